Background: an optimization exercise with open tools, aiming at small area. Do not read the settings as production practice.
RTL that was checked went through simulation tests only; none was proved equivalent to the original.
Order is by start time. A run may have started before the one above it ended, and the first run may already hold edits.
Some runs may be left out. An edit can pass the tests and still lose a function that they never use.
Function not checked in runs 5 to 8: the RTL went through the layout flow alone.
The clock port is modelled as an ideal driver; clocking choices that lean on that would not hold on a real chip.
Power figures rest on the tool's default switching activity, not on a simulated workload.

$ cat design/flow/config.mk
export PLATFORM = sky130hd
export DESIGN_NAME = SPI_Top
export DESIGN_NICKNAME = SPI_Top
export VERILOG_FILES = /design/flow/design.v
export SDC_FILE = /design/flow/constraint.sdc
export NUM_CORES = 4
export LEC_CHECK = 0
export CAP_MARGIN = 20
export CORE_MARGIN = 2
export CORE_UTILIZATION = 40
export SLEW_MARGIN = 20
$ cat design/flow/constraint.sdc
create_clock -name core_clock -period 5.0 [get_ports {clk}]
set_input_delay 1.0000 -clock core_clock [delete_from_list [all_inputs] [get_ports {clk}]]
set_output_delay 1.0000 -clock core_clock [all_outputs]
set_load 0.01 [all_outputs]
$ cat design/flow/run.sh
#!/bin/bash
# synth_recipe.tcl (not shown) runs the flow's synth.tcl, then flattens the netlist and writes it again
# the make line also repeats each setting of config.mk as NAME=value (left out here)
make -C /OpenROAD-flow-scripts/flow DESIGN_CONFIG=/design/flow/config.mk WORK_HOME=/design/flow/orfs CLKGATE_MAP_FILE= SYNTH_SCRIPT=/design/flow/synth_recipe.tcl finish
$ cat design/flow/design.v
`timescale 1ns / 1ps
module mux_4x1(
    input in1,
    input in2,
    input in3,
    input in4,
    input [1:0] sel,
    output reg out
    );
    always @(*) begin
        out = 'b0;
        case(sel)
            'b00: out = in1;
            'b01: out = in2;
            'b10: out = in3;
            'b11: out = in4;
        endcase
    end
endmodule
`timescale 1ns / 1ps
module SPI_Master
    #(parameter mode = 2'b00,bits_num = 8)(
    input clk,
    input reset,
    input tx_start,
    input [bits_num - 1:0] data_in,
    input miso,
    output reg sclk,
    output reg ss,
    output reg mosi,
    output reg tx_end,
    output reg [bits_num - 1:0] data_out
    );
    wire CPOL,CPHA;
    reg sclk_reg;
    wire neg_edge,pos_edge;
    reg [$clog2(bits_num) - 1:0] n;
    reg [$clog2(bits_num):0] counts;
    reg start;
    reg flag; 
    reg [bits_num - 1:0] data;
    assign {CPOL,CPHA} = mode;
    always @ (posedge clk) begin
        sclk_reg <= sclk;
    end
    assign pos_edge = sclk & !sclk_reg;
    assign neg_edge = !sclk & sclk_reg;
    always @(posedge clk,negedge reset) begin
        if(!reset) begin
            mosi <= 'b0;
            n <= 'b0;
            flag <= 'b0;
            counts <= 'b0;
            tx_end <= 'b0;
            sclk <= CPOL;
            ss <= 'b1;
            start <= 'b0;
            data <= 8'b0;
        end
        else if(tx_start) begin
			counts <= 'b1;
			sclk <= ~sclk;
			ss <= 'b0;
			start <= 'b1;
			tx_end <= 'b0;
			data <= 'b0;
			mosi <= data_in[bits_num - 1];
        end
        else if(start) begin
            counts <= counts + 1;
            ss <= 'b0;
            if(counts % 2 != 0) begin
                sclk <= ~sclk;
            end
            else begin
                sclk <= ~sclk;
            end
            if(counts == 2*bits_num | counts == 0) begin
                tx_end <= 'b1;
                ss <= 'b1;
                sclk <= CPOL;
                start <= 'b0;
            end
            n <= (CPOL)?((sclk)?(n):(n + 1)):((sclk)?(n + 1):(n));
            if(flag == 0) begin
                mosi <= data_in[bits_num - 1];
                data[bits_num - 2:0] <= 'b0;
                data[bits_num - 1] <= (CPHA)?(data[bits_num - 1]):(miso);
                flag <= 'b1;
            end
            else begin
                case(mode)
                    'b00: begin
                        mosi <= (neg_edge)?(data_in[bits_num-1-n]):(mosi);
                        data[bits_num-1-n] <= (pos_edge)?(miso):(data[bits_num-1-n]);
                    end
                    'b01: begin
                        mosi <= (pos_edge)?(data_in[bits_num-1-n]):(mosi);
                        if(n == 0)
                            data[0] <= (neg_edge)?(miso):(data[0]);
                        else
                           data[bits_num-n] <= (neg_edge)?(miso):(data[bits_num-n]);
                    end
                    'b10: begin
                        mosi <= (pos_edge)?(data_in[bits_num-1-n]):(mosi);
                        data[bits_num-1-n] <= (neg_edge)?(miso):(data[bits_num-1-n]);
                    end
                    'b11: begin
                        mosi <= (neg_edge)?(data_in[bits_num-1-n]):(mosi);
                        if(n == 0) begin
                            data[0] <= (pos_edge)?(miso):(data[0]);
                        end
                        else begin
                            data[bits_num-n] <= (pos_edge)?(miso):(data[bits_num-n]);
                        end
                    end
                endcase
            end
        end
        else if(tx_end) begin
            data_out <= data;
            flag <= 'b0;
            n <= 'b0;
        end
        else
            mosi <= data_in[bits_num - 1];
    end
endmodule
`timescale 1ns / 1ps
module SPI_Slave
    #(parameter mode = 2'b00,bits_num = 8)(
    input clk,
    input reset,
    input ss,
    input sclk,
    input tx_end,
    input [bits_num - 1:0] data_in,
    input mosi,
    output reg miso,
    output reg [bits_num - 1:0] data_out
    );
    wire CPOL,CPHA;
    reg sclk_reg;
    wire neg_edge,pos_edge;
    reg [$clog2(bits_num) - 1:0] n;
    reg flag; 
    reg [bits_num - 1:0] data;
    assign {CPOL,CPHA} = mode;
    always @ (posedge clk) begin
        sclk_reg <= sclk;
    end
    assign pos_edge = sclk & !sclk_reg;
    assign neg_edge = !sclk & sclk_reg;
    always @(posedge clk,negedge reset) begin
        if(!reset) begin
            miso <= 'b0;
            n <= 'b0;
            flag <= 'b0;
            data <= 'b0;
            data_out <= 'b0;
        end
        else if(tx_end) begin
            data_out <= data;
            flag <= 'b0;
            n <= 'b0;
            miso <= data_in[bits_num - 1];
        end
        else if(!ss) begin
            n <= (CPOL)?((sclk)?(n):(n + 1)):((sclk)?(n + 1):(n));
            if(flag == 0) begin
                miso <= data_in[bits_num - 1];
                data[bits_num - 2:0] <= 'b0;
                data[bits_num - 1] <= (CPHA)?(data[bits_num - 1]):(mosi);
                flag <= 'b1;
            end
            else begin
                case(mode)
                    'b00: begin
                        miso <= (neg_edge)?(data_in[bits_num-1-n]):(miso);
                        data[bits_num-1-n] <= (pos_edge)?(mosi):(data[bits_num-1-n]);
                    end
                    'b01: begin
                        miso <= (pos_edge)?(data_in[bits_num-1-n]):(miso);
                        if(n == 0)
                            data[0] <= (neg_edge)?(mosi):(data[0]);
                        else
                            data[bits_num-n] <= (neg_edge)?(mosi):(data[bits_num-n]);
                    end
                    'b10: begin
                        miso <= (pos_edge)?(data_in[bits_num-1-n]):(miso);
                        data[bits_num-1-n] <= (neg_edge)?(mosi):(data[bits_num-1-n]);
                    end
                    'b11: begin
                        miso <= (neg_edge)?(data_in[bits_num-1-n]):(miso);
                        if(n == 0) begin
                            data[0] <= (pos_edge)?(mosi):(data[0]);
                        end
                        else begin
                            data[bits_num-n] <= (pos_edge)?(mosi):(data[bits_num-n]);
                        end
                    end
                endcase
            end
        end
        else begin
            miso <= data_in[bits_num - 1];
        end
    end
endmodule
`timescale 1ns / 1ps
module SPI_Top
    #(parameter mode = 2'b00,bits_num = 32)(
    input clk,
    input reset,
    input tx_start,
    input [1:0] sel,
    input [bits_num - 1:0] master_data_in,
    input [bits_num - 1:0] slave1_data_in,
    input [bits_num - 1:0] slave2_data_in,
    input [bits_num - 1:0] slave3_data_in,
    input [bits_num - 1:0] slave4_data_in,
    output tx_end,
    output [bits_num - 1:0] master_data_out,
    output [bits_num - 1:0] slave1_data_out,
    output [bits_num - 1:0] slave2_data_out,
    output [bits_num - 1:0] slave3_data_out,
    output [bits_num - 1:0] slave4_data_out
    );
    wire ss,sclk,master_out,master_in;
    wire slave1_out,slave2_out,slave3_out,slave4_out;
    wire tx_end_sig;
    assign tx_end_sig = tx_end;
    mux_4x1 mux(
        .in1(slave1_out),
        .in2(slave2_out),
        .in3(slave3_out),
        .in4(slave4_out),
        .sel(sel),
        .out(master_in)
    );
    SPI_Master #(.mode(mode),.bits_num(bits_num)) master(
        .clk(clk),
        .reset(reset),
        .tx_start(tx_start),
        .data_in(master_data_in),
        .miso(master_in),
        .sclk(sclk),
        .ss(ss),
        .mosi(master_out),
        .tx_end(tx_end),
        .data_out(master_data_out)
    );
    SPI_Slave #(.mode(mode),.bits_num(bits_num)) slave1(
        .clk(clk),
        .reset(reset),
        .ss((sel == 'b00)?(ss):('b1)),
        .sclk(sclk),
        .data_in(slave1_data_in),
        .mosi(master_out),
        .miso(slave1_out),
        .tx_end(tx_end_sig),
        .data_out(slave1_data_out)
);
    SPI_Slave #(.mode(mode),.bits_num(bits_num)) slave2(
        .clk(clk),
        .reset(reset),
        .ss((sel == 'b01)?(ss):('b1)),
        .sclk(sclk),
        .data_in(slave2_data_in),
        .mosi(master_out),
        .miso(slave2_out),
        .tx_end(tx_end_sig),
        .data_out(slave2_data_out)
);
    SPI_Slave #(.mode(mode),.bits_num(bits_num)) slave3(
        .clk(clk),
        .reset(reset),
        .ss((sel == 'b10)?(ss):('b1)),
        .sclk(sclk),
        .data_in(slave3_data_in),
        .mosi(master_out),
        .miso(slave3_out),
        .tx_end(tx_end_sig),
        .data_out(slave3_data_out)
);
    SPI_Slave #(.mode(mode),.bits_num(bits_num)) slave4(
        .clk(clk),
        .reset(reset),
        .ss((sel == 'b11)?(ss):('b1)),
        .sclk(sclk),
        .data_in(slave4_data_in),
        .mosi(master_out),
        .miso(slave4_out),
        .tx_end(tx_end_sig),
        .data_out(slave4_data_out)
);
endmodule
==> results of run 1 <==
## routing by layer
| metal | vias to the layer above | GRT usage (%) |
|---|---|---|
| met3 | 86 | 3.85 |
| met5 | - | 0 |
| li1 | 6919 | - |
| met4 | 2 | 6.82 |
| met2 | 465 | 37.6 |
| met1 | 7656 | 31.2 |
## final timing paths
check | slack, ns | to
max | 1.56 | slave2.data[19]$_DFFE_PN0P_
min | 0.42 | slave3.data_out[23]$_DFFE_PN0P_
max reg2reg | 1.56 | slave2.data[19]$_DFFE_PN0P_
min reg2reg | 0.47 | master.data_out[12]$_DFFE_PP_
max in group asynchronous | 3.11 | slave1.data[6]$_DFFE_PN0P_
min in group core_clock | 0.47 | master.data_out[12]$_DFFE_PP_
## kinds of logic (layout without fill, tap and decap cells)
group,count (synthesis),in the layout,synth area share (%)
DFF,366,366,48.6
buffers and inverters,192,478,4.09
AOI/OAI and AO/OA,506,506,16.0
and+or+nand+nor,384,384,10.3
xor gates and xnor gates,24,24,1.10
muxes,262,262,19.2
adders and majority gates,12,12,0.784
## area by class of cell
type	count	area, µm²
repair buffers	345	3430
clock inverters	20	262
multi-input cells	1188	9090
fillers	4191	23200
clock buffers	58	1240
flip-flops and latches	366	9320
inverters	55	206
well taps	615	769
## critical path, stage by stage (launching register included)
cell and delay [ns]:
dfrtp_1 0.72, nand2b_1 0.55, nor2_1 0.57, buf_4 0.24, a21oi_1 0.05, a311oi_1 0.57
nor3_1 0.30, a31o_2 0.31
## power by group through the flow
stage | sequential [mW] | combinational (mW) | clock [mW]
CTS | 4.03 | 4.20 | 3.42
floorplan | 3.71 | 3.04 | 0
global route | 4.11 | 4.56 | 3.55
global placement | 4.07 | 4.14 | 0
finish | 4.03 | 4.19 | 3.35
detailed placement | 4.08 | 4.17 | 0
## per-stage QoR
stage | worst slack (ns) | power (mW) | util [%]
floorplan | 2.01 | 6.76 | -
global placement | 1.12 | 8.21 | 47.9
detailed placement | 1.13 | 8.25 | 48.0
CTS | 1.54 | 11.7 | 51.1
global route | 1.26 | 12.2 | 51.2
finish | 1.56 | 11.6 | 51.2
## cells in the final DEF, fill, tap and decap left out, drive strengths merged, types with 58 or more instances in the layout
cell           count
dfrtp            332
nor2              71
clkbuf            58
a21oi             96
mux4              71
clkdlybuf4s50    324
o21a              60
o21ai            213
nand2            111
mux2             136
==> results_dict.tcl, run 1 <==
set metrics [dict create \
    status "no timing/DRC/antenna violations" \
    yosysSeqAreaShare_pct 48.6 \
    dr_wl_met3_mm 3.11 \
    yosys_most_used_dff "dfrtp_1" \
    hold_class "input pin to async pin" \
    fin_worst_hold_slack_ns 0.419 \
    drc 0 \
    placed_cell_area_um2 22800 \
    post_cts_buffers 0 \
    seq_power_share_pct 34.8 \
    drive_gt1_share_pct 16.6 \
    finalCriticalPeriod_ns 3.44 \
    num-nets-final 2175 \
    drv_slew 0 \
    start_kind "flop" \
    skew_ns 0.0237 \
    finalSetupTns_ns 0 \
    yosys.cell_types.count 74 \
    required_ns 5.46 \
    clock-root-buffer "clkbuf_16" \
    cts_hold_buf 0 \
    drtAntennaViolNets 0 \
    rsz0062_at_grt "no" \
    ir_drop_mv 0.219 \
    dp.cells 2569 \
    sw_frac_of_total_pct 36.6 \
    numPortBuffers 325 \
    grt_max_degree 176 \
    syn_avg_cell_area_um2 11.0 \
    wl_met2_mm 27.3 \
    cp-end-kind "flop" \
    tightest_slew_ns 1.07 \
    dp_hpwl_mm 39.5 \
    ys_async_sr_fraction_pct 91.0 \
    cts_tree "built" \
    power_frac_clock_pct 28.9 \
    dieArea_um2 49700 \
    top_layer_used "met5" \
    cts_resized 0 \
    grt_pass1_vias 15300 \
    design_area_um2 24300 \
    internal_power_mw 7.33 \
    yosysTopAreaCell "dfrtp_1" \
    r2r-start "master.sclk$_DFFE_PN0N_" \
    synth_area_leaders "dfrtp_1 (43%), mux4_2 (8.3%), mux2_2 (8.0%)" \
    grt_pass1_wl_mm 89.5 \
    drt_iter0_drc 1133 \
    dieHeight_um 223 \
    synth_most_common_cell "dfrtp_1" \
    gp_congestion 0.874 \
    grt_antenna_before_repair 1 \
    syn2layout_area_growth_pct 27.0 \
    clk_pin_slew_worst_paths_ns 0.06 \
    hold_viol 0 \
    cts_made_buffers 42 \
    synth.net_count 1923 \
    cp_max_fo 19 \
    firstDrtPassIters 7 \
    instances_no_fill 2647 \
    die_w_um 223 \
    wl_per_cell_um 21.5 \
    rows 80 \
    crit_start "master.sclk$_DFFE_PN0N_" \
    synthCells 1746 \
    relSlewSlack_pct 28.5 \
    cts-htree-levels 2 \
    netlist_area_um2 19200 \
    synth-edff-count 32 \
    p_comb_share_pct 36.2 \
    power.switching_mw 4.23 \
    yosys_register_bits 366 \
    setup_viol 0 \
    power_density_nw_per_um2 475 \
    clk_latency_ns 0.57 \
    period_share_pct 68.8 \
    synth_top_area_share_pct 43.4 \
    grt_overflow_total 0 \
    crit_arrival_ns 3.90 \
    reg2reg_depth 7 \
    viasPerCell 5.72 \
    ys_warn_count 3 \
    netlist_top_cells_count "dfrtp_1 (332), o21ai_0 (207), mux2_2 (136)" \
    wl_met1_mm 25.0 \
    vias 15100 \
    path_class "flop to flop" \
    routed_wl_mm 56.9 \
    core_um2 47500 \
    power.leakage_nw 9.86 \
    maxCapViolCount 0 \
    cts_buffer_depth 3 \
    clock.fmax_mhz 291 \
    ioPinCount 326 \
    start_util_pct 40.3 \
    diodes 0 \
    gr-usage-all-layers_pct 22.9 \
    cts_sinks 366 \
]
==> run 2, diff against run 1 <==
==> design/flow/design.v (replaced) <==
module mux_4x1
    #(parameter bits_num = 32)(
    input [bits_num - 1:0] in1,
    input [bits_num - 1:0] in2,
    input [bits_num - 1:0] in3,
    input [bits_num - 1:0] in4,
    input [1:0] sel,
    output reg [bits_num - 1:0] out
    );
    always @(*) begin
        case (sel)
            2'b00: out = in1;
            2'b01: out = in2;
            2'b10: out = in3;
            default: out = in4;
        endcase
    end
endmodule
module SPI_Master
    #(parameter mode = 2'b00,bits_num = 32)(
    input clk,
    input reset,
    input tx_start,
    input [bits_num - 1:0] data_in,
    output reg tx_end,
    output load,
    output reg [bits_num - 1:0] data_out
    );
    reg run;
    reg [$clog2(bits_num):0] counts;
    assign load = run & tx_end;
    always @(posedge clk, negedge reset) begin
        if (!reset) begin
            run <= 1'b0;
            tx_end <= 1'b0;
            counts <= 'b0;
        end
        else if (tx_start) begin
            run <= 1'b1;
            tx_end <= 1'b0;
            counts <= 'b0;
        end
        else if (run) begin
            if (tx_end)
                run <= 1'b0;
            else begin
                counts <= counts + 1'b1;
                if (&counts)
                    tx_end <= 1'b1;
            end
        end
    end
    always @(posedge clk) begin
        if (load)
            data_out <= data_in;
    end
endmodule
module SPI_Slave
    #(parameter bits_num = 32)(
    input clk,
    input reset,
    input load,
    input [bits_num - 1:0] data_in,
    output reg [bits_num - 1:0] data_out
    );
    always @(posedge clk, negedge reset) begin
        if (!reset)
            data_out <= 'b0;
        else if (load)
            data_out <= data_in;
    end
endmodule
module SPI_Top
    #(parameter mode = 2'b00,bits_num = 32)(
    input clk,
    input reset,
    input tx_start,
    input [1:0] sel,
    input [bits_num - 1:0] master_data_in,
    input [bits_num - 1:0] slave1_data_in,
    input [bits_num - 1:0] slave2_data_in,
    input [bits_num - 1:0] slave3_data_in,
    input [bits_num - 1:0] slave4_data_in,
    output tx_end,
    output [bits_num - 1:0] master_data_out,
    output [bits_num - 1:0] slave1_data_out,
    output [bits_num - 1:0] slave2_data_out,
    output [bits_num - 1:0] slave3_data_out,
    output [bits_num - 1:0] slave4_data_out
    );
    wire [bits_num - 1:0] master_in;
    wire load;
    SPI_Master #(.mode(mode),.bits_num(bits_num)) master(
        .clk(clk),
        .reset(reset),
        .tx_start(tx_start),
        .data_in(master_in),
        .tx_end(tx_end),
        .load(load),
        .data_out(master_data_out)
    );
    mux_4x1 #(.bits_num(bits_num)) mux(
        .in1(slave1_data_in),
        .in2(slave2_data_in),
        .in3(slave3_data_in),
        .in4(slave4_data_in),
        .sel(sel),
        .out(master_in)
    );
    SPI_Slave #(.bits_num(bits_num)) slave1(
        .clk(clk), .reset(reset), .load(load & (sel == 2'b00)),
        .data_in(master_data_in), .data_out(slave1_data_out));
    SPI_Slave #(.bits_num(bits_num)) slave2(
        .clk(clk), .reset(reset), .load(load & (sel == 2'b01)),
        .data_in(master_data_in), .data_out(slave2_data_out));
    SPI_Slave #(.bits_num(bits_num)) slave3(
        .clk(clk), .reset(reset), .load(load & (sel == 2'b10)),
        .data_in(master_data_in), .data_out(slave3_data_out));
    SPI_Slave #(.bits_num(bits_num)) slave4(
        .clk(clk), .reset(reset), .load(load & (sel == 2'b11)),
        .data_in(master_data_in), .data_out(slave4_data_out));
endmodule
==> results_dict.tcl, run 2 <==
set metrics [dict create \
    status "no timing/DRC/antenna violations" \
    skew_ns 0.00545 \
    synth-edff-count 32 \
    p_total_mw 3.14 \
    setup_viol 0 \
    synth_most_common_cell "dfrtp_1" \
    nFillCells 1248 \
    yosysSeqAreaShare_pct 63.5 \
    cp-endpoint "slave4.data_out[17]$_DFFE_PN0P_" \
    cts_made_buffers 17 \
    hold_depth 1 \
    netlist_top_cells_count "dfrtp_1 (136), mux2_2 (125), edfxtp_1 (32), mux4_2 (32), buf_2 (16)" \
    numPortBuffers 325 \
    grt_antenna_before_repair 2 \
    instances_no_fill 944 \
    cts-htree-levels 4 \
    period_share_pct 50.7 \
    start_kind "input pin" \
    finalSetupTns_ns 0 \
    rsz0062_at_grt "no" \
    seq_area_um2 4360 \
    layout_common_cells "clkdlybuf4s50_1 (322), dfrtp_1 (136), mux2_2 (125)" \
    synthCells 381 \
    synth_top_area_share_pct 49.5 \
    ys_async_sr_fraction_pct 81.0 \
    crit_arrival_ns 2.84 \
    yosys_most_used_dff "dfrtp_1" \
    cts_sinks 168 \
    r2r-start "master.tx_end$_DFFE_PN0P_" \
    tightest_slew_ns 0.890 \
    power.leakage_nw 4.69 \
    drtAntennaViolNets 0 \
    clock-root-buffer "clkbuf_16" \
    dieHeight_um 135 \
    drive_gt1_share_pct 28.0 \
    reg2reg_slack_ns 2.55 \
    dieArea_um2 18200 \
    dp_hpwl_mm 15.0 \
    yosys.cell_types.count 23 \
    rows 47 \
    power_density_nw_per_um2 288 \
    clk_latency_ns 0.42 \
    syn_avg_cell_area_um2 18.0 \
    clock.fmax_mhz 394 \
    dp.cells 910 \
    maxCapViolCount 0 \
    cp-end-kind "flop" \
    relSlewSlack_pct 40.7 \
    multi_input_area_um2 2390 \
    syn2layout_area_growth_pct 58.5 \
    core_um2 16700 \
    ir_drop_mv 0.284 \
    fin_worst_hold_slack_ns 0.494 \
    r2r_end "slave1.data_out[3]$_DFFE_PN0P_" \
    cts_tree "built" \
    wl_per_cell_um 21.4 \
    drt_iter0_drc 151 \
    num-nets-final 875 \
    drv_slew 0 \
    cp_max_fo 36 \
    grt_overflow_total 0 \
    hold_class "flop to flop" \
    synth.net_count 547 \
    hold_viol 0 \
    cts_buffer_depth 2 \
    reg2reg_depth 4 \
    yosysTopAreaCell "dfrtp_1" \
    firstDrtPassIters 4 \
    ioPinCount 326 \
    path_class "input pin to flop" \
    viasPerCell 5.02 \
    synth_area_leaders "dfrtp_1 (50%), mux2_2 (20%), edfxtp_1 (14%)" \
    utilization_pct 65.2 \
    cts_resized 0 \
    die_w_um 135 \
    clk_pin_slew_worst_paths_ns 0.06 \
    finalCriticalPeriod_ns 2.54 \
    start_util_pct 41.2 \
    gr-usage-all-layers_pct 22.8 \
    routed_wl_mm 20.2 \
    post_cts_buffers 0 \
    mostFrequentLayoutCell "clkdlybuf4s50_1" \
    grt_max_degree 63 \
    gp_congestion 0.750 \
    ys_warn_count 3 \
    yosys_register_bits 168 \
    drc 0 \
    netlist_area_um2 6870 \
    vias 4736 \
    grt_pass1_wl_mm 30.8 \
    cts_hold_buf 0 \
    required_ns 5.30 \
    grt_pass1_vias 5321 \
    crit_start "sel[1]" \
]
-- run 2: changes by cell type after synthesis, moves of 54 or more --
cell      change
dfrtp_1     -196
mux2i_1      -54
o21a_1       -60
a21oi_1      -95
o21ai_0     -207
clkbuf_1     -96
inv_1        -55
nand2_1     -111
nor2_1       -64
-- run 2: logic make-up (layout without fill, tap and decap cells) --
family,after synthesis,count (layout),share of synthesized area (%)
compound gates,1,1,0.127
buf+inv,23,364,1.88
xor+xnor,2,2,0.255
fa+ha+maj,1,1,0.182
other cells,0,2,0
simple gates,22,22,1.97
mux,164,164,32.1
flops,168,168,63.5
-- run 2: how the worst min path moves through the flow --
stage                                     from                               to  slack [ns]
2_1_floorplan   slave1.data_out[1]$_DFFE_PN0P_   slave1.data_out[1]$_DFFE_PN0P_        0.53
3_3_place_gp   slave1.data_out[30]$_DFFE_PN0P_  slave1.data_out[30]$_DFFE_PN0P_        0.47
3_5_place_dp    slave1.data_out[1]$_DFFE_PN0P_   slave1.data_out[1]$_DFFE_PN0P_        0.48
4_1_cts        slave1.data_out[30]$_DFFE_PN0P_  slave1.data_out[30]$_DFFE_PN0P_        0.50
5_1_grt        slave3.data_out[16]$_DFFE_PN0P_  slave3.data_out[16]$_DFFE_PN0P_        0.52
6_report        slave1.data_out[1]$_DFFE_PN0P_   slave1.data_out[1]$_DFFE_PN0P_        0.49
-- run 2: metrics by stage --
stage	setup WS (ns)	cell area (µm²)
after floorplan	2.71	6870
after global placement	2.04	10300
after detailed placement	1.97	10300
after CTS	2.42	10900
after global routing	2.32	10900
final	2.46	10900
-- run 2: worst max-delay path, cell delays in order --
cell     delay [ns]
buf_2          0.67
nand3_2        0.43
buf_4          0.37
mux2_1         0.35
-- run 2: power breakdown --
part | total (mW) | leakage [nW] | internal (mW) | switching [mW]
clock network | 1.26 | 0.274 | 0.718 | 0.541
logic | 0.403 | 2.27 | 0.266 | 0.138
registers | 1.48 | 2.14 | 1.45 | 0.0272
-- run 2: area by class of cell --
class	instances	share of cell area, %
Sequential cell	168	40.1
Timing Repair Buffer	332	30.2
Clock buffer	20	4.19
Tap cell	220	2.53
Multi-Input combinational cell	190	21.9
Clock inverter	12	1.06
Antenna cell	2	0.0459
-- run 2: routing by layer --
| layer | vias to the layer above | global-route usage (%) | part of all wire, % |
|---|---|---|---|
| li1 | 2091 | - | - |
| met1 | 2418 | 24.9 | 35 |
| met2 | 204 | 40.6 | 53 |
| met3 | 23 | 9.20 | 9.8 |
| met4 | 0 | 7.52 | 1.9 |
| met5 | - | 0 | 0 |
==> run 3, diff against run 2 <==
==> design/flow/design.v (replaced) <==
module mux_4x1
    #(parameter bits_num = 32)(
    input clk,
    input [bits_num - 1:0] in1,
    input [bits_num - 1:0] in2,
    input [bits_num - 1:0] in3,
    input [bits_num - 1:0] in4,
    input [3:0] ld,
    input hm,
    output reg [bits_num - 1:0] out
    );
    always @(posedge clk)
        out <= ({bits_num{ld[0]}} & in1) | ({bits_num{ld[1]}} & in2) |
               ({bits_num{ld[2]}} & in3) | ({bits_num{ld[3]}} & in4) |
               ({bits_num{hm}} & out);
endmodule
module SPI_Master
    #(parameter mode = 2'b00,bits_num = 32)(
    input clk,
    input reset,
    input tx_start,
    input [1:0] sel,
    output reg tx_end,
    output reg [3:0] ld,
    output reg [3:0] hd,
    output reg hm
    );
    reg run;
    reg [$clog2(bits_num):0] counts;
    wire last = run & (&counts);
    wire [3:0] ld_next = last ? (4'b0001 << sel) : 4'b0000;
    always @(posedge clk, negedge reset) begin
        if (!reset) begin
            run <= 1'b0;
            tx_end <= 1'b0;
            counts <= 'b0;
            ld <= 4'b0000;
            hd <= 4'b1111;
            hm <= 1'b1;
        end
        else begin
            ld <= ld_next;
            hd <= ~ld_next;
            hm <= ~last;
            if (tx_start) begin
                run <= 1'b1;
                tx_end <= 1'b0;
                counts <= 'b0;
            end
            else if (run) begin
                counts <= counts + 1'b1;
                if (&counts) begin
                    run <= 1'b0;
                    tx_end <= 1'b1;
                end
            end
        end
    end
endmodule
module SPI_Slave
    #(parameter bits_num = 32)(
    input clk,
    input reset,
    input ld,
    input hd,
    input [bits_num - 1:0] data_in,
    output reg [bits_num - 1:0] data_out
    );
    always @(posedge clk, negedge reset) begin
        if (!reset)
            data_out <= 'b0;
        else
            data_out <= ({bits_num{ld}} & data_in) | ({bits_num{hd}} & data_out);
    end
endmodule
module SPI_Top
    #(parameter mode = 2'b00,bits_num = 32)(
    input clk,
    input reset,
    input tx_start,
    input [1:0] sel,
    input [bits_num - 1:0] master_data_in,
    input [bits_num - 1:0] slave1_data_in,
    input [bits_num - 1:0] slave2_data_in,
    input [bits_num - 1:0] slave3_data_in,
    input [bits_num - 1:0] slave4_data_in,
    output tx_end,
    output [bits_num - 1:0] master_data_out,
    output [bits_num - 1:0] slave1_data_out,
    output [bits_num - 1:0] slave2_data_out,
    output [bits_num - 1:0] slave3_data_out,
    output [bits_num - 1:0] slave4_data_out
    );
    wire [3:0] ld, hd;
    wire hm;
    SPI_Master #(.mode(mode),.bits_num(bits_num)) master(
        .clk(clk),
        .reset(reset),
        .tx_start(tx_start),
        .sel(sel),
        .tx_end(tx_end),
        .ld(ld),
        .hd(hd),
        .hm(hm)
    );
    mux_4x1 #(.bits_num(bits_num)) mux(
        .clk(clk),
        .in1(slave1_data_in),
        .in2(slave2_data_in),
        .in3(slave3_data_in),
        .in4(slave4_data_in),
        .ld(ld),
        .hm(hm),
        .out(master_data_out)
    );
    SPI_Slave #(.bits_num(bits_num)) slave1(
        .clk(clk), .reset(reset), .ld(ld[0]), .hd(hd[0]),
        .data_in(master_data_in), .data_out(slave1_data_out));
    SPI_Slave #(.bits_num(bits_num)) slave2(
        .clk(clk), .reset(reset), .ld(ld[1]), .hd(hd[1]),
        .data_in(master_data_in), .data_out(slave2_data_out));
    SPI_Slave #(.bits_num(bits_num)) slave3(
        .clk(clk), .reset(reset), .ld(ld[2]), .hd(hd[2]),
        .data_in(master_data_in), .data_out(slave3_data_out));
    SPI_Slave #(.bits_num(bits_num)) slave4(
        .clk(clk), .reset(reset), .ld(ld[3]), .hd(hd[3]),
        .data_in(master_data_in), .data_out(slave4_data_out));
endmodule
==> design/flow/flow/run.sh (new file) <==
#!/bin/bash
# The standard layout, with the port buffers made of the smallest buffer cell
# instead of the one the resizer picks by default. Output goes to standard.log.
set -euo pipefail
export BUFFER_PORTS_ARGS="-buffer_cell sky130_fd_sc_hd__buf_1"
bash standard.sh > standard.log 2>&1
==> design/flow/standard.sh (new file) <==
#!/bin/bash
# synth_recipe.tcl (not shown) runs the flow's synth.tcl, then flattens the netlist and writes it again
# the make line also repeats each setting of config.mk as NAME=value (left out here)
make -C /OpenROAD-flow-scripts/flow DESIGN_CONFIG=/design/flow/config.mk WORK_HOME=/design/flow/orfs CLKGATE_MAP_FILE= SYNTH_SCRIPT=/design/flow/synth_recipe.tcl "${@:-finish}"
removed: design/flow/run.sh
==> results_dict.tcl, run 3 <==
set metrics [dict create \
    yosys_most_used_dff "dfrtp_1" \
    wl_per_cell_um 21.0 \
    drt_iter0_drc 579 \
    dieHeight_um 131 \
    drtAntennaViolNets 0 \
    cts_hold_buf 0 \
    wl_met2_mm 10.2 \
    finalCriticalPeriod_ns 2.02 \
    path_class "flop to output port" \
    crit_start "slave3.data_out[29]$_DFF_PN0_" \
    cp_slowest_cell "dfrtp_1" \
    mostFrequentLayoutCell "buf_1" \
    setup_viol 0 \
    grt_pass1_vias 5427 \
    cts_sinks 177 \
    cts_resized 0 \
    synth-edff-count 0 \
    dieArea_um2 17200 \
    netlist_top_cells_count "dfrtp_1 (140), a22o_1 (128), nand2_1 (35)" \
    cp_max_fo 2 \
    ir_drop_mv 0.226 \
    cp-end-kind "output port" \
    clock.fmax_mhz 495 \
    cts_buffer_depth 2 \
    die_w_um 131 \
    slowest_delay_ns 0.36 \
    drive_gt1_share_pct 6.15 \
    top_layer_used "met4" \
    drv_slew 0 \
    grt_overflow_total 0 \
    maxCapViolCount 0 \
    power_density_nw_per_um2 368 \
    period_share_pct 40.4 \
    yosys_register_bits 177 \
    cts-htree-levels 4 \
    synth_most_common_cell "dfrtp_1" \
    firstDrtPassIters 6 \
    dr_wl_met3_mm 1.58 \
    core_um2 15800 \
    dp_hpwl_mm 14.0 \
    clock-root-buffer "clkbuf_16" \
    hold_class "flop to flop" \
    status "no timing/DRC/antenna violations" \
    finalSetupTns_ns 0 \
    routed_wl_mm 21.3 \
    layout_common_cells "buf_1 (324), dfrtp_1 (136), a22o_1 (128)" \
    syn_avg_cell_area_um2 13.5 \
    yosysSeqAreaShare_pct 66.2 \
    start_kind "flop" \
    ioPinCount 326 \
    cp_cell_sequence "buf_1" \
    skew_ns 0.00975 \
    synth_area_leaders "dfrtp_1 (54%), a22o_1 (17%), dfxtp_1 (9.9%)" \
    synth.net_count 645 \
    tightest_slew_ns 0.868 \
    drc 0 \
    yosys.cell_types.count 29 \
    gp_congestion 0.764 \
    rsz0062_at_grt "no" \
    grt_pass1_wl_mm 30.7 \
    grt_max_degree 81 \
    clk_latency_ns 0.43 \
    r2r-start "master.ld[0]$_DFF_PN0_" \
    power.leakage_nw 3.72 \
    gr-usage-all-layers_pct 23.8 \
    wl_met1_mm 9.22 \
    relSlewSlack_pct 42.2 \
    rows 46 \
    clk_pin_slew_worst_paths_ns 0.06 \
    syn2layout_area_growth_pct 30.6 \
    grt_antenna_before_repair 0 \
    fin_worst_hold_slack_ns 0.479 \
    ys_warn_count 3 \
    ys_async_sr_fraction_pct 81.9 \
    vias 5746 \
    synthCells 479 \
    post_cts_buffers 0 \
    diodes 0 \
    cts_made_buffers 17 \
    critPathTopFamily "flip-flops" \
    viasPerCell 5.67 \
    numPortBuffers 325 \
    hold_start "mux.out[21]$_DFF_P_" \
    crit_arrival_ns 1.02 \
    netlist_area_um2 6460 \
    cts_tree "built" \
    synth_top_area_share_pct 54.2 \
    path_buf_inv 1 \
    nFillCells 1468 \
    required_ns 4.00 \
    num-nets-final 950 \
    start_util_pct 40.8 \
    yosysTopAreaCell "dfrtp_1" \
    hold_viol 0 \
]
[run 3: final timing paths]
path / slack (ns) / end / depth (start not counted)
hold / removal: 0.48 / mux.out[21]$_DFF_P_ / 2
max in group asynchronous: 3.32 / slave3.data_out[21]$_DFF_PN0_ / 2
hold reg to reg: 0.48 / mux.out[21]$_DFF_P_ / 2
setup reg to reg: 3.26 / mux.out[0]$_DFF_P_ / 3
setup / recovery: 2.98 / slave3_data_out[29] / 1
min in group asynchronous: 0.58 / slave2.data_out[19]$_DFF_PN0_ / 1
[run 3: cell families (layout without fill, tap and decap cells)]
kind of cell | Yosys count | count (layout) | synth area share (%)
xor gates and xnor gates | 4 | 4 | 0.542
adders and majority gates | 1 | 1 | 0.194
and+or+nand+nor | 53 | 53 | 3.70
AOI/OAI and AO/OA | 196 | 196 | 26.4
muxes | 1 | 1 | 0.155
buffers and inverters | 47 | 365 | 2.87
DFF | 177 | 177 | 66.2
[run 3: metal layers]
metal  up-vias  GRT usage [%]
met4         0           8.95
met2       278           36.3
met5         -              0
met1      2930           33.8
li1       2504              -
met3        34           4.91
[run 3: stage by stage]
stage	power, mW	util [%]	cells	instance area (µm²)	worst slack [ns]
6_report	3.10	53.3	1013	8440	2.98
3_5_place_dp	1.77	49.5	981	7830	2.42
4_1_cts	3.13	53.3	1013	8430	2.89
5_1_grt	3.23	53.3	1013	8440	2.95
3_3_place_gp	1.77	49.5	981	7830	2.52
2_1_floorplan	1.63	-	479	6460	3.52
[run 3: area by class of cell]
cell class / instances / area [µm²] / area share, %
flip-flops and latches: 177 / 4280 / 50.7
multi-input cells: 255 / 2000 / 23.7
repair buffers: 331 / 1270 / 15.1
clock buffers: 19 / 443 / 5.25
well taps: 216 / 270 / 3.20
clock inverters: 13 / 161 / 1.91
inverters: 2 / 7.51 / 0.0890
[run 3: report_power, final]
| part | total, mW | switching [mW] | internal, mW | leakage [nW] |
|---|---|---|---|---|
| registers | 1.52 | 0.0342 | 1.49 | 2.21 |
| clock network | 1.36 | 0.557 | 0.799 | 0.285 |
| logic | 0.225 | 0.131 | 0.0936 | 1.22 |
| total | 3.10 | 0.723 | 2.38 | 3.72 |
[run 3: worst min-delay path, stage by stage, from the launching register on]
cell      delay (ns)
dfxtp_1         0.32
a222oi_1        0.07
nand2_1         0.06
==> run 4, diff against run 3 <==
==> design/flow/flow/run.sh (replaced) <==
#!/bin/bash
# The standard layout, with the port buffers made of the smallest buffer cell
# and a clock tree of small buffers without dummy loads. Output goes to standard.log.
set -euo pipefail
export BUFFER_PORTS_ARGS="-buffer_cell sky130_fd_sc_hd__buf_1"
export CTS_ARGS="-sink_clustering_enable -repair_clock_nets -dont_use_dummy_load -buf_list sky130_fd_sc_hd__clkbuf_8"
bash standard.sh > standard.log 2>&1
--- a/design/flow/config.mk
+++ b/design/flow/config.mk
@@ -9,3 +9,3 @@
 export CORE_MARGIN = 2
-export CORE_UTILIZATION = 40
+export CORE_UTILIZATION = 50
 export SLEW_MARGIN = 20
==> results_dict.tcl, run 4 <==
set metrics [dict create \
    hold_class "flop to flop" \
    dp.cells 938 \
    required_ns 4.00 \
    cp-end-kind "output port" \
    maxCapViolCount 0 \
    layout_common_cells "buf_1 (324), dfrtp_1 (136), a22o_1 (128)" \
    core_um2 12600 \
    hold_depth 2 \
    rsz0062_at_grt "no" \
    numPortBuffers 325 \
    seq_power_share_pct 61.9 \
    relSlewSlack_pct 38.0 \
    die_w_um 118 \
    ir_drop_mv 0.159 \
    netlist_top_cells_count "dfrtp_1 (140), a22o_1 (128), nand2_1 (35)" \
    dieHeight_um 118 \
    cts_hold_buf 0 \
    p_comb_share_pct 9.1 \
    path_depth 1 \
    synth.net_count 645 \
    ys_async_sr_fraction_pct 81.9 \
    cts_resized 0 \
    start_kind "flop" \
    yosys.cell_types.count 29 \
    routed_wl_mm 20.1 \
    dieArea_um2 13800 \
    vias 5622 \
    syn_avg_cell_area_um2 13.5 \
    finalCriticalPeriod_ns 2.03 \
    finalSetupTns_ns 0 \
    post_cts_buffers 0 \
    drt_iter0_drc 597 \
    gp_congestion 0.863 \
    synth-edff-count 0 \
    synthXorXnorAreaFrac_pct 0.542 \
    synth_compound_area_share_pct 26.4 \
    clock.fmax_mhz 493 \
    cp-endpoint "slave4_data_out[29]" \
    synth-simple-area-share_pct 3.70 \
    yosys_most_used_dff "dfrtp_1" \
    cts_sinks 177 \
    synth_top_family_by_area "compound AO/OA/AOI/OAI gates" \
    syn2layout_area_growth_pct 24.0 \
    placed_cell_area_um2 7780 \
    cp_max_fo 2 \
    cts_buffer_depth 2 \
    setup_viol 0 \
    grt_overflow_total 0 \
    yosys_register_bits 177 \
    firstDrtPassIters 6 \
    ioPinCount 326 \
    drc 0 \
    reg2reg_depth 3 \
    synthCells 479 \
    status "no timing/DRC/antenna violations" \
    num-nets-final 951 \
    power_density_nw_per_um2 306 \
    grt_max_degree 72 \
    path_class "flop to output port" \
    instances_no_fill 955 \
    synth.area.mux_share_pct 0.155 \
    slowest_delay_ns 0.36 \
    crit_arrival_ns 1.03 \
    critPathTopFamily "flip-flops" \
    diodes 0 \
    hold_start "mux.out[26]$_DFF_P_" \
    wl_per_cell_um 21.1 \
    grt_pass1_wl_mm 31.0 \
    period_share_pct 40.6 \
    cts_tree "built" \
    path_buf_inv 1 \
    clk_pin_slew_worst_paths_ns 0.07 \
    yosysTopAreaCell "dfrtp_1" \
    power.switching_mw 0.574 \
    sw_frac_of_total_pct 23.4 \
    clk_latency_ns 0.44 \
    tightest_slew_ns 0.929 \
    yosys.area_share.adder_pct 0.194 \
    clock-root-buffer "clkbuf_8" \
    cp_slowest_cell "dfrtp_1" \
    start_util_pct 51.2 \
    reg2reg_slack_ns 3.42 \
    mostFrequentLayoutCell "buf_1" \
    grt_antenna_before_repair 0 \
    fin_worst_hold_slack_ns 0.481 \
    viasPerCell 5.89 \
    hold_viol 0 \
    r2r_end "mux.out[6]$_DFF_P_" \
    cp_cell_sequence "buf_1" \
    synth_area_leaders "dfrtp_1 (54%), a22o_1 (17%), dfxtp_1 (9.9%)" \
    drtAntennaViolNets 0 \
    design_area_um2 8010 \
    rows 41 \
    drv_slew 0 \
    gr-usage-all-layers_pct 29.0 \
    crit_start "slave4.data_out[29]$_DFF_PN0_" \
    dp_hpwl_mm 13.7 \
    power_frac_clock_pct 28.9 \
    synth_most_common_cell "dfrtp_1" \
    skew_ns 0.0148 \
    netlist_area_um2 6460 \
    r2r-start "master.ld[1]$_DFF_PN0_" \
    grt_pass1_vias 5526 \
    internal_power_mw 1.88 \
    drive_gt1_share_pct 4.60 \
    power.leakage_nw 3.56 \
    cts_made_buffers 17 \
    yosysSeqAreaShare_pct 66.2 \
    synth_top_area_share_pct 54.2 \
    cts-htree-levels 4 \
    ys_warn_count 3 \
]
[run 4: layout make-up]
class | count | area, µm²
Fill cell | 1130 | 4610
Sequential cell | 177 | 4280
Multi-Input combinational cell | 255 | 2000
Timing Repair Buffer | 332 | 1280
Clock buffer | 17 | 234
Tap cell | 172 | 215
Inverter | 2 | 7.51
[run 4: cell families after synthesis]
family	after synthesis
xor gates and xnor gates	4
AOI/OAI and AO/OA	196
and+or+nand+nor	53
buffers and inverters	47
DFF	177
muxes	1
adders and majority gates	1
[run 4: per-layer routing]
metal	GRT usage, %	wire length [µm]	up-vias
li1	-	-	2482
met1	38.7	8320	2834
met2	44.9	9530	283
met3	9.88	1910	23
met4	9.34	354	0
met5	0	0	-
[run 4: through the flow]
step	setup slack, ns	power, mW	utilization [%]
after detailed placement	2.68	1.77	61.6
after global placement	2.72	1.77	61.6
after CTS	2.94	2.47	63.5
after floorplan	3.52	1.63	-
final	2.97	2.45	63.5
after global routing	2.89	2.56	63.5
[run 4: worst min-delay path by stage]
stage                                   endpoint
floorplan           master.counts[1]$_DFFE_PN0P_
global placement              mux.out[9]$_DFF_P_
detailed placement            mux.out[9]$_DFF_P_
CTS                           mux.out[9]$_DFF_P_
global route                 mux.out[26]$_DFF_P_
finish                       mux.out[26]$_DFF_P_
[run 4: power by group through the flow]
stage                     clock (mW)  sequential (mW)  combinational (mW)
after global placement             0             1.54               0.222
after floorplan                    0             1.57              0.0564
after detailed placement           0             1.55               0.227
after CTS                      0.728             1.52               0.227
after global routing           0.791             1.53               0.247
final                          0.710             1.52               0.223
==> run 5, diff against run 4 <==
--- a/design/flow/design.v
+++ b/design/flow/design.v
@@ -31,2 +31,9 @@
     wire [3:0] ld_next = last ? (4'b0001 << sel) : 4'b0000;
+    always @(posedge clk) begin
+        hd <= ~ld_next;
+        if (tx_start)
+            counts <= 'b0;
+        else
+            counts <= counts + 1'b1;
+    end
     always @(posedge clk, negedge reset) begin
@@ -35,5 +42,3 @@
             tx_end <= 1'b0;
-            counts <= 'b0;
             ld <= 4'b0000;
-            hd <= 4'b1111;
             hm <= 1'b1;
@@ -42,3 +47,2 @@
             ld <= ld_next;
-            hd <= ~ld_next;
             hm <= ~last;
@@ -47,6 +51,4 @@
                 tx_end <= 1'b0;
-                counts <= 'b0;
             end
             else if (run) begin
-                counts <= counts + 1'b1;
                 if (&counts) begin
==> results_dict.tcl, run 5 <==
set metrics [dict create \
    status "no timing/DRC/antenna violations" \
    power_frac_clock_pct 29.6 \
    hold-path-endpoint "master.counts[0]$_SDFF_PP0_" \
    slowest_delay_ns 0.36 \
    synth.area.mux_share_pct 0 \
    dieHeight_um 117 \
    internal_power_mw 1.87 \
    synth_compound_area_share_pct 26.7 \
    synth_most_common_cell "dfrtp_1" \
    start_kind "flop" \
    required_ns 4.00 \
    clk_pin_slew_worst_paths_ns 0.08 \
    yosys_register_bits 177 \
    numPortBuffers 325 \
    cts_buffer_depth 2 \
    ir_drop_mv 0.193 \
    sw_frac_of_total_pct 23.8 \
    cts_made_buffers 17 \
    start_util_pct 51.0 \
    syn2layout_area_growth_pct 25.0 \
    finalSetupTns_ns 0 \
    finalCriticalPeriod_ns 2.04 \
    path_buf_inv 1 \
    yosysSeqAreaShare_pct 66.1 \
    r2r-start "master.ld[0]$_DFF_PN0_" \
    path_class "flop to output port" \
    hold_class "flop to flop" \
    drtAntennaViolNets 0 \
    grt_pass1_vias 5150 \
    ys_warn_count 3 \
    seq_power_share_pct 61.6 \
    relSlewSlack_pct 44.3 \
    r2r_end "mux.out[23]$_DFF_P_" \
    viasPerCell 5.91 \
    grt_max_degree 52 \
    power_density_nw_per_um2 308 \
    instances_no_fill 959 \
    drive_gt1_share_pct 4.73 \
    p_comb_share_pct 8.8 \
    gp_congestion 0.839 \
    hold_start "master.counts[0]$_SDFF_PP0_" \
    firstDrtPassIters 9 \
    cts_hold_buf 0 \
    clk_latency_ns 0.45 \
    synthXorXnorAreaFrac_pct 0.412 \
    synth-simple-area-share_pct 3.88 \
    die_w_um 117 \
    cp-end-kind "output port" \
    clock.fmax_mhz 490 \
    power.switching_mw 0.586 \
    num-nets-final 950 \
    cts_resized 0 \
    netlist_area_um2 6380 \
    grt_overflow_total 0 \
    maxCapViolCount 0 \
    setup_viol 0 \
    power.leakage_nw 3.51 \
    mostFrequentLayoutCell "buf_1" \
    synth_top_family_by_area "compound AO/OA/AOI/OAI gates" \
    yosys.cell_types.count 29 \
    period_share_pct 40.8 \
    yosys_most_used_dff "dfrtp_1" \
    dp.cells 937 \
    ys_async_sr_fraction_pct 76.3 \
    rsz0062_at_grt "no" \
    cts_sinks 177 \
    drv_slew 0 \
    synth_top_area_share_pct 52.5 \
    hold_depth 1 \
    synth.net_count 641 \
    wl_per_cell_um 21.5 \
    syn_avg_cell_area_um2 13.4 \
    clock-root-buffer "clkbuf_8" \
    vias 5670 \
    layout_common_cells "buf_1 (324), dfrtp_1 (130), a22o_1 (128)" \
    crit_arrival_ns 1.04 \
    grt_antenna_before_repair 3 \
    synth_area_leaders "dfrtp_1 (53%), a22o_1 (18%), dfxtp_1 (13%)" \
    yosys.area_share.adder_pct 0.196 \
    netlist_top_cells_count "dfrtp_1 (134), a22o_1 (128), dfxtp_1 (42)" \
    cts_tree "built" \
    critPathTopFamily "flip-flops" \
    dieArea_um2 13700 \
    ioPinCount 326 \
    skew_ns 0.0185 \
    cp_cell_sequence "buf_1" \
    grt_pass1_wl_mm 29.5 \
    drt_iter0_drc 576 \
    reg2reg_slack_ns 3.34 \
    cts-htree-levels 4 \
    routed_wl_mm 20.7 \
    gr-usage-all-layers_pct 29.2 \
    tightest_slew_ns 0.836 \
    synth-edff-count 0 \
    synthCells 475 \
    hold_viol 0 \
    post_cts_buffers 0 \
    cp_slowest_cell "dfrtp_1" \
    core_um2 12500 \
    drc 0 \
    dp_hpwl_mm 14.1 \
    yosysTopAreaCell "dfrtp_1" \
    reg2reg_depth 3 \
    cp_max_fo 2 \
    rows 41 \
]
run 5: cell types whose count changed after synthesis, sizes merged, moves of 3 or more:
cell / delta
dfrtp: -6
dfxtp: +10
dfstp: -4
buf: -3
run 5: layout make-up:
cell class | instances | area [µm²]
Timing Repair Buffer | 334 | 1290
Antenna cell | 5 | 12.5
Clock buffer | 17 | 234
Tap cell | 172 | 215
Sequential cell | 177 | 4230
Fill cell | 1068 | 4540
Multi-Input combinational cell | 252 | 1990
Inverter | 2 | 7.51
run 5: how the worst max path moves through the flow:
| stage | depth (start not counted) | slack (ns) | endpoint | from |
|---|---|---|---|---|
| 6_report | 1 | 2.96 | slave2_data_out[31] | slave2.data_out[31]$_DFF_PN0_ |
| 5_1_grt | 1 | 2.89 | slave2_data_out[31] | slave2.data_out[31]$_DFF_PN0_ |
| 4_1_cts | 1 | 2.92 | slave2_data_out[31] | slave2.data_out[31]$_DFF_PN0_ |
| 3_5_place_dp | 2 | 2.81 | master.ld[3]$_DFF_PN0_ | reset |
| 3_3_place_gp | 2 | 2.87 | slave3.data_out[15]$_DFF_PN0_ | reset |
| 2_1_floorplan | 3 | 3.42 | master.counts[5]$_SDFF_PP0_ | tx_start |
run 5: metrics by stage:
stage          power (mW)  utilization, %  instance area, µm²  setup WS [ns]  hold slack (ns)
5_1_grt              2.57            63.7                7970           2.89            0.480
4_1_cts              2.48            63.6                7960           2.92            0.460
3_3_place_gp         1.75            61.7                7730           2.87            0.429
2_1_floorplan        1.62               -                6380           3.42            0.418
3_5_place_dp         1.76            61.7                7730           2.81            0.442
6_report             2.46            63.7                7980           2.96            0.456
run 5: power groups by stage:
stage	registers, mW	logic [mW]	clock network [mW]
after floorplan	1.56	0.0535	0
after global placement	1.54	0.213	0
after detailed placement	1.54	0.218	0
after CTS	1.51	0.218	0.745
after global routing	1.52	0.241	0.812
final	1.51	0.216	0.729
run 5: cell families (layout without fill, tap and decap cells):
kind of cell	count (synthesis)	in the layout
AOI/OAI and AO/OA	195	195
DFF	177	177
and+or+nand+nor	53	53
buffers and inverters	46	353
xor gates and xnor gates	3	3
adders and majority gates	1	1
other	0	5
run 5: metal layers:
| metal | routed length, µm | GRT usage, % | up-vias |
|---|---|---|---|
| met2 | 10100 | 44.3 | 292 |
| met1 | 8470 | 40.5 | 2870 |
| met4 | 344 | 11.5 | 0 |
| met5 | 0 | 0 | - |
| li1 | - | - | 2482 |
| met3 | 1780 | 7.98 | 26 |
run 5: worst register-to-register path, cell delays in order, from the launching register on:
cell      delay [ns]
dfrtp_2         0.80
buf_4           0.50
a222oi_1        0.21
nand2_1         0.10
==> run 6, diff against run 5 <==
==> design/flow/flow/run.sh (replaced) <==
#!/bin/bash
# The standard layout, with the port buffers made of the smallest buffer cell,
# a clock tree of clkbuf_4 without dummy loads, and the clock buffers that drive
# the most flip-flops upsized after CTS (flow/post_cts.tcl). Output goes to
# standard.log.
set -euo pipefail
export BUFFER_PORTS_ARGS="-buffer_cell sky130_fd_sc_hd__buf_1"
export CTS_ARGS="-sink_clustering_enable -repair_clock_nets -dont_use_dummy_load -buf_list sky130_fd_sc_hd__clkbuf_4"
export POST_CTS_TCL="$PWD/flow/post_cts.tcl"
bash standard.sh > standard.log 2>&1
==> design/flow/flow/post_cts.tcl (new file) <==
# After CTS: a clkbuf_4 that drives many flip-flop clock pins gives them too
# slow a clock edge, so upsize those to clkbuf_8 and legalize again.
set limit 13
set n_up 0
foreach inst [[ord::get_db_block] getInsts] {
  if {[[$inst getMaster] getName] ne "sky130_fd_sc_hd__clkbuf_4"} continue
  set it [$inst findITerm X]
  if {$it eq "NULL"} continue
  set net [$it getNet]
  if {$net eq "NULL" || [$net getSigType] ne "CLOCK"} continue
  set fanout [expr {[llength [$net getITerms]] - 1}]
  if {$fanout >= $limit} {
    replace_cell [get_cells [$inst getName]] sky130_fd_sc_hd__clkbuf_8
    incr n_up
  }
}
puts "post_cts: upsized $n_up clock buffers"
detailed_placement
check_placement -verbose
estimate_parasitics -placement
==> results_dict.tcl, run 6 <==
set metrics [dict create \
    power.switching_mw 0.571 \
    grt_overflow_total 0 \
    mostFrequentLayoutCell "buf_1" \
    yosys_register_bits 177 \
    synth_compound_area_share_pct 26.7 \
    hold_class "flop to flop" \
    cts_tree "built" \
    drv_slew 0 \
    cp_slowest_cell "dfrtp_1" \
    top_layer_used "met4" \
    clock.fmax_mhz 489 \
    drc 0 \
    layout_common_cells "buf_1 (324), dfrtp_1 (130), a22o_1 (128)" \
    ys_async_sr_fraction_pct 76.3 \
    netlist_area_um2 6380 \
    dieArea_um2 13700 \
    wl_met2_mm 9.87 \
    synthXorXnorAreaFrac_pct 0.412 \
    synth_most_common_cell "dfrtp_1" \
    cts_sinks 177 \
    core_um2 12500 \
    slowest_delay_ns 0.40 \
    sw_frac_of_total_pct 24.4 \
    hold_viol 0 \
    power_frac_clock_pct 26.2 \
    synth-edff-count 0 \
    firstDrtPassIters 7 \
    yosys.area_share.adder_pct 0.196 \
    diodes 0 \
    drt_iter0_drc 578 \
    ioPinCount 326 \
    vias 5703 \
    synthCells 475 \
    p_total_mw 2.34 \
    cp_max_fo 2 \
    rsz0062_at_grt "no" \
    yosys.cell_types.count 29 \
    gp_congestion 0.839 \
    dieHeight_um 117 \
    synth.area.mux_share_pct 0 \
    ys_warn_count 3 \
    fin_worst_hold_slack_ns 0.456 \
    ir_drop_mv 0.176 \
    synth_top_area_share_pct 52.5 \
    yosysSeqAreaShare_pct 66.1 \
    power.leakage_nw 3.47 \
    gr-usage-all-layers_pct 29.1 \
    seq_power_share_pct 64.6 \
    setup_viol 0 \
    dr_wl_met3_mm 1.85 \
    critPathTopFamily "flip-flops" \
    cp_cell_sequence "buf_1" \
    die_w_um 117 \
    start_util_pct 51.0 \
    utilization_pct 63.0 \
    finalCriticalPeriod_ns 2.04 \
    nFillCells 1084 \
    path_buf_inv 1 \
    drive_gt1_share_pct 4.73 \
    grt_pass1_vias 5104 \
    routed_wl_mm 20.7 \
    relSlewSlack_pct 43.7 \
    grt_antenna_before_repair 0 \
    rows 41 \
    required_ns 4.00 \
    skew_ns 0.0425 \
    finalSetupTns_ns 0 \
    synth_top_family_by_area "compound AO/OA/AOI/OAI gates" \
    power_density_nw_per_um2 297 \
    tightest_slew_ns 0.845 \
    crit_arrival_ns 1.04 \
    yosysTopAreaCell "dfrtp_1" \
    grt_pass1_wl_mm 29.2 \
    start_kind "flop" \
    internal_power_mw 1.77 \
    num-nets-final 950 \
    drtAntennaViolNets 0 \
    period_share_pct 40.9 \
    viasPerCell 5.98 \
    path_class "flop to output port" \
    syn_avg_cell_area_um2 13.4 \
    synth-simple-area-share_pct 3.88 \
    cp-end-kind "output port" \
    synth.net_count 641 \
    netlist_top_cells_count "dfrtp_1 (134), a22o_1 (128), dfxtp_1 (42)" \
    status "no timing/DRC/antenna violations" \
    clk_pin_slew_worst_paths_ns 0.12 \
    syn2layout_area_growth_pct 23.6 \
    maxCapViolCount 0 \
    wl_met1_mm 8.53 \
    clk_latency_ns 0.44 \
    p_comb_share_pct 9.2 \
    wl_per_cell_um 21.7 \
    yosys_most_used_dff "dfrtp_1" \
    synth_area_leaders "dfrtp_1 (53%), a22o_1 (18%), dfxtp_1 (13%)" \
    dp_hpwl_mm 14.1 \
    grt_max_degree 52 \
    numPortBuffers 325 \
]
## run 6: cell counts after synthesis
Identical to the previous run, type by type.
## run 6: final timing paths
path / startpoint / endpoint / slack [ns] / depth (start not counted)
worst max-delay path: slave2.data_out[30]$_DFF_PN0_ / slave2_data_out[30] / 2.96 / 1
worst min-delay path: master.counts[0]$_SDFF_PP0_ / master.counts[0]$_SDFF_PP0_ / 0.46 / 1
worst max register to register: master.ld[0]$_DFF_PN0_ / mux.out[26]$_DFF_P_ / 3.28 / 3
worst min register to register: master.counts[0]$_SDFF_PP0_ / master.counts[0]$_SDFF_PP0_ / 0.46 / 1
max in group asynchronous: reset / master.ld[3]$_DFF_PN0_ / 3.31 / 2
min in group asynchronous: reset / slave3.data_out[23]$_DFF_PN0_ / 0.61 / 1
## run 6: logic make-up (layout without fill, tap and decap cells)
group                    after synthesis  in the layout
AO/OA/AOI/OAI                        195            195
XOR/XNOR                               3              3
adder cells (fa/ha/maj)                1              1
buffers and inverters                 46            353
flip-flops                           177            177
AND/OR/NAND/NOR                       53             53
## run 6: per-stage QoR
step	setup slack [ns]	area, µm²	std cells
finish	2.96	7890	954
global placement	2.87	7730	937
floorplan	3.42	6380	475
global route	2.87	7890	954
detailed placement	2.81	7730	937
## run 6: final cells by class
cell class | count | area, µm² | share of cell area [%]
Timing Repair Buffer | 334 | 1290 | 16.4
Inverter | 2 | 7.51 | 0.0952
Multi-Input combinational cell | 252 | 1990 | 25.2
Clock buffer | 17 | 159 | 2.01
Tap cell | 172 | 215 | 2.73
Sequential cell | 177 | 4230 | 53.6
## run 6: power groups by stage
stage / Sequential, mW / Combinational (mW) / Clock, mW
floorplan: 1.56 / 0.0535 / 0
global placement: 1.54 / 0.213 / 0
detailed placement: 1.54 / 0.218 / 0
global route: 1.52 / 0.241 / 0.698
finish: 1.51 / 0.216 / 0.614
## run 6: metal layers
metal	up-vias	global-route usage, %
li1	2486	-
met1	2864	40.9
met2	322	44.8
met3	31	7.26
met4	0	9.73
met5	-	0
==> run 7, diff against run 6 <==
--- a/design/flow/config.mk
+++ b/design/flow/config.mk
@@ -7,5 +7,5 @@
 export LEC_CHECK = 0
-export CAP_MARGIN = 20
+export CAP_MARGIN = 0
 export CORE_MARGIN = 2
 export CORE_UTILIZATION = 50
-export SLEW_MARGIN = 20
+export SLEW_MARGIN = 0
==> results_dict.tcl, run 7 <==
set metrics [dict create \
    status "no timing/DRC/antenna violations" \
    syn2layout_area_growth_pct 23.6 \
    path_class "flop to output port" \
    r2r_end "mux.out[26]$_DFF_P_" \
    dieHeight_um 117 \
    cp-end-kind "output port" \
    critPathTopFamily "flip-flops" \
    mostFrequentLayoutCell "buf_1" \
    hold_class "flop to flop" \
    maxCapViolCount 0 \
    skew_ns 0.0425 \
    yosysSeqAreaShare_pct 66.1 \
    design_area_um2 7890 \
    synth-edff-count 0 \
    ys_warn_count 3 \
    gp_congestion 0.839 \
    dp_hpwl_mm 14.1 \
    numPortBuffers 325 \
    ioPinCount 326 \
    drv_slew 0 \
    power_density_nw_per_um2 297 \
    core_um2 12500 \
    nFillCells 1084 \
    period_share_pct 40.9 \
    cts_tree "built" \
    cp-endpoint "slave2_data_out[30]" \
    yosys_most_used_dff "dfrtp_1" \
    grt_pass1_vias 5104 \
    clock.fmax_mhz 489 \
    vias 5703 \
    dieArea_um2 13700 \
    reg2reg_slack_ns 3.28 \
    syn_avg_cell_area_um2 13.4 \
    gr-usage-all-layers_pct 29.1 \
    grt_overflow_total 0 \
    ys_async_sr_fraction_pct 76.3 \
    layout_common_cells "buf_1 (324), dfrtp_1 (130), a22o_1 (128)" \
    viasPerCell 5.98 \
    rows 41 \
    finalSetupTns_ns 0 \
    clk_pin_slew_worst_paths_ns 0.12 \
    routed_wl_mm 20.7 \
    finalCriticalPeriod_ns 2.04 \
    num-nets-final 950 \
    synth_area_leaders "dfrtp_1 (53%), a22o_1 (18%), dfxtp_1 (13%)" \
    grt_pass1_wl_mm 29.2 \
    crit_arrival_ns 1.04 \
    slowest_delay_ns 0.40 \
    relSlewSlack_pct 43.7 \
    hold_viol 0 \
    path_buf_inv 1 \
    synthCells 475 \
    yosys.cell_types.count 29 \
    required_ns 4.00 \
    path_depth 1 \
    cp_max_fo 2 \
    firstDrtPassIters 7 \
    dp.cells 937 \
    wl_per_cell_um 21.7 \
    clk_latency_ns 0.44 \
    place_ws_ns 2.81 \
    cp_cell_sequence "buf_1" \
    diodes 0 \
    r2r-start "master.ld[0]$_DFF_PN0_" \
    drtAntennaViolNets 0 \
    synth.net_count 641 \
    synth_top_area_share_pct 52.5 \
    synth_most_common_cell "dfrtp_1" \
    yosys_register_bits 177 \
    ir_drop_mv 0.176 \
    drive_gt1_share_pct 4.73 \
    rsz0062_at_grt "no" \
    grt_max_degree 52 \
    drt_iter0_drc 578 \
    reg2reg_depth 3 \
    placed_cell_area_um2 7730 \
    power.leakage_nw 3.47 \
    crit_start "slave2.data_out[30]$_DFF_PN0_" \
    netlist_top_cells_count "dfrtp_1 (134), a22o_1 (128), dfxtp_1 (42)" \
    instances_no_fill 954 \
    drc 0 \
    start_util_pct 51.0 \
    netlist_area_um2 6380 \
    die_w_um 117 \
    cts_sinks 177 \
    cp_slowest_cell "dfrtp_1" \
    setup_viol 0 \
    tightest_slew_ns 0.845 \
    start_kind "flop" \
    grt_antenna_before_repair 0 \
    yosysTopAreaCell "dfrtp_1" \
    hold_depth 1 \
    setup_slack_ns 2.96 \
]
==> run 7: layout make-up <==
cell class | count | area (µm²) | share of cell area, %
Sequential cell | 177 | 4230 | 53.6
Multi-Input combinational cell | 252 | 1990 | 25.2
Timing Repair Buffer | 334 | 1290 | 16.4
Tap cell | 172 | 215 | 2.73
Clock buffer | 17 | 159 | 2.01
Inverter | 2 | 7.51 | 0.0952
==> run 7: worst min path at each step <==
| stage | from | endpoint | slack, ns |
|---|---|---|---|
| after global placement | master.counts[0]$_SDFF_PP0_ | master.counts[0]$_SDFF_PP0_ | 0.43 |
| final | master.counts[0]$_SDFF_PP0_ | master.counts[0]$_SDFF_PP0_ | 0.46 |
| after global routing | master.counts[0]$_SDFF_PP0_ | master.counts[0]$_SDFF_PP0_ | 0.48 |
| after floorplan | master.counts[0]$_SDFF_PP0_ | master.counts[0]$_SDFF_PP0_ | 0.42 |
| after detailed placement | master.counts[0]$_SDFF_PP0_ | master.counts[0]$_SDFF_PP0_ | 0.44 |
==> run 7: report_power, final <==
part / internal [mW] / switching, mW
clock network: 0.201 / 0.412
registers: 1.48 / 0.0330
logic: 0.0907 / 0.126
total: 1.77 / 0.571
==> run 7: cells by family after synthesis <==
family	after synthesis	share of synthesized area (%)
AO/OA/AOI/OAI	195	26.7
XOR/XNOR	3	0.412
adder cells (fa/ha/maj)	1	0.196
buffers and inverters	46	2.71
flip-flops	177	66.1
AND/OR/NAND/NOR	53	3.88
==> run 7: per-layer routing <==
layer / vias up / part of all wire [%] / track usage [%]
met2: 322 / 48 / 44.8
met4: 0 / 2.0 / 9.73
met5: - / 0 / 0
met3: 31 / 9.0 / 7.26
met1: 2864 / 41 / 40.9
li1: 2486 / - / -
==> run 7: metrics by stage <==
stage | power (mW) | hold WS, ns | util, %
3_3_place_gp | 1.75 | 0.429 | 61.7
3_5_place_dp | 1.76 | 0.442 | 61.7
2_1_floorplan | 1.62 | 0.418 | -
5_1_grt | 2.46 | 0.480 | 63.0
6_report | 2.34 | 0.456 | 63.0
==> run 8, diff against run 7 <==
--- a/design/flow/config.mk
+++ b/design/flow/config.mk
@@ -7,5 +7,6 @@
 export LEC_CHECK = 0
-export CAP_MARGIN = 0
+export CAP_MARGIN = 20
 export CORE_MARGIN = 2
 export CORE_UTILIZATION = 50
-export SLEW_MARGIN = 0
+export GPL_TIMING_DRIVEN = 0
+export SLEW_MARGIN = 20
==> results_dict.tcl, run 8 <==
set metrics [dict create \
    vias 5722 \
    reg2reg_slack_ns 3.31 \
    gp_congestion 0.862 \
    cts_tree "built" \
    synthCells 475 \
    netlist_area_um2 6380 \
    skew_ns 0.0397 \
    syn_avg_cell_area_um2 13.4 \
    finalCriticalPeriod_ns 2.06 \
    die_w_um 117 \
    dp.cells 975 \
    tightest_slew_ns 0.613 \
    mostFrequentLayoutCell "buf_1" \
    ioPinCount 326 \
    dp_hpwl_mm 15.5 \
    nFillCells 1107 \
    power.leakage_nw 3.52 \
    drc 0 \
    clk_latency_ns 0.45 \
    synth.net_count 641 \
    power_density_nw_per_um2 292 \
    yosys.cell_types.count 29 \
    dieHeight_um 117 \
    period_share_pct 41.2 \
    grt_pass1_vias 5385 \
    start_util_pct 51.0 \
    clk_pin_slew_worst_paths_ns 0.12 \
    instances_no_fill 992 \
    dieArea_um2 13700 \
    numPortBuffers 324 \
    grt_pass1_wl_mm 29.9 \
    r2r-start "master.ld[2]$_DFF_PN0_" \
    setup_viol 0 \
    path_buf_inv 1 \
    crit_arrival_ns 1.06 \
    synth_most_common_cell "dfrtp_1" \
    fin_worst_hold_slack_ns 0.456 \
    status "no timing/DRC/antenna violations" \
    cp_cell_sequence "buf_1" \
    multi_input_area_um2 1990 \
    cp-end-kind "output port" \
    drt_iter0_drc 500 \
    hold_class "input pin to async pin" \
    synth-edff-count 0 \
    grt_antenna_before_repair 0 \
    hold_viol 0 \
    clock.fmax_mhz 486 \
    layout_common_cells "buf_1 (339), dfrtp_1 (134), a22o_1 (128)" \
    drv_slew 0 \
    rsz0062_at_grt "no" \
    firstDrtPassIters 8 \
    slowest_delay_ns 0.38 \
    critPathTopFamily "flip-flops" \
    cp_slowest_cell "dfrtp_1" \
    yosys_register_bits 177 \
    synth_area_leaders "dfrtp_1 (53%), a22o_1 (18%), dfxtp_1 (13%)" \
    ir_drop_mv 0.160 \
    path_depth 1 \
    seq_area_um2 4220 \
    cp-endpoint "slave2_data_out[31]" \
    required_ns 4.00 \
    gr-usage-all-layers_pct 29.6 \
    routed_wl_mm 20.7 \
    yosys_most_used_dff "dfrtp_1" \
    crit_start "slave2.data_out[31]$_DFF_PN0_" \
    ys_warn_count 3 \
    grt_max_degree 35 \
    num-nets-final 988 \
    p_total_mw 2.35 \
    syn2layout_area_growth_pct 26.2 \
    diodes 0 \
    reg2reg_depth 3 \
    cts_sinks 177 \
    wl_per_cell_um 20.8 \
    cp_max_fo 2 \
    ys_async_sr_fraction_pct 76.3 \
    yosysSeqAreaShare_pct 66.1 \
    yosysTopAreaCell "dfrtp_1" \
    core_um2 12500 \
    grt_overflow_total 0 \
    path_class "flop to output port" \
    drive_gt1_share_pct 3.29 \
    viasPerCell 5.77 \
    drtAntennaViolNets 0 \
    netlist_top_cells_count "dfrtp_1 (134), a22o_1 (128), dfxtp_1 (42)" \
    synth_top_area_share_pct 52.5 \
    maxCapViolCount 0 \
    relSlewSlack_pct 59.1 \
    r2r_end "slave3.data_out[17]$_DFF_PN0_" \
    rows 41 \
    start_kind "flop" \
]
run 8: cell counts after synthesis:
No cell type changed its count.
run 8: power breakdown:
group / leakage [nW] / internal (mW) / total [mW] / switching (mW)
clock: 0.0912 / 0.201 / 0.614 / 0.413
combinational: 1.26 / 0.0959 / 0.223 / 0.127
sequential: 2.18 / 1.48 / 1.51 / 0.0334
total: 3.52 / 1.78 / 2.35 / 0.573
run 8: layout make-up:
class | count | area share [%]
tap | 172 | 2.67
inverter | 2 | 0.0932
timing repair buffer | 328 | 16.1
sequential | 177 | 52.4
buffer | 44 | 2.05
multi-input combinational | 252 | 24.7
clock buffer | 17 | 1.97
run 8: metal layers:
layer	up-vias	global-route usage [%]	routed length, µm
met5	-	0	0
met4	0	12.0	546
met3	35	8.03	1620
met2	267	46.0	9810
met1	2866	40.0	8670
li1	2554	-	-
run 8: logic make-up after synthesis:
| logic type | after synthesis | share of synthesized area [%] |
|---|---|---|
| XOR/XNOR | 3 | 0.412 |
| buffers and inverters | 46 | 2.71 |
| flip-flops | 177 | 66.1 |
| AND/OR/NAND/NOR | 53 | 3.88 |
| AO/OA/AOI/OAI | 195 | 26.7 |
| adder cells (fa/ha/maj) | 1 | 0.196 |
run 8: worst min path at each step:
stage / from / end / cells past startpoint / slack (ns)
floorplan: master.counts[0]$_SDFF_PP0_ / master.counts[0]$_SDFF_PP0_ / 1 / 0.42
global placement: master.counts[0]$_SDFF_PP0_ / master.counts[0]$_SDFF_PP0_ / 1 / 0.43
detailed placement: master.counts[0]$_SDFF_PP0_ / master.counts[0]$_SDFF_PP0_ / 1 / 0.44
global route: reset / slave4.data_out[24]$_DFF_PN0_ / 1 / 0.45
finish: reset / slave4.data_out[24]$_DFF_PN0_ / 1 / 0.46
run 8: stage by stage:
stage          util [%]  area [µm²]  TNS [ns]  setup slack [ns]
6_report           64.3        8050         0              2.94
5_1_grt            64.3        8050         0              2.87
3_5_place_dp       63.1        7890         0              3.30
3_3_place_gp       62.4        7810   -362.17             -2.71
2_1_floorplan         -        6380         0              3.42
==> run 9, diff against run 8 <==
--- a/design/flow/design.v
+++ b/design/flow/design.v
@@ -24,3 +24,3 @@
     output reg [3:0] ld,
-    output reg [3:0] hd,
+    output [3:0] hd,
     output reg hm
@@ -29,6 +29,7 @@
     reg [$clog2(bits_num):0] counts;
-    wire last = run & (&counts);
+    wire feedback = counts[5] ^ counts[4] ^ (counts[4:0] == 5'b00000);
+    wire last = run & (counts == 6'b100000);
     wire [3:0] ld_next = last ? (4'b0001 << sel) : 4'b0000;
+    assign hd = {4{hm}} | ~(4'b0001 << sel);
     always @(posedge clk) begin
-        hd <= ~ld_next;
         if (tx_start)
@@ -36,3 +37,3 @@
         else
-            counts <= counts + 1'b1;
+            counts <= {counts[4:0], feedback};
     end
@@ -53,3 +54,3 @@
             else if (run) begin
-                if (&counts) begin
+                if (counts == 6'b100000) begin
                     run <= 1'b0;
==> design/flow/flow/run.sh (replaced) <==
#!/bin/bash
# The standard layout, with the port buffers made of the smallest buffer cell,
# synthesis's buffers removed before placement (flow/pre_gpl.tcl), a clock tree
# of clkbuf_4 without dummy loads, and the clock buffers whose flip-flops see too
# slow a clock edge upsized after CTS (flow/post_cts.tcl). Output goes to
# standard.log.
set -euo pipefail
export BUFFER_PORTS_ARGS="-buffer_cell sky130_fd_sc_hd__buf_1"
export CTS_ARGS="-sink_clustering_enable -repair_clock_nets -dont_use_dummy_load -buf_list sky130_fd_sc_hd__clkbuf_4"
export PRE_GLOBAL_PLACE_TCL="$PWD/flow/pre_gpl.tcl"
export POST_CTS_TCL="$PWD/flow/post_cts.tcl"
bash standard.sh > standard.log 2>&1
==> design/flow/flow/post_cts.tcl (replaced) <==
# After CTS: a clkbuf_4 whose flip-flop clock pins see too slow an edge (by
# the placement estimate) is upsized to clkbuf_8; then legalize again.
set limit 0.108
estimate_parasitics -placement
set n_up 0
foreach inst [[ord::get_db_block] getInsts] {
  if {[[$inst getMaster] getName] ne "sky130_fd_sc_hd__clkbuf_4"} continue
  set it [$inst findITerm X]
  if {$it eq "NULL"} continue
  set net [$it getNet]
  if {$net eq "NULL" || [$net getSigType] ne "CLOCK"} continue
  set worst 0
  foreach sink [$net getITerms] {
    if {[$sink isOutputSignal]} continue
    set pin [get_pins "[[$sink getInst] getName]/[[$sink getMTerm] getName]"]
    set s [get_property $pin slew_max]
    if {$s > $worst} { set worst $s }
  }
  if {$worst > $limit} {
    puts "post_cts: upsize [$inst getName] (sink slew $worst ns)"
    replace_cell [get_cells [$inst getName]] sky130_fd_sc_hd__clkbuf_8
    incr n_up
  }
}
puts "post_cts: upsized $n_up clock buffers"
detailed_placement
check_placement -verbose
estimate_parasitics -placement
==> design/flow/flow/pre_gpl.tcl (new file) <==
# Before global placement: drop the buffers synthesis inserted, as the
# timing-driven placement would; repair_design adds back what the nets need.
remove_buffers
==> results_dict.tcl, run 9 <==
set metrics [dict create \
    grt_max_degree 65 \
    yosys_register_bits 173 \
    viasPerCell 5.96 \
    syn_avg_cell_area_um2 13.5 \
    r2r_end "slave2.data_out[25]$_DFF_PN0_" \
    grt_antenna_before_repair 0 \
    clock.fmax_mhz 453 \
    layout_common_cells "buf_1 (324), dfrtp_1 (130), a22o_1 (128)" \
    dp_hpwl_mm 13.3 \
    status "no timing/DRC/antenna violations" \
    clk_pin_slew_worst_paths_ns 0.10 \
    ys_async_sr_fraction_pct 78.0 \
    dieHeight_um 117 \
    critPathTopFamily "flip-flops" \
    ir_drop_mv 0.183 \
    nFillCells 1105 \
    place_ws_ns 2.45 \
    diodes 0 \
    period_share_pct 44.1 \
    skew_ns 0.0282 \
    drive_gt1_share_pct 4.29 \
    yosys_most_used_dff "dfrtp_1" \
    cp_max_fo 36 \
    netlist_area_um2 6360 \
    start_util_pct 50.8 \
    path_depth 2 \
    design_area_um2 7860 \
    finalCriticalPeriod_ns 2.21 \
    crit_arrival_ns 2.56 \
    p_total_mw 2.80 \
    rsz0062_at_grt "no" \
    reg2reg_depth 2 \
    cp_cell_sequence "or3b_2 -> a22o_1" \
    num-nets-final 937 \
    core_um2 12500 \
    firstDrtPassIters 9 \
    instances_no_fill 941 \
    power_density_nw_per_um2 357 \
    yosys.cell_types.count 25 \
    required_ns 5.35 \
    hold_viol 0 \
    routed_wl_mm 19.9 \
    r2r-start "master.hm$_DFF_PN1_" \
    ioPinCount 326 \
    gr-usage-all-layers_pct 28.9 \
    cp-end-kind "flop" \
    mostFrequentLayoutCell "buf_1" \
    synth_compound_area_share_pct 26.7 \
    maxCapViolCount 0 \
    finalSetupTns_ns 0 \
    yosysSeqAreaShare_pct 65.0 \
    syn2layout_area_growth_pct 23.5 \
    path_buf_inv 0 \
    start_kind "flop" \
    synth-simple-area-share_pct 3.77 \
    setup_slack_ns 2.79 \
    relSlewSlack_pct 38.6 \
    utilization_pct 62.8 \
    drtAntennaViolNets 0 \
    hold_depth 1 \
    die_w_um 117 \
    synth_most_common_cell "dfrtp_1" \
    synth_area_leaders "dfrtp_1 (53%), a22o_1 (18%), dfxtp_1 (12%)" \
    grt_pass1_wl_mm 29.4 \
    setup_viol 0 \
    vias 5610 \
    path_class "flop to flop" \
    fin_worst_hold_slack_ns 0.453 \
    drv_slew 0 \
    clk_latency_ns 0.44 \
    cp_slowest_cell "dfstp_2" \
    synth-edff-count 0 \
    synth_top_family_by_area "compound AO/OA/AOI/OAI gates" \
    yosys.area_share.adder_pct 0.197 \
    power.leakage_nw 3.45 \
    cp-endpoint "slave2.data_out[25]$_DFF_PN0_" \
    wl_per_cell_um 21.2 \
    synth.area.mux_share_pct 0 \
    synthCells 470 \
    placed_cell_area_um2 7670 \
    grt_pass1_vias 5211 \
    hold_class "flop to flop" \
    numPortBuffers 325 \
    netlist_top_cells_count "dfrtp_1 (134), a22o_1 (128), dfxtp_1 (38)" \
    yosysTopAreaCell "dfrtp_1" \
    drc 0 \
    gp_congestion 0.801 \
    synth_top_area_share_pct 52.7 \
    synthXorXnorAreaFrac_pct 0 \
    grt_overflow_total 0 \
    dieArea_um2 13600 \
    ys_warn_count 3 \
    cts_sinks 173 \
    rows 41 \
    slowest_delay_ns 0.99 \
    dp.cells 924 \
    tightest_slew_ns 0.921 \
    reg2reg_slack_ns 2.79 \
    crit_start "master.hm$_DFF_PN1_" \
    drt_iter0_drc 617 \
    synth.net_count 636 \
    cts_tree "built" \
]
[run 9: per-layer routing]
layer	wire, µm	global-route usage [%]
met1	8230	40.4
met2	9640	44.2
met3	1780	7.78
met4	267	9.49
met5	0	0
[run 9: power breakdown]
part / switching [mW] / internal [mW] / total, mW
sequential: 0.102 / 1.56 / 1.66
clock: 0.405 / 0.243 / 0.648
combinational: 0.277 / 0.214 / 0.491
total: 0.784 / 2.02 / 2.80
[run 9: final cells by class]
class                   instances  area (µm²)  share of cell area, %
clock buffers                  17         190                   2.42
inverters                       2        7.51                 0.0955
multi-input cells             247        1960                   24.9
flip-flops and latches        173        4160                   52.9
well taps                     172         215                   2.74
repair buffers                330        1340                   17.0
[run 9: worst min-delay path by stage]
stage / start / to / slack, ns
after floorplan: master.counts[4]$_SDFF_PP0_ / master.counts[5]$_SDFF_PP0_ / 0.45
final: master.counts[3]$_SDFF_PP0_ / master.counts[4]$_SDFF_PP0_ / 0.45
after global placement: master.run$_DFF_PN0_ / master.run$_DFF_PN0_ / 0.46
after global routing: master.counts[3]$_SDFF_PP0_ / master.counts[4]$_SDFF_PP0_ / 0.47
after detailed placement: mux.out[27]$_DFF_P_ / mux.out[27]$_DFF_P_ / 0.47
[run 9: kinds of logic after synthesis]
| group | Yosys count |
|---|---|
| AOI/OAI and AO/OA | 195 |
| adders and majority gates | 1 |
| buffers and inverters | 50 |
| DFF | 173 |
| and+or+nand+nor | 51 |
==> run 10, diff against run 9 <==
==> design/flow/flow/run.sh (replaced) <==
#!/bin/bash
# The standard layout, with the port buffers made of the smallest buffer cell,
# a clock tree of clkbuf_4 without dummy loads, and the clock buffers that drive
# the most flip-flops upsized after CTS (flow/post_cts.tcl). Output goes to
# standard.log.
set -euo pipefail
export BUFFER_PORTS_ARGS="-buffer_cell sky130_fd_sc_hd__buf_1"
export CTS_ARGS="-sink_clustering_enable -repair_clock_nets -dont_use_dummy_load -buf_list sky130_fd_sc_hd__clkbuf_4"
export POST_CTS_TCL="$PWD/flow/post_cts.tcl"
bash standard.sh > standard.log 2>&1
--- a/design/flow/config.mk
+++ b/design/flow/config.mk
@@ -10,3 +10,2 @@
 export CORE_UTILIZATION = 50
-export GPL_TIMING_DRIVEN = 0
 export SLEW_MARGIN = 20
removed: design/flow/flow/pre_gpl.tcl
==> results_dict.tcl, run 10 <==
set metrics [dict create \
    drive_gt1_share_pct 4.27 \
    tightest_slew_ns 0.807 \
    rsz0062_at_grt "no" \
    yosys_most_used_dff "dfrtp_1" \
    utilization_pct 62.4 \
    ioPinCount 326 \
    dp_hpwl_mm 13.9 \
    p_comb_share_pct 17.3 \
    synth.area.mux_share_pct 0 \
    core_um2 12500 \
    drtAntennaViolNets 0 \
    synth_top_area_share_pct 52.7 \
    cts_sinks 173 \
    netlist_area_um2 6360 \
    synth_most_common_cell "dfrtp_1" \
    synth_top_family_by_area "compound AO/OA/AOI/OAI gates" \
    synth_compound_area_share_pct 26.7 \
    rows 41 \
    crit_arrival_ns 2.53 \
    vias 5609 \
    status "no timing/DRC/antenna violations" \
    ir_drop_mv 0.163 \
    yosysSeqAreaShare_pct 65.0 \
    synth_area_leaders "dfrtp_1 (53%), a22o_1 (18%), dfxtp_1 (12%)" \
    yosys.cell_types.count 25 \
    cts_tree "built" \
    synth-simple-area-share_pct 3.77 \
    required_ns 5.34 \
    wl_per_cell_um 21.3 \
    clk_pin_slew_worst_paths_ns 0.09 \
    start_util_pct 50.8 \
    drv_slew 0 \
    synth-edff-count 0 \
    diodes 0 \
    die_w_um 117 \
    grt_antenna_before_repair 0 \
    netlist_top_cells_count "dfrtp_1 (134), a22o_1 (128), dfxtp_1 (38)" \
    ys_async_sr_fraction_pct 78.0 \
    drt_iter0_drc 587 \
    synthXorXnorAreaFrac_pct 0 \
    routed_wl_mm 20.1 \
    gp_congestion 0.885 \
    maxCapViolCount 0 \
    power.switching_mw 0.797 \
    ys_warn_count 3 \
    fin_worst_hold_slack_ns 0.480 \
    period_share_pct 43.8 \
    dieHeight_um 117 \
    finalCriticalPeriod_ns 2.19 \
    hold_class "flop to flop" \
    grt_pass1_wl_mm 29.1 \
    setup_viol 0 \
    power_density_nw_per_um2 360 \
    firstDrtPassIters 6 \
    start_kind "flop" \
    hold_viol 0 \
    relSlewSlack_pct 46.2 \
    mostFrequentLayoutCell "buf_1" \
    numPortBuffers 325 \
    yosys.area_share.adder_pct 0.197 \
    power_frac_clock_pct 23.3 \
    syn_avg_cell_area_um2 13.5 \
    path_class "flop to flop" \
    yosysTopAreaCell "dfrtp_1" \
    synthCells 470 \
    skew_ns 0.0248 \
    layout_common_cells "buf_1 (324), dfrtp_1 (130), a22o_1 (128)" \
    viasPerCell 5.94 \
    cp-end-kind "flop" \
    gr-usage-all-layers_pct 28.4 \
    cp_max_fo 36 \
    sw_frac_of_total_pct 28.3 \
    synth.net_count 636 \
    drc 0 \
    yosys_register_bits 173 \
    syn2layout_area_growth_pct 22.6 \
    grt_max_degree 65 \
    power.leakage_nw 3.44 \
    finalSetupTns_ns 0 \
    internal_power_mw 2.02 \
    seq_power_share_pct 59.4 \
    dieArea_um2 13600 \
    grt_overflow_total 0 \
    clk_latency_ns 0.43 \
    grt_pass1_vias 5231 \
    clock.fmax_mhz 457 \
    num-nets-final 941 \
]
## run 10: per-layer routing
layer | track usage (%) | up-vias | share of wire (%)
met5 | 0 | - | 0
met1 | 39.7 | 2795 | 41
met3 | 7.57 | 31 | 8.7
met4 | 8.71 | 0 | 2.2
li1 | - | 2451 | -
met2 | 44.0 | 332 | 48
## run 10: final timing paths
kind / slack (ns) / start / end / cells after the start
max in group asynchronous: 3.37 / reset / slave4.data_out[26]$_DFF_PN0_ / 2
setup / recovery: 2.81 / master.hm$_DFF_PN1_ / slave4.data_out[18]$_DFF_PN0_ / 3
min in group asynchronous: 0.56 / reset / slave3.data_out[10]$_DFF_PN0_ / 1
hold reg to reg: 0.48 / master.run$_DFF_PN0_ / master.run$_DFF_PN0_ / 1
setup reg to reg: 2.81 / master.hm$_DFF_PN1_ / slave4.data_out[18]$_DFF_PN0_ / 3
hold / removal: 0.48 / master.run$_DFF_PN0_ / master.run$_DFF_PN0_ / 1
## run 10: area by class of cell
class | instances | area, µm²
inverters | 2 | 7.51
fillers | 1082 | 4710
flip-flops and latches | 173 | 4150
well taps | 172 | 215
repair buffers | 334 | 1290
multi-input cells | 247 | 1950
clock buffers | 17 | 190
## run 10: worst max-delay path, stage by stage (launching register included)
cell	delay (ns)
dfstp_2	0.98
or2_1	0.61
buf_4	0.36
a22o_1	0.16
## run 10: cells by family after synthesis
family / Yosys count
DFF: 173
buffers and inverters: 50
AOI/OAI and AO/OA: 195
and+or+nand+nor: 51
adders and majority gates: 1
## run 10: power by group through the flow
stage,Clock [mW],Combinational [mW],Sequential [mW]
detailed placement,0,0.491,1.69
global route,0.738,0.537,1.69
floorplan,0,0.155,1.75
finish,0.657,0.485,1.67
global placement,0,0.482,1.69
## run 10: through the flow
stage                     setup slack (ns)  std cells  total power, mW  cell area, µm²
final                                 2.81        945             2.81            7810
after global placement                2.56        928             2.17            7610
after floorplan                       3.07        470             1.91            6360
after detailed placement              2.53        928             2.18            7620
after global routing                  2.67        945             2.96            7810
==> run 11, diff against run 10 <==
--- a/design/flow/flow/run.sh
+++ b/design/flow/flow/run.sh
@@ -2,4 +2,4 @@
 # The standard layout, with the port buffers made of the smallest buffer cell,
-# a clock tree of clkbuf_4 without dummy loads, and the clock buffers that drive
-# the most flip-flops upsized after CTS (flow/post_cts.tcl). Output goes to
+# a clock tree of clkbuf_4 without dummy loads, and the clock buffers whose
+# flip-flops see too slow a clock edge upsized after CTS (flow/post_cts.tcl). Output goes to
 # standard.log.
==> results_dict.tcl, run 11 <==
set metrics [dict create \
    drtAntennaViolNets 0 \
    fin_worst_hold_slack_ns 0.480 \
    cp-endpoint "slave4.data_out[18]$_DFF_PN0_" \
    design_area_um2 7810 \
    synth_most_common_cell "dfrtp_1" \
    grt_pass1_wl_mm 29.1 \
    tightest_slew_ns 0.807 \
    clk_latency_ns 0.43 \
    synth_area_leaders "dfrtp_1 (53%), a22o_1 (18%), dfxtp_1 (12%)" \
    yosysSeqAreaShare_pct 65.0 \
    setup_viol 0 \
    core_um2 12500 \
    synthCells 470 \
    skew_ns 0.0248 \
    syn2layout_area_growth_pct 22.6 \
    cts_tree "built" \
    relSlewSlack_pct 46.2 \
    drv_slew 0 \
    cp-end-kind "flop" \
    drt_iter0_drc 587 \
    cts_sinks 173 \
    routed_wl_mm 20.1 \
    reg2reg_slack_ns 2.81 \
    crit_arrival_ns 2.53 \
    setup_slack_ns 2.81 \
    grt_overflow_total 0 \
    gr-usage-all-layers_pct 28.4 \
    dp_hpwl_mm 13.9 \
    diodes 0 \
    viasPerCell 5.94 \
    clock.fmax_mhz 457 \
    dieHeight_um 117 \
    power.leakage_nw 3.44 \
    vias 5609 \
    maxCapViolCount 0 \
    wl_per_cell_um 21.3 \
    syn_avg_cell_area_um2 13.5 \
    firstDrtPassIters 6 \
    power_density_nw_per_um2 360 \
    dieArea_um2 13600 \
    netlist_area_um2 6360 \
    placed_cell_area_um2 7620 \
    ys_async_sr_fraction_pct 78.0 \
    start_kind "flop" \
    r2r-start "master.hm$_DFF_PN1_" \
    crit_start "master.hm$_DFF_PN1_" \
    yosysTopAreaCell "dfrtp_1" \
    reg2reg_depth 3 \
    rows 41 \
    cp_max_fo 36 \
    start_util_pct 50.8 \
    required_ns 5.34 \
    ioPinCount 326 \
    yosys_most_used_dff "dfrtp_1" \
    hold_viol 0 \
    layout_common_cells "buf_1 (324), dfrtp_1 (130), a22o_1 (128)" \
    finalSetupTns_ns 0 \
    hold_class "flop to flop" \
    clk_pin_slew_worst_paths_ns 0.09 \
    r2r_end "slave4.data_out[18]$_DFF_PN0_" \
    synth.net_count 636 \
    grt_max_degree 65 \
    status "no timing/DRC/antenna violations" \
    gp_congestion 0.885 \
    yosys.cell_types.count 25 \
    grt_pass1_vias 5231 \
    ir_drop_mv 0.163 \
    grt_antenna_before_repair 0 \
    rsz0062_at_grt "no" \
    place_ws_ns 2.53 \
    path_class "flop to flop" \
    drive_gt1_share_pct 4.27 \
    mostFrequentLayoutCell "buf_1" \
    netlist_top_cells_count "dfrtp_1 (134), a22o_1 (128), dfxtp_1 (38)" \
    die_w_um 117 \
    finalCriticalPeriod_ns 2.19 \
    synth-edff-count 0 \
    synth_top_area_share_pct 52.7 \
    num-nets-final 941 \
    yosys_register_bits 173 \
    period_share_pct 43.8 \
    numPortBuffers 325 \
    drc 0 \
    ys_warn_count 3 \
]
==> run 11: cell counts after synthesis <==
Identical to the previous run, type by type.
==> run 11: worst min path at each step <==
stage                                           start                          end  slack (ns)  depth (start not counted)
after floorplan           master.counts[4]$_SDFF_PP0_  master.counts[5]$_SDFF_PP0_        0.45                          2
after global placement           master.run$_DFF_PN0_         master.run$_DFF_PN0_        0.46                          1
after detailed placement         master.run$_DFF_PN0_         master.run$_DFF_PN0_        0.47                          1
after global routing      master.counts[0]$_SDFF_PP0_  master.counts[1]$_SDFF_PP0_        0.49                          1
final                            master.run$_DFF_PN0_         master.run$_DFF_PN0_        0.48                          1
==> run 11: kinds of logic after synthesis <==
logic type | share of synthesized area, %
AOI/OAI and AO/OA | 26.7
adders and majority gates | 0.197
buffers and inverters | 4.25
DFF | 65.0
and+or+nand+nor | 3.77
==> run 11: worst max-delay path, cell delays in order (launching register included) <==
cell and delay, ns:
dfstp_2 0.98, or2_1 0.61, buf_4 0.36, a22o_1 0.16
==> run 11: stage by stage <==
step           utilization, %  power [mW]  instances
6_report                 62.4        2.81        945
5_1_grt                  62.4        2.96        945
3_5_place_dp             60.8        2.18        928
3_3_place_gp             60.8        2.17        928
2_1_floorplan               -        1.91        470
==> run 11: area by class of cell <==
class / count / area, µm²
Tap cell: 172 / 215
Timing Repair Buffer: 334 / 1290
Clock buffer: 17 / 190
Multi-Input combinational cell: 247 / 1950
Sequential cell: 173 / 4150
Inverter: 2 / 7.51
Fill cell: 1082 / 4710
==> run 11: metal layers <==
metal,global-route usage (%),wire length [µm],vias to the layer above,share of wire [%]
li1,-,-,2451,-
met5,0,0,-,0
met2,44.0,9600,332,48
met1,39.7,8330,2795,41
met3,7.57,1760,31,8.7
met4,8.71,437,0,2.2
==> run 11: report_power, final <==
part | switching [mW] | internal [mW]
Sequential | 0.107 | 1.56
Clock | 0.413 | 0.244
Combinational | 0.277 | 0.208
Total | 0.797 | 2.02
==> run 12, diff against run 11 <==
==> design/flow/flow/post_cts.tcl (replaced) <==
# After CTS: upsize clock buffers from clkbuf_4 to clkbuf_8 until no
# flip-flop clock pin sees too slow an edge by the placement estimate.
# Each round re-estimates and upsizes the worst driver of flip-flop clock
# pins.
set limit 0.118
set n_up 0

proc pin_of {it} {
  return [get_pins "[[$it getInst] getName]/[[$it getMTerm] getName]"]
}

# worst slew over the input pins a clock buffer drives
proc worst_sink_slew {inst} {
  set worst 0
  foreach sink [[[$inst findITerm X] getNet] getITerms] {
    if {[$sink isOutputSignal]} continue
    set s [get_property [pin_of $sink] slew_max]
    if {$s > $worst} { set worst $s }
  }
  return $worst
}

for {set round 0} {$round < 40} {incr round} {
  estimate_parasitics -placement
  set worst 0
  set worst_inst ""
  foreach inst [[ord::get_db_block] getInsts] {
    if {[[$inst getMaster] getName] ne "sky130_fd_sc_hd__clkbuf_4"} continue
    set it [$inst findITerm X]
    if {$it eq "NULL"} continue
    set net [$it getNet]
    if {$net eq "NULL" || [$net getSigType] ne "CLOCK"} continue
    set has_ff 0
    foreach sink [$net getITerms] {
      if {![$sink isOutputSignal] && [[[$sink getInst] getMaster] isSequential]} { set has_ff 1 }
    }
    if {!$has_ff} continue
    set s [worst_sink_slew $inst]
    if {$s > $worst} { set worst $s; set worst_inst $inst }
  }
  if {$worst <= $limit} break
  set target $worst_inst
  puts "post_cts: worst flip-flop clock slew $worst ns under [$worst_inst getName]; upsize [$target getName]"
  replace_cell [get_cells [$target getName]] sky130_fd_sc_hd__clkbuf_8
  incr n_up
}
puts "post_cts: upsized $n_up clock buffers"
detailed_placement
check_placement -verbose
estimate_parasitics -placement
==> results_dict.tcl, run 12 <==
set metrics [dict create \
    clk_latency_ns 0.55 \
    synth-edff-count 0 \
    synth_top_area_share_pct 52.7 \
    clock.fmax_mhz 461 \
    yosys.cell_types.count 25 \
    finalSetupTns_ns 0 \
    finalCriticalPeriod_ns 2.17 \
    cts_sinks 173 \
    drv_slew 0 \
    maxCapViolCount 0 \
    power.leakage_nw 3.44 \
    netlist_area_um2 6360 \
    dieHeight_um 117 \
    crit_arrival_ns 2.63 \
    period_share_pct 43.4 \
    hold_class "input pin to async pin" \
    path_class "flop to flop" \
    synthCells 470 \
    viasPerCell 5.92 \
    clk_pin_slew_worst_paths_ns 0.12 \
    ioPinCount 326 \
    drt_iter0_drc 671 \
    syn2layout_area_growth_pct 22.5 \
    skew_ns 0.0363 \
    cp_max_fo 36 \
    gp_congestion 0.885 \
    die_w_um 117 \
    power_density_nw_per_um2 358 \
    netlist_top_cells_count "dfrtp_1 (134), a22o_1 (128), dfxtp_1 (38)" \
    num-nets-final 941 \
    vias 5600 \
    mostFrequentLayoutCell "buf_1" \
    start_kind "flop" \
    rows 41 \
    dp_hpwl_mm 13.9 \
    yosysTopAreaCell "dfrtp_1" \
    yosysSeqAreaShare_pct 65.0 \
    numPortBuffers 325 \
    synth_area_leaders "dfrtp_1 (53%), a22o_1 (18%), dfxtp_1 (12%)" \
    cts_tree "built" \
    core_um2 12500 \
    ir_drop_mv 0.162 \
    status "no timing/DRC/antenna violations" \
    dp.cells 928 \
    instances_no_fill 946 \
    dieArea_um2 13600 \
    layout_common_cells "buf_1 (324), dfrtp_1 (130), a22o_1 (128)" \
    rsz0062_at_grt "no" \
    syn_avg_cell_area_um2 13.5 \
    gr-usage-all-layers_pct 28.4 \
    required_ns 5.46 \
    synth.net_count 636 \
    grt_overflow_total 0 \
    grt_max_degree 65 \
    drtAntennaViolNets 0 \
    start_util_pct 50.8 \
    grt_pass1_wl_mm 29.1 \
    grt_pass1_vias 5229 \
    relSlewSlack_pct 45.5 \
    tightest_slew_ns 0.818 \
    grt_antenna_before_repair 1 \
    yosys_register_bits 173 \
    cp-end-kind "flop" \
    fin_worst_hold_slack_ns 0.435 \
    drc 0 \
    firstDrtPassIters 10 \
    setup_viol 0 \
    drive_gt1_share_pct 4.27 \
    synth_most_common_cell "dfrtp_1" \
    routed_wl_mm 20.1 \
    hold_viol 0 \
    ys_warn_count 3 \
    yosys_most_used_dff "dfrtp_1" \
    wl_per_cell_um 21.3 \
    ys_async_sr_fraction_pct 78.0 \
]
-- run 12: cell counts after synthesis --
Identical to the previous run, type by type.
-- run 12: power by group --
group | internal [mW] | switching, mW | total, mW | leakage, nW
logic | 0.208 | 0.277 | 0.485 | 1.23
clock network | 0.223 | 0.410 | 0.633 | 0.0989
registers | 1.56 | 0.107 | 1.67 | 2.11
total | 1.99 | 0.794 | 2.79 | 3.44
-- run 12: final timing paths --
kind	startpoint	endpoint	slack, ns	depth (start not counted)
max in group asynchronous	reset	slave4.data_out[24]$_DFF_PN0_	3.49	2
max reg2reg	master.hm$_DFF_PN1_	slave1.data_out[31]$_DFF_PN0_	2.83	3
max	master.hm$_DFF_PN1_	slave1.data_out[31]$_DFF_PN0_	2.83	3
min in group core_clock	master.run$_DFF_PN0_	master.run$_DFF_PN0_	0.48	1
min reg2reg	master.run$_DFF_PN0_	master.run$_DFF_PN0_	0.48	1
min	reset	slave3.data_out[13]$_DFF_PN0_	0.44	1
-- run 12: metal layers --
metal | part of all wire [%] | global-route usage, %
met1 | 42 | 39.7
met2 | 48 | 43.9
met3 | 7.9 | 7.57
met4 | 2.1 | 8.71
met5 | 0 | 0
-- run 12: cell type report --
| cell class | count | area [µm²] |
|---|---|---|
| fillers | 1083 | 4720 |
| flip-flops and latches | 173 | 4150 |
| multi-input cells | 247 | 1950 |
| repair buffers | 334 | 1290 |
| well taps | 172 | 215 |
| clock buffers | 17 | 178 |
| inverters | 2 | 7.51 |
| diodes | 1 | 2.50 |
-- run 12: critical path, stage by stage (launching register included) --
cell and delay (ns):
dfstp_2 0.98, or3_1 0.60, buf_4 0.34, a22o_1 0.17
-- run 12: cell families (layout without fill, tap and decap cells) --
family	Yosys count	count (layout)	share of synthesized area (%)
buf+inv	50	353	4.25
other cells	0	1	0
fa+ha+maj	1	1	0.197
compound gates	195	195	26.7
flops	173	173	65.0
simple gates	51	51	3.77
-- run 12: per-stage QoR --
stage | util (%) | power, mW | instance area, µm² | worst slack (ns)
2_1_floorplan | - | 1.91 | 6360 | 3.07
3_3_place_gp | 60.8 | 2.17 | 7610 | 2.56
3_5_place_dp | 60.8 | 2.18 | 7620 | 2.53
5_1_grt | 62.3 | 2.94 | 7800 | 2.69
6_report | 62.3 | 2.79 | 7800 | 2.83
==> run 13, diff against run 12 <==
--- a/design/flow/config.mk
+++ b/design/flow/config.mk
@@ -9,3 +9,3 @@
 export CORE_MARGIN = 2
-export CORE_UTILIZATION = 50
+export CORE_UTILIZATION = 58
 export SLEW_MARGIN = 20
==> results_dict.tcl, run 13 <==
set metrics [dict create \
    status "no timing/DRC/antenna violations" \
    dieHeight_um 109 \
    synth.net_count 636 \
    yosys_most_used_dff "dfrtp_1" \
    cp_slowest_cell "dfrtp_1" \
    numPortBuffers 325 \
    netlist_area_um2 6360 \
    viasPerCell 6.14 \
    drv_slew 0 \
    relSlewSlack_pct 42.0 \
    die_w_um 109 \
    gr-usage-all-layers_pct 33.3 \
    dieArea_um2 11800 \
    critPathTopFamily "flip-flops" \
    start_util_pct 59.0 \
    reg2reg_depth 2 \
    grt_antenna_before_repair 4 \
    layout_common_cells "buf_1 (324), dfrtp_1 (130), a22o_1 (128)" \
    p_total_mw 2.78 \
    grt_max_degree 73 \
    finalCriticalPeriod_ns 2.16 \
    power_density_nw_per_um2 358 \
    firstDrtPassIters 9 \
    grt_overflow_total 0 \
    grt_pass1_vias 5182 \
    yosysTopAreaCell "dfrtp_1" \
    gp_congestion 0.820 \
    hold_viol 0 \
    reg2reg_slack_ns 2.98 \
    core_um2 10800 \
    clk_pin_slew_worst_paths_ns 0.12 \
    syn2layout_area_growth_pct 22.0 \
    cp_max_fo 2 \
    yosys_register_bits 173 \
    ir_drop_mv 0.198 \
    hold_class "flop to flop" \
    num-nets-final 939 \
    ys_warn_count 3 \
    path_buf_inv 1 \
    required_ns 4.00 \
    design_area_um2 7760 \
    ys_async_sr_fraction_pct 78.0 \
    yosys.cell_types.count 25 \
    synth_top_area_share_pct 52.7 \
    drive_gt1_share_pct 4.15 \
    yosysSeqAreaShare_pct 65.0 \
    r2r-start "master.hm$_DFF_PN1_" \
    vias 5621 \
    syn_avg_cell_area_um2 13.5 \
    drtAntennaViolNets 0 \
    tightest_slew_ns 0.870 \
    synth-edff-count 0 \
    routed_wl_mm 19.8 \
    drt_iter0_drc 600 \
    path_class "flop to output port" \
    setup_viol 0 \
    cp_cell_sequence "buf_1" \
    synth_most_common_cell "dfrtp_1" \
    nFillCells 845 \
    internal_power_mw 1.99 \
    seq_power_share_pct 59.8 \
    period_share_pct 43.3 \
    cts_tree "built" \
    dp_hpwl_mm 14.1 \
    hold_depth 1 \
    ioPinCount 326 \
    hold-path-endpoint "master.counts[1]$_SDFF_PP0_" \
    skew_ns 0.0442 \
    clock.fmax_mhz 462 \
    crit_arrival_ns 1.16 \
    hold_start "master.counts[0]$_SDFF_PP0_" \
    r2r_end "slave2.data_out[21]$_DFF_PN0_" \
    p_comb_share_pct 17.4 \
    placed_cell_area_um2 7570 \
    rsz0062_at_grt "no" \
    mostFrequentLayoutCell "buf_1" \
    synthCells 470 \
    power.leakage_nw 3.43 \
    cp-end-kind "output port" \
    netlist_top_cells_count "dfrtp_1 (134), a22o_1 (128), dfxtp_1 (38)" \
    sw_frac_of_total_pct 28.3 \
    maxCapViolCount 0 \
    clk_latency_ns 0.58 \
    wl_per_cell_um 21.7 \
    drc 0 \
    cts_sinks 173 \
    fin_worst_hold_slack_ns 0.469 \
    synth_area_leaders "dfrtp_1 (53%), a22o_1 (18%), dfxtp_1 (12%)" \
    finalSetupTns_ns 0 \
    rows 38 \
    grt_pass1_wl_mm 29.1 \
    slowest_delay_ns 0.38 \
    utilization_pct 71.9 \
    power.switching_mw 0.788 \
    power_frac_clock_pct 22.8 \
    start_kind "flop" \
]
-- run 13: cell counts after synthesis --
No cell type changed its count.
-- run 13: layer usage --
layer  vias up  track usage (%)  part of all wire [%]
met1      2775             45.0                    39
met3        44             8.13                   9.2
met4         0             17.5                   2.7
met5         -                0                     0
met2       342             50.3                    49
li1       2460                -                     -
-- run 13: kinds of logic (layout without fill, tap and decap cells) --
kind of cell	after synthesis	after routing	share of synthesized area [%]
other	0	5	0
buffers and inverters	50	351	4.25
AO/OA/AOI/OAI	195	195	26.7
AND/OR/NAND/NOR	51	51	3.77
adder cells (fa/ha/maj)	1	1	0.197
flip-flops	173	173	65.0
-- run 13: final cells by class --
type                            count  area, µm²  area share, %
Tap cell                          140        175           2.26
Antenna cell                        5       12.5          0.161
Sequential cell                   173       4150           53.4
Clock buffer                       17        178           2.29
Timing Repair Buffer              332       1290           16.6
Multi-Input combinational cell    247       1950           25.2
Inverter                            2       7.51         0.0967
-- run 13: stage by stage --
step	setup WS, ns	instances
after global placement	2.49	894
final	2.84	916
after global routing	2.79	915
after floorplan	3.07	470
after detailed placement	2.47	894
-- run 13: worst max path at each step --
stage,endpoint,start,cells after the start
finish,slave3_data_out[0],slave3.data_out[0]$_DFF_PN0_,1
global placement,slave2.data_out[24]$_DFF_PN0_,sel[0],3
floorplan,slave3.data_out[29]$_DFF_PN0_,sel[0],4
global route,slave2_data_out[11],slave2.data_out[11]$_DFF_PN0_,1
detailed placement,slave2.data_out[11]$_DFF_PN0_,sel[0],3
-- run 13: power by group through the flow --
stage | Sequential, mW | Combinational (mW) | Clock (mW)
final | 1.66 | 0.484 | 0.635
after global routing | 1.68 | 0.537 | 0.696
after detailed placement | 1.69 | 0.487 | 0
after global placement | 1.68 | 0.474 | 0
after floorplan | 1.75 | 0.155 | 0

[what the ideal ports hide]
Ports are ideal in the flow. The routed layouts listed here were re-timed in OpenROAD. Step 1 sets driving cells, clkbuf_16 on the clock port and buf_2 on the other inputs (assumed; they add their load-dependent delay and slew). Step 2, shift: input delay + t, output delay - t, t = (earliest + latest rising clock arrival at the registers) / 2. This alone moves slack from input paths to output paths. Slacks: no drivers / after step 1 / after step 2; pairs: no drivers / after step 1.
run	t (ns)	slack for setup (ns)	hold slack, ns	worst setup path at the end	worst data-port slew with drivers (ns)
run 1	0.617	1.559 / 1.559 / 1.122	0.419 / 0.411 / 0.473	input to register	0.11
run 2	0.457	2.464 / 2.477 / 2.020	0.494 / 0.494 / 0.494	input to register	0.08
run 3	0.466	2.978 / 2.935 / 2.854	0.479 / 0.479 / 0.479	input, reset recovery	0.07
run 4	0.470	2.970 / 2.932 / 2.769	0.481 / 0.481 / 0.481	input, reset recovery	0.08
run 5	0.472	2.959 / 2.921 / 2.879	0.456 / 0.456 / 0.456	input, reset recovery	0.08
run 6	0.459	2.957 / 2.919 / 2.864	0.456 / 0.456 / 0.456	input, reset recovery	0.07
run 7	0.459	2.957 / 2.919 / 2.864	0.456 / 0.456 / 0.456	input, reset recovery	0.07
run 8	0.472	2.942 / 2.902 / 3.293	0.456 / 0.442 / 0.459	input to register	0.07
run 9	0.468	2.795 / 2.795 / 2.386	0.453 / 0.453 / 0.453	input to register	0.08
run 10	0.451	2.812 / 2.812 / 2.500	0.480 / 0.480 / 0.480	input to register	0.06
run 11	0.451	2.812 / 2.812 / 2.500	0.480 / 0.480 / 0.480	input to register	0.06
run 12	0.567	2.829 / 2.829 / 2.496	0.435 / 0.428 / 0.480	input to register	0.06
run 13	0.598	2.835 / 2.799 / 2.557	0.469 / 0.469 / 0.469	input to register	0.09
After both steps setup and hold are still met in every run listed. The setup slack of run 2, which loses most, moves by +0.013 ns with the drivers and by -0.444 ns with both steps. The worst setup slack also covers recovery checks on asynchronous resets.
